Source: an optimization exercise on an open RTL-to-GDS flow (aim: small area). Production flows keep margins and buffers that such runs may drop. At most, simulation tests tie the RTL to the original design; equivalence was not proved. Runs are listed by start time; runs that overlapped did not see each other's results, and the first one shown may already differ from the original design. The series may have gaps, and a smaller design here may also do less where the tests do not look. Only the layout flow was run in runs 3 to 7; the RTL was not checked for function there. Power and IR drop assume default switching activity.

===== design.v =====
`timescale 1ns / 1ns
module source(copy_memory, instruction, r1, r2, r3, clk);
input wire [11:0] instruction;
input wire clk;
parameter 	S0 = 3'b000,
			S1 = 3'b001,
			S2 = 3'b010,
			S3 = 3'b011,
			S4 = 3'b100,
			S5 = 3'b101,
			S6 = 3'b110,
			S7 = 3'b111;
integer c;
reg [7:0] memory [7:0];
output reg [7:0] r1;
output reg [7:0] r2;
output reg [7:0] r3;
output reg [63:0] copy_memory;
always@(posedge clk) begin
	if (instruction[11:9] > 0) begin
		r1 = memory[instruction[8:6]];
		r2 = memory[instruction[5:3]];
	end
	case(instruction[11:9])
		S0: begin
			memory[instruction[8:6]] = 0;
			memory[instruction[8:6]] = instruction[5:0];
		end
		S1: begin
			r3 = r1 ^ r2;
		end
		S2: begin
			r3 = r1 | r2;
		end
		S3: begin
			r3 = r1 & r2;
		end
		S4: begin
			r3 = ~r1;
		end
		S5: begin
			r3 = r1 << r2;
		end
		S6: begin
			r3 = r1 << instruction[5:3];
		end
		S7: begin
			r3 = r1 + r2;
		end
	endcase
	if (instruction[11:9] > 0) begin
		memory[instruction[2:0]] = r3;
	end
	for (c = 0; c < 8; c ++) begin
		copy_memory[c * 8 +:8] = memory[c];
	end
end
endmodule

===== run.sh =====
#!/bin/bash
# synth_recipe.tcl (not shown) runs the flow's synth.tcl, then flattens the netlist and writes it again
# the make line also repeats each setting of config.mk as NAME=value (left out here)
make -C /OpenROAD-flow-scripts/flow DESIGN_CONFIG=/design/flow/config.mk WORK_HOME=/design/flow/orfs CLKGATE_MAP_FILE= SYNTH_SCRIPT=/design/flow/synth_recipe.tcl finish

===== config.mk =====
export PLATFORM = sky130hd
export DESIGN_NAME = source
export DESIGN_NICKNAME = source
export VERILOG_FILES = /design/flow/design.v
export SDC_FILE = /design/flow/constraint.sdc
export NUM_CORES = 4
export LEC_CHECK = 0
export CAP_MARGIN = 20
export CORE_MARGIN = 2
export CORE_UTILIZATION = 40
export SLEW_MARGIN = 20

===== constraint.sdc =====
create_clock -name core_clock -period 5.5 [get_ports {clk}]
set_input_delay 1.1000 -clock core_clock [delete_from_list [all_inputs] [get_ports {clk}]]
set_output_delay 1.1000 -clock core_clock [all_outputs]
set_load 0.01 [all_outputs]

==> results of run 1 <==
## cell usage in the layout, fill, tap and decap left out, drive strengths merged, types with 15 or more instances in the layout
cell type      Yosys  final
a211oi            22     22
ha                16     16
mux2              33     33
nor2              75     75
o21ai             40     40
mux2i             64     64
nor2b             15     15
a21oi             66     66
inv               28     30
nand2             62     62
dfxtp             88     88
nand3             20     20
clkdlybuf4s50      0     99
buf               20     44
## worst max-delay path, stage by stage
cell and delay (ns):
clkdlybuf4s50_1 0.45, buf_4 0.20, mux4_2 0.54, o21ai_0 0.39
inv_1 0.15, ha_1 0.33, a21o_1 0.18, a21oi_1 0.22
o21ai_0 0.21, a2111oi_0 0.61, o21ai_0 0.16, nor3b_1 0.16
buf_4 0.18, nor4_1 0.30, a21oi_1 0.11
## per-layer routing
layer / wire, microns / vias up / share of wire / global-route usage
met5: 0 / - / 0 / 0
met4: 663 / 0 / 0.032 / 0.09869
met3: 999 / 44 / 0.048 / 0.04621
met2: 9573 / 228 / 0.46 / 0.4130
met1: 9684 / 2873 / 0.46 / 0.3639
li1: - / 2794 / - / -
## layout make-up
type	count	area (sq um)	area share
well taps	184	230.2	0.03050
multi-input cells	549	3832	0.5078
inverters	29	108.9	0.01442
flip-flops and latches	88	1762	0.2334
repair buffers	143	1344	0.1781
clock buffers	9	225.2	0.02984
clock inverters	6	45.04	0.005968
## registers in the layout (all words and copies together), names as in the netlist
signal       flops
memory          56
copy_memory      8
r1               8
r2               8
r3               8
## power breakdown
part	internal (uW)	switching, uW
Sequential	853	251
Clock	306	282
Combinational	799	769
## worst max path at each step
stage | to | cells past startpoint | slack [ns] | start
2_1_floorplan | copy_memory[63]$_DFF_P_ | 15 | 0.70 | instruction[11]
3_3_place_gp | memory[5][6]$_DFF_P_ | 19 | 0.18 | instruction[7]
3_5_place_dp | copy_memory[31]$_DFF_P_ | 15 | 0.13 | instruction[5]
4_1_cts | copy_memory[31]$_DFF_P_ | 15 | 0.48 | instruction[5]
5_1_grt | copy_memory[31]$_DFF_P_ | 16 | 0.06 | instruction[7]
6_report | copy_memory[31]$_DFF_P_ | 15 | 0.40 | instruction[5]
## logic make-up after synthesis
kind of cell / share of synthesized area
buffers and inverters: 0.05486
and+or+nand+nor: 0.1925
xor gates and xnor gates: 0.005932
adders and majority gates: 0.03728
AOI/OAI and AO/OA: 0.2207
DFF: 0.2982
muxes: 0.1904
## stage by stage
step	area [sq um]	utilization
global placement	7277	0.5026
detailed placement	7277	0.5026
global route	7547	0.5213
floorplan	5907	-
CTS	7547	0.5213
finish	7547	0.5213
==> results.cfg, run 1 <==
[outcome]
outcome = timing/DRC/antenna clean

[synthesis]
synthCells = 711
synth_top_area_frac = 0.2982
synthTopCellsByCount = dfxtp_1, nor2_1, a21oi_1
yosysTopAreaCell = dfxtp_1
async_flop_share = 0
ys_types = 73
yosysSeqAreaShare = 0.2982
synth_edf_count = 0
ys_warn_count = 2
synth_ff_type = dfxtp_1
yosysMostFrequentCell = dfxtp_1
synth_area_sq_mm = 0.005907
avgSynthCellArea_sq_um = 8.308
synth_area_leaders = dfxtp_1, mux2i_1, mux2_2, a21oi_1, nor2_1
syn-num-nets = 741
ys_ff_latch = 88

[floorplan]
die_h_microns = 125.5
die_x_microns = 125.5
core_sq_mm = 0.01448
placementRows = 44
dieArea_sq_mm = 0.01576
initial_core_util = 0.4080
io_pins = 101

[sta]
final_hold_viol_count = 0
slew_viol_final = 0
worst_slack_ns = 0.4007
fin_setup_tns_ns = 0
worst_pin_slew_ns = 1.031
period_share = 0.9271
fin_crit_ns = 5.099
setup_viol = 0
rsz0062_at_grt = no
slew_headroom = 0.3100
hold_ws_ns = 0.4837
clock.fmax_mhz = 196.1
clock_skew_ns = 0.009122

[placement]
dp_hpwl_microns = 15970
port_buffers = 100
dp_slack_ns = 0.1345
place_inst = 993
place_congestion = 0.9524

[global_route]
grtUsageTotal = 0.2639
globalRouteOverflowTotal = 0
grt_max_degree = 23
grt_pass1_wl_microns = 32910
antenna_found_initial = 0
grt_pass1_vias = 5879

[cts]
post_cts_resized = 0
cts_root_buf = clkbuf_16
cts_setup_buffers = 0
clk_pin_slew_worst_paths_ns = 0.07
cts_max_path_buffers = 2
h-tree-depth = 3
cts_buffers = 9
cts.sinks = 88
holdBufCountCts = 0
clkLatencyLatePin_ns = 0.36
cts_tree = built

[critical_path]
reg2reg_to = copy_memory[31]$_DFF_P_
crit_required_ns = 5.70
rrSetupSlack_ns = 1.27
ff2ff_path_depth = 14
path_class = input pin to flip-flop
rr_startpoint = memory[3][1]$_DFF_P_
cp.arrival_ns = 5.30
cp-start-kind = input pin
worstPathMaxFanout = 13
critPathCaptureType = flip-flop

[routing]
wirelength_microns = 20920
vias = 5939
drt-pass1-iter-count = 5
antenna_left = 0
drc_errors = 0
drtIter0Drc = 512
avgViaCountPerCell = 5.892
wl_per_cell_microns = 20.75

[worst_hold_path]
hp-class = flip-flop to flip-flop
hold_depth = 2
hold_end = r3[6]$_DFF_P_
min_from = r3[6]$_DFF_P_

[finish]
n_antenna_cell = 0
drive_above_1_share = 0.1444
fill_cells = 1396
final_cells = 1008
area_growth_pct = 27.77
nets = 850

[power_and_ir_drop]
power_leakage_uw = 0.003093
ir_drop_mv = 0.2462
power.density_mw_per_mm2 = 432.0
power_uw = 3260

[job]
maxCapViolCount = 0
==> inputs of run 2 (changes only) <==
==> design.v (replaced) <==
`timescale 1ns / 1ns
module source(copy_memory, instruction, r1, r2, r3, clk);
input wire [11:0] instruction;
input wire clk;
output reg [7:0] r1;
output reg [7:0] r2;
output reg [7:0] r3;
output wire [63:0] copy_memory;
reg [7:0] mem [0:7];
wire [2:0] op = instruction[11:9];
wire [2:0] fa = instruction[8:6];
wire [2:0] fb = instruction[5:3];
wire [2:0] fd = instruction[2:0];
wire alu = |op;
reg [7:0] a, b;
integer k;
always @(*) begin
	a = alu ? 8'd0 : r1;
	b = alu ? 8'd0 : r2;
	for (k = 0; k < 8; k = k + 1) begin
		a = a | (mem[k] & {8{alu && fa == k}});
		b = b | (mem[k] & {8{alu && fb == k}});
	end
end
wire [2:0] sh = op[0] ? b[2:0] : fb;
wire [7:0] shl = a << sh;
wire kill = op[0] & |b[7:3];
reg [7:0] res;
always @(*) begin
	case (op)
		3'd1: res = a ^ b;
		3'd2: res = a | b;
		3'd3: res = a & b;
		3'd4: res = ~a;
		3'd5, 3'd6: res = kill ? 8'd0 : shl;
		3'd7: res = a + b;
		default: res = {2'b00, instruction[5:0]};
	endcase
end
wire [2:0] wa = alu ? fd : fa;
always @(posedge clk) begin
	r1 <= a;
	r2 <= b;
	if (alu) r3 <= res;
	for (k = 0; k < 8; k = k + 1)
		if (wa == k) mem[k] <= res;
end
genvar g;
generate for (g = 0; g < 8; g = g + 1) begin : cm
	assign copy_memory[8*g +: 8] = mem[g];
end endgenerate
endmodule
==> run 2 against run 1 <==
Effect of this change: maximum frequency is 4.2% higher; area after synthesis is 15% lower; core utilization up 0.89 points; setup slack gained 0.21 ns; register-to-register slack gained 0.41 ns; clock skew down 0.0020 ns; hold slack improved by 0.048 ns; total power is 36% lower; combinational power down 67%; via count down 31%; sequential power shrank 23%; final cell count decreased by 28%; critical path type unchanged; highest routed layer unchanged.
==> results.cfg, run 2 <==
[outcome]
outcome = timing/DRC/antenna clean

[finish]
nets = 574
n_antenna_cell = 0
fill_cells = 1069
drive_above_1_share = 0.1275
final_cell_mix = clkdlybuf4s50_1, edfxtp_1, mux2i_1, nor2_1, a21oi_1
largest_register_ffs = 64
fin_util = 0.5302
final_common_cell = clkdlybuf4s50_1
area_growth_pct = 31.00

[critical_path]
worstPathMaxFanout = 11
worstSetupStartpoint = instruction[3]
cp.arrival_ns = 4.84
ff2ff_path_depth = 13
crit_required_ns = 5.45
cp-start-kind = input pin
reg2reg_to = mem[7][6]$_DFFE_PN_
slowest_delay_ns = 0.62
crit_slowest_cell = clkdlybuf4s50_1
rr_startpoint = mem[5][0]$_DFFE_PN_
timing.critical_path.cells = clkdlybuf4s50_1 > buf_4 > and2_1 > a221oi_1 > a2bb2oi_1 > nand3_1 > o21a_1 > ha_1 > a21o_1 > a21oi_1 > o21bai_1 > a21oi_1 > o21ai_0 > xor2_1 > nand2b_1 > o2111ai_1
path_class = input pin to flip-flop
rrSetupSlack_ns = 1.68
cpMostUsedCell = a21oi_1
cp-endpoint = mem[7][7]$_DFFE_PN_
critPathCaptureType = flip-flop

[floorplan]
dieArea_sq_mm = 0.01353
placementRows = 41
initial_core_util = 0.4047
die_h_microns = 116.3
core_sq_mm = 0.01247
die_x_microns = 116.3
io_pins = 101

[synthesis]
synth_xor_area_frac = 0.01042
ys_warn_count = 2
synth_top_family_by_area = compound AO/OA/AOI/OAI gates
async_flop_share = 0
yosysSeqAreaShare = 0.4921
syn-num-nets = 470
synth_edf_count = 72
synth-compound-area-share = 0.1644
synthCells = 440
muxShareOfSynthArea = 0.1364
synth_ff_type = edfxtp_1
synth_area_sq_mm = 0.005045
synthTopCellsByCount = edfxtp_1, mux2i_1, nor2_1
synth_area_leaders = edfxtp_1, mux2i_1, dfxtp_1, mux4_2, ha_1
yosysTopAreaCell = edfxtp_1
yosysMostFrequentCell = edfxtp_1
synthAdderAreaFrac = 0.04365
synth_top_area_frac = 0.4286
yosys.area_share.simple = 0.1047
ys_types = 69
ys_ff_latch = 88
avgSynthCellArea_sq_um = 11.47

[job]
maxCapViolCount = 0

[global_route]
grt_pass1_vias = 3953
grt_max_degree = 28
globalRouteOverflowTotal = 0
grtUsageTotal = 0.2377
antenna_found_initial = 0
grt_pass1_wl_microns = 23630

[routing]
wirelength_microns = 15810
wl_per_cell_microns = 21.92
drt-pass1-iter-count = 6
vias = 4082
avgViaCountPerCell = 5.662
antenna_left = 0
drtIter0Drc = 338
drc_errors = 0

[sta]
slew_headroom = 0.3194
fin_setup_tns_ns = 0
clock_skew_ns = 0.007152
worst_pin_slew_ns = 1.017
rsz0062_at_grt = no
period_share = 0.8897
slew_viol_final = 0
clock.fmax_mhz = 204.4
final_hold_viol_count = 0
fin_crit_ns = 4.893
setup_viol = 0

[cts]
cts_root_buf = clkbuf_16
clkLatencyLatePin_ns = 0.34
cts_tree = built
cts.sinks = 88
cts_max_path_buffers = 2
holdBufCountCts = 0
cts_buffers = 9
post_cts_resized = 0
cts_setup_buffers = 0
clk_pin_slew_worst_paths_ns = 0.06
h-tree-depth = 3

[placement]
place_congestion = 0.8875
dp_hpwl_microns = 11470
port_buffers = 100

[power_and_ir_drop]
power_leakage_uw = 0.002509
ir_drop_mv = 0.1545
power.density_mw_per_mm2 = 313.3

[worst_hold_path]
hp-class = flip-flop to flip-flop
==> run 2: worst min-delay path by stage <==
stage / from / to / slack (ns) / depth (start not counted)
2_1_floorplan: r2[7]$_DFF_P_ / r2[7]$_DFF_P_ / 0.53 / 2
3_3_place_gp: r2[7]$_DFF_P_ / r2[7]$_DFF_P_ / 0.52 / 2
3_5_place_dp: r2[7]$_DFF_P_ / r2[7]$_DFF_P_ / 0.52 / 2
4_1_cts: r2[7]$_DFF_P_ / r2[7]$_DFF_P_ / 0.53 / 2
5_1_grt: r2[7]$_DFF_P_ / r2[7]$_DFF_P_ / 0.59 / 2
6_report: r2[7]$_DFF_P_ / r2[7]$_DFF_P_ / 0.53 / 2
==> run 2: cells by family after synthesis <==
group	Yosys count
xor+xnor	6
mux	56
compound gates	119
flops	88
buf+inv	53
simple gates	101
fa+ha+maj	17
==> run 2: per-layer routing <==
layer  vias up  GRT usage  share of wire
met3        14    0.03892          0.063
met2       179     0.3574           0.46
met4         0    0.07063          0.015
li1       1883          -              -
met1      2006     0.3541           0.46
met5         -          0              0
==> run 2: final cells by class <==
class	count	area, sq um	area share
flip-flops and latches	88	2482	0.3756
clock buffers	11	252.7	0.03824
clock inverters	5	85.08	0.01287
repair buffers	121	1159	0.1753
well taps	172	215.2	0.03256
multi-input cells	299	2321	0.3512
inverters	25	93.84	0.01420
==> run 2: report_power, final <==
part	internal, uW	leakage (uW)	total [uW]	switching (uW)
clock network	427	0.000163	697	271
logic	242	0.00153	523	281
registers	808	0.000814	850	41.7
==> run 2: through the flow <==
stage	cell area, sq um	setup slack [ns]	power, uW	hold slack (ns)	instances
2_1_floorplan	5045	0.8919	1153	0.5342	440
3_3_place_gp	6269	0.3393	1378	0.5178	705
3_5_place_dp	6271	0.3447	1379	0.5227	705
4_1_cts	6609	0.6810	2072	0.5338	721
5_1_grt	6609	0.3220	2151	0.5873	721
6_report	6609	0.6069	2070	0.5319	721
==> run 2: worst max-delay path, delay by kind of cell <==
family                   cells  cell delay [ns]
AO/OA/AOI/OAI                9             1.91
adder cells (fa/ha/maj)      1             0.32
XOR/XNOR                     1             0.16
AND/OR/NAND/NOR              3             0.45
buffers and inverters        2             0.90
==> inputs of run 3 (changes only) <==
--- a/design.v
+++ b/design.v
@@ -26,16 +26,23 @@
 wire [7:0] shl = a << sh;
 wire kill = op[0] & |b[7:3];
-reg [7:0] res;
+reg [3:0] tt;
 always @(*) begin
 	case (op)
-		3'd1: res = a ^ b;
-		3'd2: res = a | b;
-		3'd3: res = a & b;
-		3'd4: res = ~a;
-		3'd5, 3'd6: res = kill ? 8'd0 : shl;
-		3'd7: res = a + b;
-		default: res = {2'b00, instruction[5:0]};
+		3'd2: tt = 4'b1110;
+		3'd3: tt = 4'b1000;
+		3'd4: tt = 4'b0011;
+		default: tt = 4'b0110;
 	endcase
 end
+wire add = &op;
+reg [7:0] lu, c;
+integer i;
+always @(*) begin
+	for (i = 0; i < 8; i = i + 1) lu[i] = tt[{a[i], b[i]}];
+	c[0] = 1'b0;
+	for (i = 1; i < 8; i = i + 1) c[i] = add & (a[i-1] & b[i-1] | (a[i-1] ^ b[i-1]) & c[i-1]);
+end
+wire isshift = op[2] & (op[1] ^ op[0]);
+wire [7:0] res = !alu ? {2'b00, instruction[5:0]} : isshift ? (kill ? 8'd0 : shl) : (lu ^ c);
 wire [2:0] wa = alu ? fd : fa;
 always @(posedge clk) begin
==> flow/run.sh (new file) <==
#!/bin/bash
# Standard ORFS layout with two changes: an area-only ABC mapping script and
# minimum-size port buffers. Every step's log stays under orfs/logs.
set -euo pipefail
W=$PWD
SD=$W/scripts_mod
rm -rf "$SD"
cp -r "$FLOW_HOME/scripts" "$SD"
cp "$W/flow/abc_area.script" "$SD/abc_area.script"
bash "$W/standard.sh" SCRIPTS_DIR="$SD" \
  BUFFER_PORTS_ARGS="-buffer_cell sky130_fd_sc_hd__buf_1" finish > "$W/make_finish.log" 2>&1
==> flow/abc_area.script (new file) <==
strash
&get -n
&st
&dch
&nf -a
&put
topo
==> standard.sh (new file) <==
#!/bin/bash
# synth_recipe.tcl (not shown) runs the flow's synth.tcl, then flattens the netlist and writes it again
# the make line also repeats each setting of config.mk as NAME=value (left out here)
make -C /OpenROAD-flow-scripts/flow DESIGN_CONFIG=/design/flow/config.mk WORK_HOME=/design/flow/orfs CLKGATE_MAP_FILE= SYNTH_SCRIPT=/design/flow/synth_recipe.tcl "${@:-finish}"
--- a/config.mk
+++ b/config.mk
@@ -6,4 +6,5 @@
 export NUM_CORES = 4
 export LEC_CHECK = 0
+export ABC_AREA = 1
 export CAP_MARGIN = 20
 export CORE_MARGIN = 2
removed: run.sh
==> run 3 against run 2 <==
Effect of this change: combinational power is 22% lower; hold slack better by 0.16 ns; final cell count shrank 12%; routed wire length decreased by 6.1%; non-clock buffer count grew 9; clock skew up 0.00099 ns; critical path type unchanged; critical endpoint unchanged.
==> results.cfg, run 3 <==
[outcome]
outcome = timing/DRC/antenna clean

[critical_path]
reg2reg_to = mem[2][5]$_DFFE_PN_
crit_required_ns = 5.56
cp.arrival_ns = 5.26
rr_startpoint = mem[6][4]$_DFFE_PN_
ff2ff_path_depth = 9
rrSetupSlack_ns = 1.80
critPathCaptureType = flip-flop
cp-start-kind = input pin
worstPathMaxFanout = 34
path_class = input pin to flip-flop

[worst_hold_path]
hold_end = r2[6]$_DFF_P_
hold_depth = 2
hp-class = flip-flop to flip-flop
min_from = mem[1][6]$_DFFE_PN_

[cts]
cts_setup_buffers = 0
cts_tree = built
clk_pin_slew_worst_paths_ns = 0.10
clkLatencyLatePin_ns = 0.36
cts_max_path_buffers = 2
post_cts_resized = 0
holdBufCountCts = 0
cts.sinks = 88
cts_buffers = 9
cts_root_buf = clkbuf_8
h-tree-depth = 3

[power_and_ir_drop]
ir_drop_mv = 0.1798
power.density_mw_per_mm2 = 332.1
power_leakage_uw = 0.001849
power_uw = 1730

[sta]
clock_skew_ns = 0.008138
final_hold_viol_count = 0
fin_setup_tns_ns = 0
clock.fmax_mhz = 192.5
period_share = 0.9447
worst_pin_slew_ns = 1.128
slew_viol_final = 0
fin_crit_ns = 5.196
rsz0062_at_grt = no
slew_headroom = 0.2452
setup_viol = 0
hold_ws_ns = 0.6947

[routing]
dr_wl_met2_microns = 6898
wl_per_cell_microns = 23.26
drc_errors = 0
drtIter0Drc = 571
wirelength_microns = 14840
wirelength_met1_microns = 6204
avgViaCountPerCell = 6.089
antenna_left = 0
vias = 3885
drt-pass1-iter-count = 8
topRoutingLayerUsed = met4
wl_met3_microns = 1393

[synthesis]
muxShareOfSynthArea = 0.04452
synth_edf_count = 72
ys_ff_latch = 88
yosys.area_share.simple = 0.1365
yosysSeqAreaShare = 0.5889
synth_ff_type = edfxtp_1
ys_types = 39
yosysTopAreaCell = edfxtp_1
synth_top_family_by_area = compound AO/OA/AOI/OAI gates
synth_area_sq_mm = 0.004215
synthTopCellsByCount = edfxtp_1, nand2_1, a222oi_1
yosysMostFrequentCell = edfxtp_1
avgSynthCellArea_sq_um = 11.84
synthCells = 356
ys_warn_count = 2
synthAdderAreaFrac = 0.02671
async_flop_share = 0
synth-compound-area-share = 0.1846
syn-num-nets = 378
synth_area_leaders = edfxtp_1, a222oi_1, dfxtp_1, nand2_1, a21oi_1
synth_top_area_frac = 0.5129
synth_xor_area_frac = 0.01247

[job]
maxCapViolCount = 0

[floorplan]
dieArea_sq_mm = 0.01138
die_h_microns = 106.7
die_x_microns = 106.7
io_pins = 101
core_sq_mm = 0.01028
placementRows = 37
initial_core_util = 0.4102

[global_route]
grtUsageTotal = 0.2562
grt_pass1_vias = 3655
antenna_found_initial = 0
grt_max_degree = 35
globalRouteOverflowTotal = 0
grt_pass1_wl_microns = 21560

[finish]
final_cells = 638
area_growth_pct = 23.57
area.sequential_sq_mm = 0.002482
nets = 519
multi_input_area_sq_mm = 0.001722
design_area_sq_mm = 0.005209
fill_cells = 981
drive_above_1_share = 0.09960
final_common_cell = buf_1
final_cell_mix = buf_1, edfxtp_1, nand2_1, a222oi_1, a21oi_1
largest_register_ffs = 64
n_antenna_cell = 0

[placement]
port_buffers = 100
place_inst = 622
place_area_sq_mm = 0.005015
place_congestion = 0.8985
dp_hpwl_microns = 10960
## run 3: changes by cell type after synthesis, sizes merged, moves of 9 or more
cell / change
a221oi: -11
a222oi: +39
o21ai: -10
buf: -20
and2: +10
nand2: +39
mux4: -9
nor2: -12
nor3b: -9
mux2i: -23
inv: -25
## run 3: cell type report
| class | count | area share |
|---|---|---|
| timing repair buffer | 130 | 0.1177 |
| multi-input combinational | 261 | 0.3305 |
| tap | 136 | 0.03267 |
| inverter | 7 | 0.005285 |
| sequential | 88 | 0.4766 |
| clock inverter | 7 | 0.01345 |
| clock buffer | 9 | 0.02378 |
## run 3: stage by stage
stage / util / worst slack, ns
CTS: 0.5068 / 0.4575
floorplan: - / 0.09459
global placement: 0.4879 / 0.1337
global route: 0.5068 / 0.1717
detailed placement: 0.4879 / 0.08148
finish: 0.5068 / 0.3041
## run 3: power breakdown
part           internal (uW)  leakage, uW  switching [uW]  total (uW)
clock                    179    0.0000977             269         448
sequential               824     0.000814            48.3         873
combinational            140     0.000938             268         409
total                   1140      0.00185             586        1730
## run 3: cell families after synthesis
family / after synthesis
adder cells (fa/ha/maj): 9
AND/OR/NAND/NOR: 124
XOR/XNOR: 6
flip-flops: 88
multiplexers: 18
AO/OA/AOI/OAI: 104
buffers and inverters: 7
## run 3: metal layers
| metal | global-route usage | vias up |
|---|---|---|
| met5 | 0 | - |
| met4 | 0.1002 | 0 |
| met2 | 0.3867 | 253 |
| li1 | - | 1736 |
| met3 | 0.04742 | 30 |
| met1 | 0.3670 | 1866 |
## run 3: critical path, stage by stage
cell,delay [ns]
buf_1,0.13
clkinv_1,0.10
ha_1,0.19
nor2b_2,0.19
buf_12,0.18
nor4_1,0.75
a222oi_1,0.14
and4_1,0.28
nand4_1,0.24
a41oi_1,0.21
o21bai_1,0.23
a21o_1,0.17
a21oi_1,0.10
o31ai_1,0.33
a21oi_1,0.14
xnor2_1,0.14
a21oi_1,0.63
## run 3: worst max path at each step
stage                          from                  end  slack [ns]  cells after the start
floorplan            instruction[9]  mem[0][6]$_DFFE_PN_        0.09                     17
global placement     instruction[9]  mem[7][7]$_DFFE_PN_        0.13                     18
detailed placement  instruction[10]  mem[7][7]$_DFFE_PN_        0.08                     18
CTS                 instruction[10]  mem[7][7]$_DFFE_PN_        0.46                     17
global route        instruction[10]  mem[7][7]$_DFFE_PN_        0.17                     17
finish              instruction[10]  mem[7][7]$_DFFE_PN_        0.30                     17
==> inputs of run 4 (changes only) <==
==> design.v (replaced) <==
`timescale 1ns / 1ns
module source(copy_memory, instruction, r1, r2, r3, clk);
input wire [11:0] instruction;
input wire clk;
output reg [7:0] r1;
output reg [7:0] r2;
output reg [7:0] r3;
output wire [63:0] copy_memory;
reg [7:0] mem0, mem1, mem2, mem3, mem4, mem5, mem6, mem7;
assign copy_memory = {mem7, mem6, mem5, mem4, mem3, mem2, mem1, mem0};
wire [2:0] op = instruction[11:9];
wire [2:0] fa = instruction[8:6];
wire [2:0] fb = instruction[5:3];
wire [2:0] fd = instruction[2:0];
wire nalu, alu, add, x01, isshift, t2x;
wire [3:0] tt;
g_nor3 u_nalu (.a(op[2]), .b(op[1]), .c(op[0]), .y(nalu));    
g_inv u_alu (.a(nalu), .y(alu));
g_and3 u_add (.a(op[2]), .b(op[1]), .c(op[0]), .y(add));      
g_xor2 u_x01 (.a(op[1]), .b(op[0]), .y(x01));
g_and2 u_sh (.a(op[2]), .b(x01), .y(isshift));               
g_nor3b u_t0 (.a(op[1]), .b(op[0]), .cn(op[2]), .y(tt[0]));   
g_mux2 u_t2 (.a0(x01), .a1(add), .s(op[2]), .y(tt[2]));       
g_or2 u_t1 (.a(tt[2]), .b(tt[0]), .y(tt[1]));                 
g_nor2b u_t3 (.a(op[2]), .bn(op[1]), .y(tt[3]));              
wire [2:0] fan, fbn;
wire [7:0] sa, sb;
genvar k, i;
generate for (i = 0; i < 3; i = i + 1) begin : inv_ab
	g_inv u_ia (.a(fa[i]), .y(fan[i]));
	g_inv u_ib (.a(fb[i]), .y(fbn[i]));
end endgenerate
generate for (k = 0; k < 8; k = k + 1) begin : dec_ab
	g_nor4 u_da (.a(nalu), .b(k[2] ? fan[2] : fa[2]), .c(k[1] ? fan[1] : fa[1]),
		.d(k[0] ? fan[0] : fa[0]), .y(sa[k]));
	g_nor4 u_db (.a(nalu), .b(k[2] ? fbn[2] : fb[2]), .c(k[1] ? fbn[1] : fb[1]),
		.d(k[0] ? fbn[0] : fb[0]), .y(sb[k]));
end endgenerate
wire [7:0] a, b;
generate for (i = 0; i < 8; i = i + 1) begin : rd
	wire a1, a2, a3, b1, b2, b3;
	g_a222oi u_a1 (.a1(sa[0]), .a2(mem0[i]), .b1(sa[1]), .b2(mem1[i]), .c1(sa[2]), .c2(mem2[i]), .y(a1));
	g_a222oi u_a2 (.a1(sa[3]), .a2(mem3[i]), .b1(sa[4]), .b2(mem4[i]), .c1(sa[5]), .c2(mem5[i]), .y(a2));
	g_a222oi u_a3 (.a1(sa[6]), .a2(mem6[i]), .b1(sa[7]), .b2(mem7[i]), .c1(nalu), .c2(r1[i]), .y(a3));
	g_nand3 u_a (.a(a1), .b(a2), .c(a3), .y(a[i]));
	g_a222oi u_b1 (.a1(sb[0]), .a2(mem0[i]), .b1(sb[1]), .b2(mem1[i]), .c1(sb[2]), .c2(mem2[i]), .y(b1));
	g_a222oi u_b2 (.a1(sb[3]), .a2(mem3[i]), .b1(sb[4]), .b2(mem4[i]), .c1(sb[5]), .c2(mem5[i]), .y(b2));
	g_a222oi u_b3 (.a1(sb[6]), .a2(mem6[i]), .b1(sb[7]), .b2(mem7[i]), .c1(nalu), .c2(r2[i]), .y(b3));
	g_nand3 u_b (.a(b1), .b(b2), .c(b3), .y(b[i]));
end endgenerate
wire [7:0] lu;
generate for (i = 0; i < 8; i = i + 1) begin : lut
	g_mux4 u_lu (.a0(tt[0]), .a1(tt[1]), .a2(tt[2]), .a3(tt[3]), .s0(b[i]), .s1(a[i]), .y(lu[i]));
end endgenerate
wire [7:0] cg;
wire [7:0] ag;
g_and3 u_c1 (.a(add), .b(a[0]), .c(b[0]), .y(cg[1]));
generate for (i = 1; i < 7; i = i + 1) begin : carry
	g_and2 u_ag (.a(add), .b(a[i]), .y(ag[i]));
	g_maj3 u_c (.a(ag[i]), .b(b[i]), .c(cg[i]), .y(cg[i+1]));
end endgenerate
wire [7:0] ln;
generate for (i = 1; i < 8; i = i + 1) begin : sum
	g_xnor2 u_x (.a(lu[i]), .b(cg[i]), .y(ln[i]));
end endgenerate
wire [2:0] sn, sp;
wire hi, big, enn;
generate for (i = 0; i < 3; i = i + 1) begin : samt
	g_mux2i u_s (.a0(fb[i]), .a1(b[i]), .s(op[0]), .y(sn[i]));
	g_inv u_si (.a(sn[i]), .y(sp[i]));
end endgenerate
g_nor4 u_hi (.a(b[7]), .b(b[6]), .c(b[5]), .d(b[4]), .y(hi));     
g_or2b u_big (.a(b[3]), .bn(hi), .y(big));                     
g_a21bo u_en (.a1(op[0]), .a2(big), .b1n(isshift), .y(enn));      
wire [7:0] d;
generate for (k = 0; k < 8; k = k + 1) begin : sdec
	g_nor4 u_d (.a(enn), .b(k[2] ? sn[2] : sp[2]), .c(k[1] ? sn[1] : sp[1]),
		.d(k[0] ? sn[0] : sp[0]), .y(d[k]));
end endgenerate
wire [7:0] res;
wire r0n;
g_a221oi u_r0 (.a1(d[0]), .a2(a[0]), .b1(nalu), .b2(instruction[0]), .c1(lu[0]), .y(r0n));
g_inv u_r0i (.a(r0n), .y(res[0]));
wire r1a;
g_a222oi u_r1a (.a1(d[0]), .a2(a[1]), .b1(d[1]), .b2(a[0]), .c1(nalu), .c2(instruction[1]), .y(r1a));
g_nand2 u_r1 (.a(r1a), .b(ln[1]), .y(res[1]));
wire r2a, r2b;
g_a222oi u_r2a (.a1(d[0]), .a2(a[2]), .b1(d[1]), .b2(a[1]), .c1(d[2]), .c2(a[0]), .y(r2a));
g_nand2 u_r2b (.a(nalu), .b(instruction[2]), .y(r2b));
g_nand3 u_r2 (.a(r2a), .b(r2b), .c(ln[2]), .y(res[2]));
wire r3a, r3b;
g_a222oi u_r3a (.a1(d[0]), .a2(a[3]), .b1(d[1]), .b2(a[2]), .c1(d[2]), .c2(a[1]), .y(r3a));
g_a22oi u_r3b (.a1(d[3]), .a2(a[0]), .b1(nalu), .b2(instruction[3]), .y(r3b));
g_nand3 u_r3 (.a(r3a), .b(r3b), .c(ln[3]), .y(res[3]));
wire r4a, r4b;
g_a222oi u_r4a (.a1(d[0]), .a2(a[4]), .b1(d[1]), .b2(a[3]), .c1(d[2]), .c2(a[2]), .y(r4a));
g_a222oi u_r4b (.a1(d[3]), .a2(a[1]), .b1(d[4]), .b2(a[0]), .c1(nalu), .c2(instruction[4]), .y(r4b));
g_nand3 u_r4 (.a(r4a), .b(r4b), .c(ln[4]), .y(res[4]));
wire r5a, r5b, r5c;
g_a222oi u_r5a (.a1(d[0]), .a2(a[5]), .b1(d[1]), .b2(a[4]), .c1(d[2]), .c2(a[3]), .y(r5a));
g_a222oi u_r5b (.a1(d[3]), .a2(a[2]), .b1(d[4]), .b2(a[1]), .c1(d[5]), .c2(a[0]), .y(r5b));
g_nand2 u_r5c (.a(nalu), .b(instruction[5]), .y(r5c));
g_nand4 u_r5 (.a(r5a), .b(r5b), .c(r5c), .d(ln[5]), .y(res[5]));
wire r6a, r6b, r6c;
g_a222oi u_r6a (.a1(d[0]), .a2(a[6]), .b1(d[1]), .b2(a[5]), .c1(d[2]), .c2(a[4]), .y(r6a));
g_a222oi u_r6b (.a1(d[3]), .a2(a[3]), .b1(d[4]), .b2(a[2]), .c1(d[5]), .c2(a[1]), .y(r6b));
g_nand2 u_r6c (.a(d[6]), .b(a[0]), .y(r6c));
g_nand4 u_r6 (.a(r6a), .b(r6b), .c(r6c), .d(ln[6]), .y(res[6]));
wire r7a, r7b, r7c;
g_a222oi u_r7a (.a1(d[0]), .a2(a[7]), .b1(d[1]), .b2(a[6]), .c1(d[2]), .c2(a[5]), .y(r7a));
g_a222oi u_r7b (.a1(d[3]), .a2(a[4]), .b1(d[4]), .b2(a[3]), .c1(d[5]), .c2(a[2]), .y(r7b));
g_a22oi u_r7c (.a1(d[6]), .a2(a[1]), .b1(d[7]), .b2(a[0]), .y(r7c));
g_nand4 u_r7 (.a(r7a), .b(r7b), .c(r7c), .d(ln[7]), .y(res[7]));
wire [2:0] wn, wp;
wire [7:0] we;
generate for (i = 0; i < 3; i = i + 1) begin : wadr
	g_mux2i u_w (.a0(fd[i]), .a1(fa[i]), .s(nalu), .y(wn[i]));
	g_inv u_wi (.a(wn[i]), .y(wp[i]));
end endgenerate
generate for (k = 0; k < 8; k = k + 1) begin : wdec
	g_nor3 u_we (.a(k[2] ? wn[2] : wp[2]), .b(k[1] ? wn[1] : wp[1]),
		.c(k[0] ? wn[0] : wp[0]), .y(we[k]));
end endgenerate
always @(posedge clk) begin
	r1 <= a;
	r2 <= b;
	if (alu) r3 <= res;
	if (we[0]) mem0 <= res;
	if (we[1]) mem1 <= res;
	if (we[2]) mem2 <= res;
	if (we[3]) mem3 <= res;
	if (we[4]) mem4 <= res;
	if (we[5]) mem5 <= res;
	if (we[6]) mem6 <= res;
	if (we[7]) mem7 <= res;
end
endmodule
module g_inv(input a, output y);
	assign y = ~a;
endmodule
module g_or2(input a, input b, output y);
	assign y = a | b;
endmodule
module g_nor2b(input a, input bn, output y);
	assign y = ~a & bn;
endmodule
module g_nor3b(input a, input b, input cn, output y);
	assign y = ~a & ~b & cn;
endmodule
module g_xor2(input a, input b, output y);
	assign y = a ^ b;
endmodule
module g_mux2(input a0, input a1, input s, output y);
	assign y = s ? a1 : a0;
endmodule
module g_mux2i(input a0, input a1, input s, output y);
	assign y = ~(s ? a1 : a0);
endmodule
module g_a21bo(input a1, input a2, input b1n, output y);
	assign y = a1 & a2 | ~b1n;
endmodule
module g_or2b(input a, input bn, output y);
	assign y = a | ~bn;
endmodule
module g_nand2(input a, input b, output y);
	assign y = ~(a & b);
endmodule
module g_nand3(input a, input b, input c, output y);
	assign y = ~(a & b & c);
endmodule
module g_nand4(input a, input b, input c, input d, output y);
	assign y = ~(a & b & c & d);
endmodule
module g_nor3(input a, input b, input c, output y);
	assign y = ~(a | b | c);
endmodule
module g_nor4(input a, input b, input c, input d, output y);
	assign y = ~(a | b | c | d);
endmodule
module g_and2(input a, input b, output y);
	assign y = a & b;
endmodule
module g_and3(input a, input b, input c, output y);
	assign y = a & b & c;
endmodule
module g_maj3(input a, input b, input c, output y);
	assign y = a & b | a & c | b & c;
endmodule
module g_xnor2(input a, input b, output y);
	assign y = ~(a ^ b);
endmodule
module g_a22oi(input a1, input a2, input b1, input b2, output y);
	assign y = ~(a1 & a2 | b1 & b2);
endmodule
module g_a221oi(input a1, input a2, input b1, input b2, input c1, output y);
	assign y = ~(a1 & a2 | b1 & b2 | c1);
endmodule
module g_a222oi(input a1, input a2, input b1, input b2, input c1, input c2, output y);
	assign y = ~(a1 & a2 | b1 & b2 | c1 & c2);
endmodule
module g_mux4(input a0, input a1, input a2, input a3, input s0, input s1, output y);
	assign y = s1 ? (s0 ? a3 : a2) : (s0 ? a1 : a0);
endmodule
==> flow/run.sh (replaced) <==
#!/bin/bash
# The standard ORFS layout (standard.sh) with three changes:
#  - ABC maps for area only (flow/abc_area.script, no buffering or upsizing);
#    synthesis is otherwise the standard one, so the registers are unchanged;
#  - port buffers are the smallest buffer, sky130_fd_sc_hd__buf_1;
#  - clock tree synthesis adds no dummy loads.
# Each ORFS step writes its full log under orfs/logs; make's output goes to make_finish.log.
set -euo pipefail
W=$PWD
SD=$W/scripts_mod
rm -rf "$SD"
cp -r "$FLOW_HOME/scripts" "$SD"
cp "$W/flow/abc_area.script" "$SD/abc_area.script"
bash "$W/standard.sh" SCRIPTS_DIR="$SD" \
  BUFFER_PORTS_ARGS="-buffer_cell sky130_fd_sc_hd__buf_1" \
  CTS_ARGS="-sink_clustering_enable -repair_clock_nets -dont_use_dummy_load" \
  finish > "$W/make_finish.log" 2>&1
--- a/config.mk
+++ b/config.mk
@@ -11,2 +11,4 @@
 export CORE_UTILIZATION = 40
 export SLEW_MARGIN = 20
+export SYNTH_HIERARCHICAL = 1
+export SYNTH_MINIMUM_KEEP_SIZE = 0
==> run 4 against run 3 <==
Effect of this change: hold slack worse by 0.048 ns; via count decreased by 6.8%; critical path type unchanged; clock power down 24%; sequential share of layout area shrank 0.30 points; synthesized cell count fell by 25%; register-to-register slack got worse by 0.19 ns; highest routed layer unchanged; global-route usage fell by 0.91 points; count of clock-buffer cells in the layout unchanged; final cell count down 10%.
==> results.cfg, run 4 <==
[placement]
place_area_sq_mm = 0.005102
place_congestion = 0.9344
dp_hpwl_microns = 9895
place_inst = 561
port_buffers = 100

[power_and_ir_drop]
power_leakage_uw = 0.001745
ir_drop_mv = 0.1989
power.density_mw_per_mm2 = 302.9
power_uw = 1588

[sta]
slew_viol_final = 0
clock.fmax_mhz = 191.9
rsz0062_at_grt = no
final_hold_viol_count = 0
setup_viol = 0
slew_headroom = 0.5478
hold_ws_ns = 0.6465
clock_skew_ns = 0.03673
fin_crit_ns = 5.212
period_share = 0.9476
worst_pin_slew_ns = 0.6761

[critical_path]
cp-start-kind = input pin
critPathCaptureType = flip-flop
crit_required_ns = 5.59
rrSetupSlack_ns = 1.61
cp.arrival_ns = 5.30
rr_startpoint = mem0[0]$_DFFE_PP_
worstSetupStartpoint = instruction[10]
ff2ff_path_depth = 13
path_class = input pin to flip-flop
cp-endpoint = mem7[7]$_DFFE_PP_
worstPathMaxFanout = 13
reg2reg_to = mem7[7]$_DFFE_PP_

[cts]
clk_pin_slew_worst_paths_ns = 0.08
cts_root_buf = clkbuf_8
cts_buffers = 9
holdBufCountCts = 0
cts.sinks = 88
cts_setup_buffers = 0
cts_tree = built
cts_max_path_buffers = 2
h-tree-depth = 3
post_cts_resized = 0
clkLatencyLatePin_ns = 0.36

[global_route]
grt_pass1_wl_microns = 19100
antenna_found_initial = 0
globalRouteOverflowTotal = 0
grtUsageTotal = 0.2471
grt_pass1_vias = 3308
grt_max_degree = 20

[synthesis]
yosysSeqAreaShare = 0.6278
synth_ff_type = edfxtp_1
synth_top_area_frac = 0.5468
syn-num-nets = 280
async_flop_share = 0
synth_edf_count = 72
synth_area_sq_mm = 0.003954
ys_ff_latch = 88
synthCells = 267
yosysTopAreaCell = edfxtp_1
avgSynthCellArea_sq_um = 14.81
synth_area_leaders = edfxtp_1, a222oi_1, dfxtp_1, mux4_2, nor4_1
synthTopCellsByCount = edfxtp_1, a222oi_1, nor4_1
ys_warn_count = 7
yosysMostFrequentCell = edfxtp_1
ys_types = 24

[routing]
wirelength_microns = 13000
drc_errors = 0
vias = 3622
wl_per_cell_microns = 22.72
antenna_left = 0
drtIter0Drc = 552
drt-pass1-iter-count = 9
avgViaCountPerCell = 6.332

[floorplan]
placementRows = 36
core_sq_mm = 0.009684
dieArea_sq_mm = 0.01070
io_pins = 101
die_h_microns = 103.4
initial_core_util = 0.4083
die_x_microns = 103.4

[worst_hold_path]
hp-class = flip-flop to flip-flop

[finish]
nets = 454
drive_above_1_share = 0.2323
fill_cells = 832
area_growth_pct = 32.56
final_common_cell = buf_1
n_antenna_cell = 0
design_area_sq_mm = 0.005241
multi_input_area_sq_mm = 0.001555
final_cells = 572
area.sequential_sq_mm = 0.002482
final_cell_mix = buf_1, edfxtp_1, buf_4, a222oi_1, nand3_1

[outcome]
outcome = timing/DRC/antenna clean

[job]
maxCapViolCount = 0
## run 4: changes by cell type after synthesis, sizes merged, moves of 7 or more
| cell | before | now |
|---|---|---|
| o21ai | 11 | 0 |
| nand3 | 3 | 19 |
| nand2 | 59 | 4 |
| nor4 | 2 | 25 |
| clkinv | 7 | 14 |
| nor2 | 21 | 0 |
| ha | 9 | 0 |
| a21oi | 32 | 0 |
| a222oi | 39 | 59 |
| mux4 | 0 | 8 |
## run 4: stage by stage
stage | setup TNS (ns) | setup WS [ns] | util
3_3_place_gp | -0.7599 | -0.08463 | 0.5269
4_1_cts | 0 | 0.1812 | 0.5397
6_report | 0 | 0.2880 | 0.5412
2_1_floorplan | -3.616 | -0.3407 | -
3_5_place_dp | -1.694 | -0.1817 | 0.5269
5_1_grt | 0 | 0.1218 | 0.5412
## run 4: cells by family (layout without fill, tap and decap cells)
logic type | after synthesis | count (layout) | share of synthesized area
DFF | 88 | 88 | 0.6278
AOI/OAI and AO/OA | 63 | 63 | 0.1579
buffers and inverters | 14 | 186 | 0.01329
muxes | 15 | 15 | 0.06361
xor gates and xnor gates | 8 | 8 | 0.01772
adders and majority gates | 6 | 6 | 0.01519
and+or+nand+nor | 73 | 73 | 0.1044
## run 4: power by group
group          total [uW]  switching [uW]  internal (uW)
logic                 375             233            143
clock network         341             195            147
registers             871            43.5            828
total                1590             471           1120
## run 4: final cells by class
type	instances	share of cell area
timing repair buffer	163	0.1642
inverter	14	0.01003
tap	133	0.03175
sequential	88	0.4736
clock buffer	9	0.02363
multi-input combinational	165	0.2967
## run 4: per-module statistics from Yosys (local to each module, per instance), excerpt
module / flip-flops and latches / cell area (sq um) / cells inside
g_or2: 0 / 6.256 / 1
g_and3: 0 / 6.256 / 1
g_a21bo: 0 / 10.01 / 1
g_inv: 0 / 3.754 / 1
g_mux2i: 0 / 10.01 / 1
g_nor3: 0 / 5.005 / 1
g_or2b: 0 / 6.256 / 1
g_nand2: 0 / 3.754 / 1
g_xor2: 0 / 8.758 / 1
g_a222oi: 0 / 10.01 / 1
g_xnor2: 0 / 8.758 / 1
g_mux4: 0 / 22.52 / 1
g_a22oi: 0 / 7.507 / 1
## run 4: metal layers
| metal | part of all wire | global-route usage |
|---|---|---|
| met1 | 0.41 | 0.3390 |
| met3 | 0.084 | 0.03495 |
| met5 | 0 | 0 |
| met2 | 0.48 | 0.3935 |
| met4 | 0.028 | 0.1083 |
## run 4: critical path: stages
cell	delay [ns]
buf_1	0.11
nor3_4	0.60
buf_4	0.27
nor4_2	0.07
a222oi_1	0.44
nand3_1	0.17
and3_4	0.18
maj3_2	0.30
maj3_2	0.32
maj3_2	0.31
maj3_2	0.33
maj3_2	0.32
maj3_2	0.31
xnor2_1	0.17
nand4_1	0.11
buf_4	0.19
## run 4: worst min-delay path by stage
stage	start	endpoint	cells past startpoint	slack, ns
6_report	r1[7]$_DFF_P_	r1[7]$_DFF_P_	2	0.65
5_1_grt	r1[7]$_DFF_P_	r1[7]$_DFF_P_	2	0.65
4_1_cts	r2[7]$_DFF_P_	r2[7]$_DFF_P_	2	0.65
3_5_place_dp	r2[7]$_DFF_P_	r2[7]$_DFF_P_	2	0.63
3_3_place_gp	r1[7]$_DFF_P_	r1[7]$_DFF_P_	2	0.61
2_1_floorplan	r1[7]$_DFF_P_	r1[7]$_DFF_P_	2	0.60
==> inputs of run 5 (changes only) <==
--- a/config.mk
+++ b/config.mk
@@ -10,4 +10,5 @@
 export CORE_MARGIN = 2
 export CORE_UTILIZATION = 40
+export GPL_TIMING_DRIVEN = 0
 export SLEW_MARGIN = 20
 export SYNTH_HIERARCHICAL = 1
==> run 5 against run 4 <==
Effect of this change: core utilization decreased by 3.3 points; critical endpoint is now r3[7]$_DFFE_PP_; routed wire length decreased by 3.3%; sequential power about the same; count of clock-buffer cells in the layout unchanged; still clean on timing, DRC and antenna; via count decreased by 4.9%.
==> results.cfg, run 5 <==
[sta]
slew_headroom = 0.2996
clock_skew_ns = 0.04052
final_hold_viol_count = 0
clock.fmax_mhz = 187.8
fin_crit_ns = 5.326
slew_viol_final = 0
worst_pin_slew_ns = 1.042
period_share = 0.9683
setup_viol = 0
rsz0062_at_grt = no
fin_setup_tns_ns = 0

[outcome]
outcome = timing/DRC/antenna clean

[global_route]
grt_max_degree = 21
antenna_found_initial = 0
grt_pass1_wl_microns = 18530
grt_pass1_vias = 3166
grtUsageTotal = 0.2372
globalRouteOverflowTotal = 0

[floorplan]
io_pins = 101
core_sq_mm = 0.009684
die_x_microns = 103.4
dieArea_sq_mm = 0.01070
die_h_microns = 103.4
placementRows = 36
initial_core_util = 0.4083

[cts]
cts.sinks = 88
cts_buffers = 9
holdBufCountCts = 0
h-tree-depth = 3
clkLatencyLatePin_ns = 0.37
clk_pin_slew_worst_paths_ns = 0.07
cts_max_path_buffers = 2
cts_tree = built
cts_root_buf = clkbuf_8

[synthesis]
yosysTopAreaCell = edfxtp_1
yosysMostFrequentCell = edfxtp_1
synth_top_area_frac = 0.5468
ys_types = 24
syn-num-nets = 280
async_flop_share = 0
synth_area_sq_mm = 0.003954
ys_ff_latch = 88
avgSynthCellArea_sq_um = 14.81
yosysSeqAreaShare = 0.6278
synth_edf_count = 72
synthTopCellsByCount = edfxtp_1, a222oi_1, nor4_1
synth_ff_type = edfxtp_1
synth_area_leaders = edfxtp_1, a222oi_1, dfxtp_1, mux4_2, nor4_1
ys_warn_count = 7
synthCells = 267

[job]
maxCapViolCount = 0

[routing]
drt-pass1-iter-count = 8
vias = 3444
drc_errors = 0
avgViaCountPerCell = 6.649
drtIter0Drc = 594
wl_per_cell_microns = 24.27
wirelength_microns = 12570
antenna_left = 0

[power_and_ir_drop]
ir_drop_mv = 0.2249
power_uw = 1562
p_comb_frac = 0.218
power.switching_uw = 477.9
power_leakage_uw = 0.001484
power.density_mw_per_mm2 = 317.1
p_sw_frac = 0.3061
power_frac_clock = 0.224
p_seq_frac = 0.558
internal_power_uw = 1084

[critical_path]
cpMostUsedCell = maj3_2
rr_startpoint = mem0[1]$_DFFE_PP_
crit_slowest_cell = a222oi_1
crit_required_ns = 5.60
slowest_delay_ns = 0.52
worstSetupStartpoint = instruction[9]
cp.arrival_ns = 5.42
rrSetupSlack_ns = 1.42
ff2ff_path_depth = 12
worstPathMaxFanout = 20
reg2reg_to = r3[7]$_DFFE_PP_
path_class = input pin to flip-flop
timing.critical_path.cells = clkbuf_2 > nor3_4 > buf_12 > buf_8 > nor4_4 > a222oi_1 > nand3_2 > and2_0 > maj3_2 > maj3_2 > maj3_2 > maj3_2 > maj3_2 > maj3_2 > xnor2_1 > nand4_1 > buf_4
critPathCaptureType = flip-flop
cp-start-kind = input pin

[worst_hold_path]
min_from = r1[7]$_DFF_P_
hold_end = r1[7]$_DFF_P_
hp-class = flip-flop to flip-flop
hold_depth = 2

[finish]
nets = 400
final_cells = 518
final_common_cell = buf_1
drive_above_1_share = 0.1636
fill_cells = 848
final_cell_mix = buf_1, edfxtp_1, a222oi_1, nand3_1, dfxtp_1
n_antenna_cell = 0
fin_util = 0.5085
area_growth_pct = 24.56

[placement]
dp_hpwl_microns = 9430
port_buffers = 100
place_congestion = 0.8949
place_inst = 504
run 5: timing repair:
| action | in CTS | in global routing |
|---|---|---|
| buffers inserted | 2 | 3 |
| endpoints found under the setup margin | 18 | 21 |
| pin swaps | 1 | 5 |
| resized for setup | 1 | 2 |
run 5: layout make-up:
| cell class | count | area [sq um] | share of cell area |
|---|---|---|---|
| Tap cell | 133 | 166.4 | 0.03379 |
| Timing Repair Buffer | 109 | 467.9 | 0.09502 |
| Multi-Input combinational cell | 165 | 1632 | 0.3313 |
| Clock buffer | 9 | 123.9 | 0.02515 |
| Inverter | 14 | 52.55 | 0.01067 |
| Sequential cell | 88 | 2482 | 0.5041 |
run 5: stage by stage:
step	hold WS, ns	setup slack, ns	instance area [sq um]
final	0.6695	0.1744	4925
after global routing	0.6816	0.006403	4925
after CTS	0.6624	0.01647	4875
after detailed placement	0.6468	-0.7216	4731
after global placement	0.6087	-1.811	4632
after floorplan	0.6032	-0.3407	4090
run 5: power by group through the flow:
stage	registers (uW)	logic, uW	clock network [uW]
floorplan	905	160	0
global route	876	366	378
CTS	870	329	351
global placement	883	310	0
detailed placement	884	321	0
finish	871	341	349
run 5: critical path: cells and delay by family:
| kind | cells | cell delay [ns] |
|---|---|---|
| compound gates | 1 | 0.52 |
| buf+inv | 4 | 0.78 |
| fa+ha+maj | 6 | 1.94 |
| xor+xnor | 1 | 0.17 |
| simple gates | 5 | 0.89 |
run 5: Yosys stat by module, one instance, submodules excluded, a selection:
module	copies in the design	cells inside	cell area, sq um
g_or2b	1	1	6.256
g_nor3	9	1	5.005
g_nor4	25	1	6.256
g_a22oi	2	1	7.507
g_or2	1	1	6.256
g_mux4	8	1	22.52
g_nand4	3	1	6.256
g_a21bo	1	1	10.01
g_a221oi	1	1	8.758
g_nor3b	1	1	7.507
g_nand2	4	1	3.754
g_and2	7	1	6.256
g_nand3	19	1	5.005
g_nor2b	1	1	6.256
run 5: worst max path at each step:
stage                             end  slack [ns]
CTS                   r3[7]$_DFFE_PP_        0.02
global route          r3[7]$_DFFE_PP_       0.006
detailed placement  mem1[7]$_DFFE_PP_       -0.72
global placement      r3[7]$_DFFE_PP_       -1.81
floorplan           mem0[7]$_DFFE_PP_       -0.34
finish                r3[7]$_DFFE_PP_        0.17
run 5: per-layer routing:
metal  vias to the layer above  wire, microns  global-route usage
li1                       1472              -                   -
met1                      1702           4893              0.3228
met2                       236           6049              0.3712
met3                        34           1310             0.05645
met4                         0            317             0.08907
met5                         -              0                   0
run 5: logic make-up after synthesis:
kind of cell             count (synthesis)  synth area share
AO/OA/AOI/OAI                           63            0.1579
XOR/XNOR                                 8           0.01772
adder cells (fa/ha/maj)                  6           0.01519
buffers and inverters                   14           0.01329
flip-flops                              88            0.6278
multiplexers                            15           0.06361
AND/OR/NAND/NOR                         73            0.1044
==> inputs of run 6 (changes only) <==
--- a/design.v
+++ b/design.v
@@ -16,4 +16,7 @@
 wire [3:0] tt;
 g_nor3 u_nalu (.a(op[2]), .b(op[1]), .c(op[0]), .y(nalu));    
+wire nalu_a, nalu_b;                                          
+g_nor3 u_nalu_a (.a(op[2]), .b(op[1]), .c(op[0]), .y(nalu_a));
+g_nor3 u_nalu_b (.a(op[2]), .b(op[1]), .c(op[0]), .y(nalu_b));
 g_inv u_alu (.a(nalu), .y(alu));
 g_and3 u_add (.a(op[2]), .b(op[1]), .c(op[0]), .y(add));      
@@ -32,7 +35,7 @@
 end endgenerate
 generate for (k = 0; k < 8; k = k + 1) begin : dec_ab
-	g_nor4 u_da (.a(nalu), .b(k[2] ? fan[2] : fa[2]), .c(k[1] ? fan[1] : fa[1]),
+	g_nor4 u_da (.a(nalu_a), .b(k[2] ? fan[2] : fa[2]), .c(k[1] ? fan[1] : fa[1]),
 		.d(k[0] ? fan[0] : fa[0]), .y(sa[k]));
-	g_nor4 u_db (.a(nalu), .b(k[2] ? fbn[2] : fb[2]), .c(k[1] ? fbn[1] : fb[1]),
+	g_nor4 u_db (.a(nalu_b), .b(k[2] ? fbn[2] : fb[2]), .c(k[1] ? fbn[1] : fb[1]),
 		.d(k[0] ? fbn[0] : fb[0]), .y(sb[k]));
 end endgenerate
@@ -42,26 +45,43 @@
 	g_a222oi u_a1 (.a1(sa[0]), .a2(mem0[i]), .b1(sa[1]), .b2(mem1[i]), .c1(sa[2]), .c2(mem2[i]), .y(a1));
 	g_a222oi u_a2 (.a1(sa[3]), .a2(mem3[i]), .b1(sa[4]), .b2(mem4[i]), .c1(sa[5]), .c2(mem5[i]), .y(a2));
-	g_a222oi u_a3 (.a1(sa[6]), .a2(mem6[i]), .b1(sa[7]), .b2(mem7[i]), .c1(nalu), .c2(r1[i]), .y(a3));
+	g_a222oi u_a3 (.a1(sa[6]), .a2(mem6[i]), .b1(sa[7]), .b2(mem7[i]), .c1(nalu_a), .c2(r1[i]), .y(a3));
 	g_nand3 u_a (.a(a1), .b(a2), .c(a3), .y(a[i]));
 	g_a222oi u_b1 (.a1(sb[0]), .a2(mem0[i]), .b1(sb[1]), .b2(mem1[i]), .c1(sb[2]), .c2(mem2[i]), .y(b1));
 	g_a222oi u_b2 (.a1(sb[3]), .a2(mem3[i]), .b1(sb[4]), .b2(mem4[i]), .c1(sb[5]), .c2(mem5[i]), .y(b2));
-	g_a222oi u_b3 (.a1(sb[6]), .a2(mem6[i]), .b1(sb[7]), .b2(mem7[i]), .c1(nalu), .c2(r2[i]), .y(b3));
+	g_a222oi u_b3 (.a1(sb[6]), .a2(mem6[i]), .b1(sb[7]), .b2(mem7[i]), .c1(nalu_b), .c2(r2[i]), .y(b3));
 	g_nand3 u_b (.a(b1), .b(b2), .c(b3), .y(b[i]));
 end endgenerate
 wire [7:0] lu;
 generate for (i = 0; i < 8; i = i + 1) begin : lut
-	g_mux4 u_lu (.a0(tt[0]), .a1(tt[1]), .a2(tt[2]), .a3(tt[3]), .s0(b[i]), .s1(a[i]), .y(lu[i]));
-end endgenerate
-wire [7:0] cg;
-wire [7:0] ag;
-g_and3 u_c1 (.a(add), .b(a[0]), .c(b[0]), .y(cg[1]));
-generate for (i = 1; i < 7; i = i + 1) begin : carry
-	g_and2 u_ag (.a(add), .b(a[i]), .y(ag[i]));
-	g_maj3 u_c (.a(ag[i]), .b(b[i]), .c(cg[i]), .y(cg[i+1]));
+	if (i != 1 && i != 3 && i != 5) begin : p
+		g_mux4 u_lu (.a0(tt[0]), .a1(tt[1]), .a2(tt[2]), .a3(tt[3]), .s0(b[i]), .s1(a[i]), .y(lu[i]));
+	end
+end endgenerate
+wire [3:0] ttn;
+generate for (i = 0; i < 4; i = i + 1) begin : tinv
+	g_inv u_ti (.a(tt[i]), .y(ttn[i]));
+end endgenerate
+wire [7:0] lun;       
+wire [7:0] c;         
+wire [7:0] cn;        
+wire [7:0] g, gn;
+g_nand3 u_g0 (.a(add), .b(a[0]), .c(b[0]), .y(cn[1]));
+generate for (i = 1; i < 7; i = i + 2) begin : codd
+	g_mux4 u_lun (.a0(ttn[0]), .a1(ttn[1]), .a2(ttn[2]), .a3(ttn[3]), .s0(b[i]), .s1(a[i]), .y(lun[i]));
+	g_nand3 u_gn (.a(add), .b(a[i]), .c(b[i]), .y(gn[i]));
+	g_o21ai u_c (.a1(lun[i]), .a2(cn[i]), .b1(gn[i]), .y(c[i+1]));
+end endgenerate
+generate for (i = 2; i < 7; i = i + 2) begin : ceven
+	g_and3 u_g (.a(add), .b(a[i]), .c(b[i]), .y(g[i]));
+	g_a21oi u_c (.a1(lu[i]), .a2(c[i]), .b1(g[i]), .y(cn[i+1]));
 end endgenerate
 wire [7:0] ln;
-generate for (i = 1; i < 8; i = i + 1) begin : sum
-	g_xnor2 u_x (.a(lu[i]), .b(cg[i]), .y(ln[i]));
-end endgenerate
+g_xnor2 u_x1 (.a(lun[1]), .b(cn[1]), .y(ln[1]));
+g_xnor2 u_x2 (.a(lu[2]), .b(c[2]), .y(ln[2]));
+g_xnor2 u_x3 (.a(lun[3]), .b(cn[3]), .y(ln[3]));
+g_xnor2 u_x4 (.a(lu[4]), .b(c[4]), .y(ln[4]));
+g_xnor2 u_x5 (.a(lun[5]), .b(cn[5]), .y(ln[5]));
+g_xnor2 u_x6 (.a(lu[6]), .b(c[6]), .y(ln[6]));
+g_xor2 u_x7 (.a(lu[7]), .b(cn[7]), .y(ln[7]));
 wire [2:0] sn, sp;
 wire hi, big, enn;
@@ -184,6 +204,9 @@
 	assign y = a & b & c;
 endmodule
-module g_maj3(input a, input b, input c, output y);
-	assign y = a & b | a & c | b & c;
+module g_a21oi(input a1, input a2, input b1, output y);
+	assign y = ~(a1 & a2 | b1);
+endmodule
+module g_o21ai(input a1, input a2, input b1, output y);
+	assign y = ~((a1 | a2) & b1);
 endmodule
 module g_xnor2(input a, input b, output y);
==> run 6 against run 5 <==
Effect of this change: still clean on timing, DRC and antenna; synthesized cell count up 2.2%; die area down 0.24%; combinational power up 4%; setup slack better by 0.12 ns; critical path depth down 2; hold slack worse by 0.049 ns; routed wire length up 6.1%; global-route usage up 1.3 points; clock skew down 0.014 ns; register-to-register slack better by 0.16 ns; core utilization up 1.7 points.
==> results.cfg, run 6 <==
[sta]
period_share = 0.9456
worst_slack_ns = 0.2991
fin_setup_tns_ns = 0
final_hold_viol_count = 0
worst_pin_slew_ns = 0.9457
setup_viol = 0
clock.fmax_mhz = 192.3
clock_skew_ns = 0.02636
hold_ws_ns = 0.6200
fin_crit_ns = 5.201
slew_viol_final = 0
rsz0062_at_grt = no
slew_headroom = 0.3637

[finish]
n_antenna_cell = 0
area_growth_pct = 29.00
nets = 420
fill_cells = 843
final_common_cell = buf_1
drive_above_1_share = 0.1852
design_area_sq_mm = 0.005087
final_cell_mix = buf_1, edfxtp_1, a222oi_1, nand3_1, buf_4

[critical_path]
critPathBufInv = 3
rr_startpoint = mem3[1]$_DFFE_PP_
reg2reg_to = mem6[7]$_DFFE_PP_
cp-start-kind = input pin
crit_slowest_cell = nor4_4
cp.arrival_ns = 5.30
ff2ff_path_depth = 12
slowest_delay_ns = 0.60
timing.critical_path.cells = clkbuf_2 > clkinv_1 > nor4_4 > a222oi_1 > nand3_1 > mux4_2 > o21ai_0 > a21oi_1 > o21ai_0 > a21oi_1 > o21ai_0 > a21oi_1 > xor2_1 > nand4_1 > buf_4
rrSetupSlack_ns = 1.58
critPathCaptureType = flip-flop
crit_family = compound AO/OA/AOI/OAI gates
cp.depth = 15
crit_required_ns = 5.60
worstPathMaxFanout = 9
path_class = input pin to flip-flop

[floorplan]
die_h_microns = 103.3
core_sq_mm = 0.009684
die_x_microns = 103.3
placementRows = 36
initial_core_util = 0.4072
dieArea_sq_mm = 0.01067
io_pins = 101

[synthesis]
synth_area_leaders = edfxtp_1, a222oi_1, dfxtp_1, mux4_2, nor4_1
yosysSeqAreaShare = 0.6294
ys_ff_latch = 88
ys_types = 25
synthAdderAreaFrac = 0
synth_area_sq_mm = 0.003944
synthCells = 273
avgSynthCellArea_sq_um = 14.45
async_flop_share = 0
yosys.area_share.simple = 0.1060
synth-compound-area-share = 0.1659
ys_warn_count = 7
yosysMostFrequentCell = edfxtp_1
synthTopCellsByCount = edfxtp_1, a222oi_1, nor4_1
synth_top_area_frac = 0.5482
synth_edf_count = 72
muxShareOfSynthArea = 0.06377
yosysTopAreaCell = edfxtp_1
synth_ff_type = edfxtp_1
syn-num-nets = 286
synth_xor_area_frac = 0.01777
synth_top_family_by_area = compound AO/OA/AOI/OAI gates

[cts]
h-tree-depth = 3
cts_tree = built
clk_pin_slew_worst_paths_ns = 0.07
cts_root_buf = clkbuf_8
cts_max_path_buffers = 2
holdBufCountCts = 0
cts.sinks = 88
cts_buffers = 9
clkLatencyLatePin_ns = 0.36

[worst_hold_path]
hold_end = r1[7]$_DFF_P_
hp-class = flip-flop to flip-flop
hold_depth = 2
min_from = r1[7]$_DFF_P_

[global_route]
grt_util_met3 = 0.03831
grt_max_degree = 18
grt_pass1_vias = 3303
grtUsageTotal = 0.2505
busiest_layer = met2
globalRouteOverflowTotal = 0
met2_usage = 0.4031
grt_pass1_wl_microns = 19380
antenna_found_initial = 0
globalRouteMet1Util = 0.3336

[power_and_ir_drop]
power.density_mw_per_mm2 = 308.0
power_uw = 1567
ir_drop_mv = 0.1783
power_leakage_uw = 0.001571

[outcome]
outcome = timing/DRC/antenna clean

[routing]
wl_per_cell_microns = 24.79
drt-pass1-iter-count = 10
vias = 3591
wirelength_microns = 13340
drc_errors = 0
drtIter0Drc = 759
avgViaCountPerCell = 6.675
antenna_left = 0

[placement]
dp_hpwl_microns = 9719
place_area_sq_mm = 0.004688
port_buffers = 100
place_congestion = 0.9402
dp_slack_ns = -0.7764

[job]
maxCapViolCount = 0
run 6: timing repair:
item | CTS | global route
gates resized for setup | 18 | 6
endpoints found under the setup margin | 27 | 54
pin swaps | 2 | 10
setup buffers | 3 | 12
endpoints found under the hold margin | 0 | 0
run 6: cell type report:
cell class | instances | area [sq um] | area share
Sequential cell | 88 | 2482 | 0.4879
Multi-Input combinational cell | 167 | 1700 | 0.3342
Timing Repair Buffer | 123 | 546.8 | 0.1075
Tap cell | 133 | 166.4 | 0.03271
Clock buffer | 9 | 123.9 | 0.02435
Inverter | 18 | 67.56 | 0.01328
run 6: routing by layer:
metal,part of all wire,routed length (microns)
met1,0.37,4950
met2,0.50,6622
met3,0.10,1362
met4,0.030,400
met5,0,0
run 6: cells by family after synthesis:
| logic type | after synthesis |
|---|---|
| flip-flops | 88 |
| AND/OR/NAND/NOR | 75 |
| AO/OA/AOI/OAI | 69 |
| buffers and inverters | 18 |
| multiplexers | 15 |
| XOR/XNOR | 8 |
run 6: power by group:
part	switching, uW	total [uW]	internal (uW)
registers	43.2	870	827
logic	241	353	111
clock network	198	345	147
total	482	1570	1080
run 6: worst register-to-register path: cells and delay by family, from the launching register on:
family,cells,cell delay [ns]
AND/OR/NAND/NOR,2,0.44
flip-flops,1,0.43
AO/OA/AOI/OAI,7,1.87
multiplexers,1,0.55
XOR/XNOR,1,0.17
buffers and inverters,1,0.20
run 6: Yosys stat by module, one instance, submodules excluded, excerpt:
module / cells / flops+latches
source: 88 / 88
g_mux4: 1 / 0
g_a222oi: 1 / 0
g_a21bo: 1 / 0
g_or2b: 1 / 0
g_and3: 1 / 0
g_and2: 1 / 0
g_nand2: 1 / 0
g_inv: 1 / 0
run 6: worst max-delay path by stage:
stage,end,startpoint,slack [ns]
6_report,mem6[7]$_DFFE_PP_,instruction[3],0.30
3_3_place_gp,r3[7]$_DFFE_PP_,instruction[9],-1.56
5_1_grt,mem0[7]$_DFFE_PP_,instruction[3],0.001
4_1_cts,mem7[6]$_DFFE_PP_,instruction[10],0.14
2_1_floorplan,mem0[7]$_DFFE_PP_,instruction[10],0.34
3_5_place_dp,r3[7]$_DFFE_PP_,instruction[9],-0.78
run 6: metrics by stage:
step / std cells / utilization
2_1_floorplan: 273 / -
6_report: 538 / 0.5253
3_5_place_dp: 514 / 0.4841
5_1_grt: 538 / 0.5253
3_3_place_gp: 506 / 0.4632
4_1_cts: 526 / 0.5127
==> inputs of run 7 (changes only) <==
--- a/config.mk
+++ b/config.mk
@@ -9,5 +9,7 @@
 export CAP_MARGIN = 20
 export CORE_MARGIN = 2
-export CORE_UTILIZATION = 40
+export CORE_UTILIZATION = 60
+export CTS_CLUSTER_DIAMETER = 60
+export CTS_CLUSTER_SIZE = 30
 export GPL_TIMING_DRIVEN = 0
 export SLEW_MARGIN = 20
==> run 7 against run 6 <==
Effect of this change: count of clock-buffer cells in the layout stayed put; via count is 4.9% higher; critical path depth rose by 1; die area is 32% lower; critical endpoint is now mem4[7]$_DFFE_PP_; largest power group unchanged.
==> results.cfg, run 7 <==
[outcome]
outcome = timing/DRC/antenna clean

[routing]
drt-pass1-iter-count = 10
vias = 3768
wirelength_microns = 13030
wl_per_cell_microns = 27.04
antenna_left = 0
avgViaCountPerCell = 7.817
drc_errors = 0
drtIter0Drc = 790

[synthesis]
yosysMostFrequentCell = edfxtp_1
yosysTopAreaCell = edfxtp_1
synth_xor_area_frac = 0.01777
ys_warn_count = 7
synth_ff_type = edfxtp_1
synth_top_family_by_area = compound AO/OA/AOI/OAI gates
async_flop_share = 0
synth_edf_count = 72
syn-num-nets = 286
avgSynthCellArea_sq_um = 14.45
ys_ff_latch = 88
synth_area_leaders = edfxtp_1, a222oi_1, dfxtp_1, mux4_2, nor4_1
synthAdderAreaFrac = 0
yosysSeqAreaShare = 0.6294
ys_types = 25
synth_area_sq_mm = 0.003944
yosys.area_share.simple = 0.1060
synth-compound-area-share = 0.1659
muxShareOfSynthArea = 0.06377
synthCells = 273
synth_top_area_frac = 0.5482
synthTopCellsByCount = edfxtp_1, a222oi_1, nor4_1

[critical_path]
crit_slowest_cell = nor4_4
crit_required_ns = 5.60
crit_family = compound AO/OA/AOI/OAI gates
worstSetupStartpoint = instruction[11]
slowest_delay_ns = 0.57
path_class = input pin to flip-flop
timing.critical_path.cells = buf_1 > nor3_4 > buf_4 > nor4_4 > a222oi_1 > nand3_1 > mux4_2 > o21ai_0 > a21oi_1 > o21ai_0 > a21oi_1 > o21ai_0 > a21oi_1 > xor2_1 > nand4_1 > buf_4
worstPathMaxFanout = 10
cp.arrival_ns = 5.42
critPathBufInv = 3
rr_startpoint = mem0[1]$_DFFE_PP_
cp-start-kind = input pin
critPathCaptureType = flip-flop

[finish]
multi_input_area_sq_mm = 0.001688
nets = 420
n_antenna_cell = 0
design_area_sq_mm = 0.005005
final_cells = 482
fin_util = 0.7882
final_cell_mix = buf_1, edfxtp_1, a222oi_1, nand3_1, buf_4
fill_cells = 390
final_common_cell = buf_1
area_growth_pct = 26.90
drive_above_1_share = 0.1778
area.sequential_sq_mm = 0.002482

[floorplan]
initial_core_util = 0.6211
die_x_microns = 85.08
placementRows = 29
core_sq_mm = 0.006350
dieArea_sq_mm = 0.007238
die_h_microns = 85.08
io_pins = 101

[cts]
cts_buffers = 9
clkLatencyLatePin_ns = 0.37
cts.sinks = 88
cts_tree = built
holdBufCountCts = 0
h-tree-depth = 3
cts_root_buf = clkbuf_8
cts_max_path_buffers = 2
clk_pin_slew_worst_paths_ns = 0.07

[placement]
dp_slack_ns = -0.7591
place_area_sq_mm = 0.004616
place_inst = 458
dp_hpwl_microns = 9136
place_congestion = 0.9335
port_buffers = 100

[sta]
worst_pin_slew_ns = 1.053
setup_viol = 0
fin_setup_tns_ns = 0
fin_crit_ns = 5.323
clock_skew_ns = 0.02509
slew_headroom = 0.2914
slew_viol_final = 0
final_hold_viol_count = 0
clock.fmax_mhz = 187.9
period_share = 0.9678
worst_slack_ns = 0.1770

[job]
maxCapViolCount = 0

[worst_hold_path]
hp-class = flip-flop to flip-flop
min_from = r1[7]$_DFF_P_

[global_route]
grt_pass1_wl_microns = 18690
grtUsageTotal = 0.3505
globalRouteOverflowTotal = 0
antenna_found_initial = 0
grt_max_degree = 17
grt_pass1_vias = 3379

[power_and_ir_drop]
ir_drop_mv = 0.2466
power.density_mw_per_mm2 = 313.2
power_leakage_uw = 0.001559
[run 7: cell counts after synthesis]
No cell type changed its count.
[run 7: worst register-to-register path, stage by stage (launching register included)]
cell and delay (ns):
edfxtp_1 0.44, a222oi_1 0.50, nand3_1 0.29, mux4_2 0.53, o21ai_0 0.29, a21oi_1 0.18
o21ai_0 0.38, a21oi_1 0.16, o21ai_0 0.30, a21oi_1 0.12, xor2_1 0.17, nand4_1 0.12
buf_4 0.20
[run 7: timing repair]
item,in CTS,in global routing
pin swaps,4,8
gates cloned,0,0
setup buffers,1,14
setup endpoints to repair,22,18
resized for setup,18,1
[run 7: path summary, 6_finish.rpt]
check | to | slack (ns) | cells after the start
worst min-delay path | r1[7]$_DFF_P_ | 0.65 | 2
worst max register to register | mem4[7]$_DFFE_PP_ | 1.54 | 12
worst min register to register | r1[7]$_DFF_P_ | 0.65 | 2
worst max-delay path | mem4[7]$_DFFE_PP_ | 0.18 | 16
[run 7: cells by family after synthesis]
family	after synthesis
AOI/OAI and AO/OA	69
xor gates and xnor gates	8
buffers and inverters	18
DFF	88
muxes	15
and+or+nand+nor	75
[run 7: per-module statistics from Yosys (local to each module, per instance), a selection]
module,copies in the design,area (sq um),flip-flops and latches
g_a221oi,1,8.758,0
g_a22oi,2,7.507,0
g_and2,1,6.256,0
g_and3,4,6.256,0
g_inv,18,3.754,0
g_mux4,8,22.52,0
g_nand2,4,3.754,0
g_nand3,23,5.005,0
g_nand4,3,6.256,0
g_nor3b,1,7.507,0
g_or2,1,6.256,0
g_xnor2,6,8.758,0
g_xor2,2,8.758,0
[run 7: power by group]
group | total (uW) | internal, uW | switching, uW
clock network | 346 | 147 | 199
registers | 868 | 826 | 41.8
logic | 353 | 111 | 243
[run 7: per-stage QoR]
step	power [uW]	hold slack (ns)
global placement	1174	0.6111
CTS	1541	0.6407
finish	1568	0.6501
detailed placement	1196	0.6145
floorplan	1057	0.6032
global route	1611	0.6655
[run 7: cell type report]
class / count / share of cell area
tap: 77 / 0.01925
clock buffer: 9 / 0.02475
inverter: 18 / 0.01350
multi-input combinational: 167 / 0.3373
timing repair buffer: 123 / 0.1092
sequential: 88 / 0.4960
[run 7: per-layer routing]
metal  wire length (microns)  GRT usage  vias up  share of wire
met4                     514     0.1688        0          0.039
met2                    6095     0.5355      397           0.47
met1                    4563     0.4866     1780           0.35
met3                    1860    0.07101       58           0.14
met5                       0          0        -              0
li1                        -          -     1533              -
==> inputs of run 8 (changes only) <==
--- a/design.v
+++ b/design.v
@@ -13,14 +13,15 @@
 wire [2:0] fb = instruction[5:3];
 wire [2:0] fd = instruction[2:0];
-wire nalu, alu, add, x01, isshift, t2x;
+wire nalu, nalu_a, nalu_b, alu, alu_a, alu_b, add, x01, isshift;
 wire [3:0] tt;
-g_nor3 u_nalu (.a(op[2]), .b(op[1]), .c(op[0]), .y(nalu));    
-wire nalu_a, nalu_b;                                          
-g_nor3 u_nalu_a (.a(op[2]), .b(op[1]), .c(op[0]), .y(nalu_a));
+g_nor3 u_nalu (.a(op[2]), .b(op[1]), .c(op[0]), .y(nalu));      
+g_nor3 u_nalu_a (.a(op[2]), .b(op[1]), .c(op[0]), .y(nalu_a));  
 g_nor3 u_nalu_b (.a(op[2]), .b(op[1]), .c(op[0]), .y(nalu_b));
-g_inv u_alu (.a(nalu), .y(alu));
-g_and3 u_add (.a(op[2]), .b(op[1]), .c(op[0]), .y(add));      
+g_or3 u_alu (.a(op[2]), .b(op[1]), .c(op[0]), .y(alu));
+g_or3 u_alu_a (.a(op[2]), .b(op[1]), .c(op[0]), .y(alu_a));
+g_or3 u_alu_b (.a(op[2]), .b(op[1]), .c(op[0]), .y(alu_b));
+g_and3 u_add (.a(op[2]), .b(op[1]), .c(op[0]), .y(add));        
 g_xor2 u_x01 (.a(op[1]), .b(op[0]), .y(x01));
-g_and2 u_sh (.a(op[2]), .b(x01), .y(isshift));               
+g_and2 u_sh (.a(op[2]), .b(x01), .y(isshift));                 
 g_nor3b u_t0 (.a(op[1]), .b(op[0]), .cn(op[2]), .y(tt[0]));   
 g_mux2 u_t2 (.a0(x01), .a1(add), .s(op[2]), .y(tt[2]));       
@@ -35,8 +36,8 @@
 end endgenerate
 generate for (k = 0; k < 8; k = k + 1) begin : dec_ab
-	g_nor4 u_da (.a(nalu_a), .b(k[2] ? fan[2] : fa[2]), .c(k[1] ? fan[1] : fa[1]),
-		.d(k[0] ? fan[0] : fa[0]), .y(sa[k]));
-	g_nor4 u_db (.a(nalu_b), .b(k[2] ? fbn[2] : fb[2]), .c(k[1] ? fbn[1] : fb[1]),
-		.d(k[0] ? fbn[0] : fb[0]), .y(sb[k]));
+	g_and4 u_da (.a(alu_a), .b(k[2] ? fa[2] : fan[2]), .c(k[1] ? fa[1] : fan[1]),
+		.d(k[0] ? fa[0] : fan[0]), .y(sa[k]));
+	g_and4 u_db (.a(alu_b), .b(k[2] ? fb[2] : fbn[2]), .c(k[1] ? fb[1] : fbn[1]),
+		.d(k[0] ? fb[0] : fbn[0]), .y(sb[k]));
 end endgenerate
 wire [7:0] a, b;
@@ -54,36 +55,28 @@
 wire [7:0] lu;
 generate for (i = 0; i < 8; i = i + 1) begin : lut
-	if (i != 1 && i != 3 && i != 5) begin : p
-		g_mux4 u_lu (.a0(tt[0]), .a1(tt[1]), .a2(tt[2]), .a3(tt[3]), .s0(b[i]), .s1(a[i]), .y(lu[i]));
-	end
-end endgenerate
-wire [3:0] ttn;
-generate for (i = 0; i < 4; i = i + 1) begin : tinv
-	g_inv u_ti (.a(tt[i]), .y(ttn[i]));
-end endgenerate
-wire [7:0] lun;       
-wire [7:0] c;         
-wire [7:0] cn;        
-wire [7:0] g, gn;
+	g_mux4 u_lu (.a0(tt[0]), .a1(tt[1]), .a2(tt[2]), .a3(tt[3]), .s0(b[i]), .s1(a[i]), .y(lu[i]));
+end endgenerate
+wire [7:0] c, cn, g, gn, t, tn;
 g_nand3 u_g0 (.a(add), .b(a[0]), .c(b[0]), .y(cn[1]));
 generate for (i = 1; i < 7; i = i + 2) begin : codd
-	g_mux4 u_lun (.a0(ttn[0]), .a1(ttn[1]), .a2(ttn[2]), .a3(ttn[3]), .s0(b[i]), .s1(a[i]), .y(lun[i]));
+	g_nor2 u_tn (.a(a[i]), .b(b[i]), .y(tn[i]));
 	g_nand3 u_gn (.a(add), .b(a[i]), .c(b[i]), .y(gn[i]));
-	g_o21ai u_c (.a1(lun[i]), .a2(cn[i]), .b1(gn[i]), .y(c[i+1]));
+	g_o21ai u_c (.a1(tn[i]), .a2(cn[i]), .b1(gn[i]), .y(c[i+1]));
 end endgenerate
 generate for (i = 2; i < 7; i = i + 2) begin : ceven
+	g_or2 u_t (.a(a[i]), .b(b[i]), .y(t[i]));
 	g_and3 u_g (.a(add), .b(a[i]), .c(b[i]), .y(g[i]));
-	g_a21oi u_c (.a1(lu[i]), .a2(c[i]), .b1(g[i]), .y(cn[i+1]));
+	g_a21oi u_c (.a1(t[i]), .a2(c[i]), .b1(g[i]), .y(cn[i+1]));
 end endgenerate
 wire [7:0] ln;
-g_xnor2 u_x1 (.a(lun[1]), .b(cn[1]), .y(ln[1]));
+g_xor2 u_x1 (.a(lu[1]), .b(cn[1]), .y(ln[1]));
 g_xnor2 u_x2 (.a(lu[2]), .b(c[2]), .y(ln[2]));
-g_xnor2 u_x3 (.a(lun[3]), .b(cn[3]), .y(ln[3]));
+g_xor2 u_x3 (.a(lu[3]), .b(cn[3]), .y(ln[3]));
 g_xnor2 u_x4 (.a(lu[4]), .b(c[4]), .y(ln[4]));
-g_xnor2 u_x5 (.a(lun[5]), .b(cn[5]), .y(ln[5]));
+g_xor2 u_x5 (.a(lu[5]), .b(cn[5]), .y(ln[5]));
 g_xnor2 u_x6 (.a(lu[6]), .b(c[6]), .y(ln[6]));
 g_xor2 u_x7 (.a(lu[7]), .b(cn[7]), .y(ln[7]));
 wire [2:0] sn, sp;
-wire hi, big, enn;
+wire hi, big, en;
 generate for (i = 0; i < 3; i = i + 1) begin : samt
 	g_mux2i u_s (.a0(fb[i]), .a1(b[i]), .s(op[0]), .y(sn[i]));
@@ -92,9 +85,9 @@
 g_nor4 u_hi (.a(b[7]), .b(b[6]), .c(b[5]), .d(b[4]), .y(hi));     
 g_or2b u_big (.a(b[3]), .bn(hi), .y(big));                     
-g_a21bo u_en (.a1(op[0]), .a2(big), .b1n(isshift), .y(enn));      
+g_a21boi u_en (.a1(op[0]), .a2(big), .b1n(isshift), .y(en));     
 wire [7:0] d;
 generate for (k = 0; k < 8; k = k + 1) begin : sdec
-	g_nor4 u_d (.a(enn), .b(k[2] ? sn[2] : sp[2]), .c(k[1] ? sn[1] : sp[1]),
-		.d(k[0] ? sn[0] : sp[0]), .y(d[k]));
+	g_and4 u_d (.a(en), .b(k[2] ? sp[2] : sn[2]), .c(k[1] ? sp[1] : sn[1]),
+		.d(k[0] ? sp[0] : sn[0]), .y(d[k]));
 end endgenerate
 wire [7:0] res;
@@ -139,6 +132,6 @@
 end endgenerate
 generate for (k = 0; k < 8; k = k + 1) begin : wdec
-	g_nor3 u_we (.a(k[2] ? wn[2] : wp[2]), .b(k[1] ? wn[1] : wp[1]),
-		.c(k[0] ? wn[0] : wp[0]), .y(we[k]));
+	g_and3 u_we (.a(k[2] ? wp[2] : wn[2]), .b(k[1] ? wp[1] : wn[1]),
+		.c(k[0] ? wp[0] : wn[0]), .y(we[k]));
 end endgenerate
 always @(posedge clk) begin
@@ -177,7 +170,4 @@
 	assign y = ~(s ? a1 : a0);
 endmodule
-module g_a21bo(input a1, input a2, input b1n, output y);
-	assign y = a1 & a2 | ~b1n;
-endmodule
 module g_or2b(input a, input bn, output y);
 	assign y = a | ~bn;
@@ -210,4 +200,16 @@
 	assign y = ~((a1 | a2) & b1);
 endmodule
+module g_a21boi(input a1, input a2, input b1n, output y);
+	assign y = ~(a1 & a2 | ~b1n);
+endmodule
+module g_nor2(input a, input b, output y);
+	assign y = ~(a | b);
+endmodule
+module g_or3(input a, input b, input c, output y);
+	assign y = a | b | c;
+endmodule
+module g_and4(input a, input b, input c, input d, output y);
+	assign y = a & b & c & d;
+endmodule
 module g_xnor2(input a, input b, output y);
 	assign y = ~(a ^ b);
==> flow/run.sh (replaced) <==
#!/bin/bash
# The standard ORFS layout (standard.sh) with these changes:
#  - ABC maps for area only (flow/abc_area.script: no buffering or upsizing);
#    synthesis is otherwise the standard one, so the registers are unchanged;
#  - the weak *_0 cells are added to the platform's don't-use list (flow/dont_use.txt
#    is the platform's list plus those), so each gate gets its _1 cell of equal area;
#  - port buffers are the smallest buffer, sky130_fd_sc_hd__buf_1;
#  - clock tree synthesis adds no dummy loads.
# Each ORFS step writes its full log under orfs/logs; make's output goes to make_finish.log.
set -euo pipefail
W=$PWD
SD=$W/scripts_mod
rm -rf "$SD"
cp -r "$FLOW_HOME/scripts" "$SD"
cp "$W/flow/abc_area.script" "$SD/abc_area.script"
bash "$W/standard.sh" SCRIPTS_DIR="$SD" \
  DONT_USE_CELLS="$(cat "$W/flow/dont_use.txt")" \
  BUFFER_PORTS_ARGS="-buffer_cell sky130_fd_sc_hd__buf_1" \
  CTS_ARGS="-sink_clustering_enable -repair_clock_nets -dont_use_dummy_load" \
  finish > "$W/make_finish.log" 2>&1
==> flow/dont_use.txt (new file) <==
sky130_fd_sc_hd__probe_p_8 sky130_fd_sc_hd__probec_p_8 sky130_fd_sc_hd__lpflow_bleeder_1 sky130_fd_sc_hd__lpflow_clkbufkapwr_1 sky130_fd_sc_hd__lpflow_clkbufkapwr_16 sky130_fd_sc_hd__lpflow_clkbufkapwr_2 sky130_fd_sc_hd__lpflow_clkbufkapwr_4 sky130_fd_sc_hd__lpflow_clkbufkapwr_8 sky130_fd_sc_hd__lpflow_clkinvkapwr_1 sky130_fd_sc_hd__lpflow_clkinvkapwr_16 sky130_fd_sc_hd__lpflow_clkinvkapwr_2 sky130_fd_sc_hd__lpflow_clkinvkapwr_4 sky130_fd_sc_hd__lpflow_clkinvkapwr_8 sky130_fd_sc_hd__lpflow_decapkapwr_12 sky130_fd_sc_hd__lpflow_decapkapwr_3 sky130_fd_sc_hd__lpflow_decapkapwr_4 sky130_fd_sc_hd__lpflow_decapkapwr_6 sky130_fd_sc_hd__lpflow_decapkapwr_8 sky130_fd_sc_hd__lpflow_inputiso0n_1 sky130_fd_sc_hd__lpflow_inputiso0p_1 sky130_fd_sc_hd__lpflow_inputiso1n_1 sky130_fd_sc_hd__lpflow_inputiso1p_1 sky130_fd_sc_hd__lpflow_inputisolatch_1 sky130_fd_sc_hd__lpflow_isobufsrc_1 sky130_fd_sc_hd__lpflow_isobufsrc_16 sky130_fd_sc_hd__lpflow_isobufsrc_2 sky130_fd_sc_hd__lpflow_isobufsrc_4 sky130_fd_sc_hd__lpflow_isobufsrc_8 sky130_fd_sc_hd__lpflow_isobufsrckapwr_16 sky130_fd_sc_hd__lpflow_lsbuf_lh_hl_isowell_tap_1 sky130_fd_sc_hd__lpflow_lsbuf_lh_hl_isowell_tap_2 sky130_fd_sc_hd__lpflow_lsbuf_lh_hl_isowell_tap_4 sky130_fd_sc_hd__lpflow_lsbuf_lh_isowell_4 sky130_fd_sc_hd__lpflow_lsbuf_lh_isowell_tap_1 sky130_fd_sc_hd__lpflow_lsbuf_lh_isowell_tap_2 sky130_fd_sc_hd__lpflow_lsbuf_lh_isowell_tap_4 sky130_fd_sc_hd__a2111oi_0 sky130_fd_sc_hd__a21boi_0 sky130_fd_sc_hd__and2_0 sky130_fd_sc_hd__einvn_0 sky130_fd_sc_hd__o21ai_0 sky130_fd_sc_hd__o311ai_0 sky130_fd_sc_hd__or2_0
--- a/config.mk
+++ b/config.mk
@@ -7,11 +7,9 @@
 export LEC_CHECK = 0
 export ABC_AREA = 1
-export CAP_MARGIN = 20
+export CAP_MARGIN = 0
 export CORE_MARGIN = 2
 export CORE_UTILIZATION = 60
-export CTS_CLUSTER_DIAMETER = 60
-export CTS_CLUSTER_SIZE = 30
 export GPL_TIMING_DRIVEN = 0
-export SLEW_MARGIN = 20
+export SLEW_MARGIN = 0
 export SYNTH_HIERARCHICAL = 1
 export SYNTH_MINIMUM_KEEP_SIZE = 0
==> run 8 against run 7 <==
Effect of this change: still clean; critical path depth is 2 lower; sequential share of layout area is 3.8 points higher; highest routed layer unchanged; sequential cell count stayed put; cell area is 7.1% lower; register-to-register slack better by 0.18 ns; total power is 0.86% lower; via count is 1.4% lower; area after synthesis is 2.5% higher; first-iteration DRC count is 15% higher; critical endpoint is now mem2[7]$_DFFE_PP_; hold slack better by 0.0047 ns; largest cell class unchanged.
==> results.cfg, run 8 <==
[critical_path]
timing.critical_path.cells = buf_1 > or3_1 > and4_1 > a222oi_1 > nand3_2 > nand3_1 > o21ai_1 > a21oi_1 > o21ai_1 > a21oi_1 > o21ai_1 > a21oi_1 > xor2_1 > nand4_1
path_class = input pin to flip-flop
crit_family = simple AND/OR/NAND/NOR gates
slowest_delay_ns = 0.60
critPathBufInv = 1
crit_slowest_cell = a222oi_1
critPathCaptureType = flip-flop
worstPathMaxFanout = 13
cp.depth = 14
cp.arrival_ns = 5.13
ff2ff_path_depth = 11
cp-start-kind = input pin
crit_required_ns = 5.38

[cts]
cts_max_path_buffers = 2
holdBufCountCts = 0
cts_root_buf = clkbuf_8
cts.sinks = 88
cts_buffers = 9
cts_tree = built
h-tree-depth = 3
clk_pin_slew_worst_paths_ns = 0.06
clkLatencyLatePin_ns = 0.36
cts_setup_buffers = 0

[floorplan]
initial_core_util = 0.6293
io_pins = 101
placementRows = 29
die_x_microns = 86.07
core_sq_mm = 0.006422
die_h_microns = 86.07
dieArea_sq_mm = 0.007408

[global_route]
grtUsageTotal = 0.3565
globalRouteOverflowTotal = 0
grt_max_degree = 16
grt_pass1_vias = 3322
grt_pass1_wl_microns = 19290
antenna_found_initial = 0

[synthesis]
yosysTopAreaCell = edfxtp_1
async_flop_share = 0
synth_area_sq_mm = 0.004041
synth_ff_type = edfxtp_1
synthAdderAreaFrac = 0
ys_warn_count = 7
ys_types = 28
yosys.area_share.simple = 0.1328
avgSynthCellArea_sq_um = 14.59
synth_edf_count = 72
muxShareOfSynthArea = 0.06223
synth_area_leaders = edfxtp_1, a222oi_1, dfxtp_1, and4_1, mux4_2
synthCells = 277
synthTopCellsByCount = edfxtp_1, a222oi_1, and4_1
synth_top_area_frac = 0.5350
synth_top_family_by_area = compound AO/OA/AOI/OAI gates
ys_ff_latch = 88
syn-num-nets = 290
yosysMostFrequentCell = edfxtp_1
synth_xor_area_frac = 0.01734
yosysSeqAreaShare = 0.6142
synth-compound-area-share = 0.1613

[worst_hold_path]
hp-class = flip-flop to flip-flop
hold_depth = 2

[finish]
drive_above_1_share = 0.04922
design_area_sq_mm = 0.004647
final_common_cell = buf_1
area_growth_pct = 14.98
n_antenna_cell = 0
final_cell_mix = buf_1, edfxtp_1, a222oi_1, and4_1, nand3_1
fill_cells = 456
nets = 401
final_cells = 463

[routing]
drc_errors = 0
drt-pass1-iter-count = 8
wl_met3_microns = 1850
avgViaCountPerCell = 8.022
drtIter0Drc = 910
antenna_left = 0
vias = 3714
wl_per_cell_microns = 28.05
wirelength_met1_microns = 4825
wirelength_microns = 12990
dr_wl_met2_microns = 5863
topRoutingLayerUsed = met4

[power_and_ir_drop]
power.density_mw_per_mm2 = 334.5
ir_drop_mv = 0.2836
power_leakage_uw = 0.001516

[placement]
place_congestion = 0.9448
place_area_sq_mm = 0.004513
place_inst = 454
port_buffers = 100
dp_hpwl_microns = 9160

[outcome]
outcome = timing/DRC/antenna clean

[sta]
fin_crit_ns = 5.243
clock_skew_ns = 0.02438
slew_headroom = 0.1345
slew_viol_final = 0
fin_setup_tns_ns = 0
rsz0062_at_grt = no
period_share = 0.9533
final_hold_viol_count = 0
clock.fmax_mhz = 190.7
setup_viol = 0
worst_pin_slew_ns = 1.288

[job]
maxCapViolCount = 0
run 8: layout make-up:
type | count | area (sq um) | area share
inverter | 13 | 48.80 | 0.01050
tap | 77 | 96.34 | 0.02073
timing repair buffer | 100 | 375.4 | 0.08078
sequential | 88 | 2482 | 0.5342
multi-input combinational | 176 | 1520 | 0.3271
clock buffer | 9 | 123.9 | 0.02666
run 8: cell families (layout without fill, tap and decap cells):
| kind of cell | after synthesis | count (layout) |
|---|---|---|
| buffers and inverters | 13 | 122 |
| AND/OR/NAND/NOR | 84 | 84 |
| AO/OA/AOI/OAI | 69 | 69 |
| multiplexers | 15 | 15 |
| XOR/XNOR | 8 | 8 |
| flip-flops | 88 | 88 |
run 8: worst register-to-register path, delay by kind of cell (launching register included):
family	cells	cell delay, ns
simple gates	3	1.06
xor+xnor	1	0.16
compound gates	7	1.65
flops	1	0.42
run 8: timing repair:
action                                  in CTS  in global routing
endpoints found under the setup margin       0                  9
endpoints found under the hold margin        0                  0
resized for setup                            0                  2
run 8: modules after synthesis (local to each module, per instance), a selection:
module / times used / cells / area, sq um / flip-flops and latches
g_nor3b: 1 / 1 / 7.507 / 0
g_mux2: 1 / 1 / 11.26 / 0
g_nor3: 3 / 1 / 5.005 / 0
g_a22oi: 2 / 1 / 7.507 / 0
g_nand3: 23 / 1 / 5.005 / 0
g_nand2: 4 / 1 / 3.754 / 0
g_xor2: 5 / 1 / 8.758 / 0
g_nor2b: 1 / 1 / 6.256 / 0
run 8: metal layers:
metal / vias up / global-route usage
li1: 1501 / -
met1: 1764 / 0.5301
met2: 394 / 0.5278
met3: 55 / 0.06064
met4: 0 / 0.1400
met5: - / 0
run 8: report_power, final:
| part | leakage (uW) | internal [uW] | switching, uW | total, uW |
|---|---|---|---|---|
| logic | 0.000633 | 97.4 | 232 | 330 |
| clock network | 0.0000647 | 147 | 200 | 347 |
| registers | 0.000818 | 832 | 44.9 | 877 |
run 8: final timing paths:
check,endpoint,slack [ns],start
worst max-delay path,mem2[7]$_DFFE_PP_,0.26,instruction[9]
worst max register to register,mem2[7]$_DFFE_PP_,1.72,mem3[0]$_DFFE_PP_
worst min-delay path,r2[1]$_DFF_P_,0.65,r2[1]$_DFF_P_
worst min register to register,r2[1]$_DFF_P_,0.65,r2[1]$_DFF_P_
run 8: through the flow:
step	hold slack, ns	worst slack, ns	power, uW	util
after floorplan	0.6032	1.355	1068	-
after global placement	0.6175	0.04451	1201	0.7027
after detailed placement	0.6222	-0.002541	1206	0.7027
after CTS	0.6523	0.3613	1540	0.7220
after global routing	0.6903	0.07680	1602	0.7236
final	0.6547	0.2569	1554	0.7236
==> inputs of run 9 (changes only) <==
--- a/design.v
+++ b/design.v
@@ -13,5 +13,5 @@
 wire [2:0] fb = instruction[5:3];
 wire [2:0] fd = instruction[2:0];
-wire nalu, nalu_a, nalu_b, alu, alu_a, alu_b, add, x01, isshift;
+wire nalu, nalu_a, nalu_b, alu, add, x01, isshift;
 wire [3:0] tt;
 g_nor3 u_nalu (.a(op[2]), .b(op[1]), .c(op[0]), .y(nalu));      
@@ -19,6 +19,4 @@
 g_nor3 u_nalu_b (.a(op[2]), .b(op[1]), .c(op[0]), .y(nalu_b));
 g_or3 u_alu (.a(op[2]), .b(op[1]), .c(op[0]), .y(alu));
-g_or3 u_alu_a (.a(op[2]), .b(op[1]), .c(op[0]), .y(alu_a));
-g_or3 u_alu_b (.a(op[2]), .b(op[1]), .c(op[0]), .y(alu_b));
 g_and3 u_add (.a(op[2]), .b(op[1]), .c(op[0]), .y(add));        
 g_xor2 u_x01 (.a(op[1]), .b(op[0]), .y(x01));
@@ -28,16 +26,23 @@
 g_or2 u_t1 (.a(tt[2]), .b(tt[0]), .y(tt[1]));                 
 g_nor2b u_t3 (.a(op[2]), .bn(op[1]), .y(tt[3]));              
-wire [2:0] fan, fbn;
 wire [7:0] sa, sb;
+wire [1:0] ha, hb;    
+wire [3:0] la, lb;    
+g_or2 u_ha0 (.a(nalu_a), .b(fa[2]), .y(ha[0]));
+g_nand2b u_ha1 (.an(nalu_a), .b(fa[2]), .y(ha[1]));
+g_or2 u_la0 (.a(fa[1]), .b(fa[0]), .y(la[0]));
+g_nand2b u_la1 (.an(fa[1]), .b(fa[0]), .y(la[1]));
+g_nand2b u_la2 (.an(fa[0]), .b(fa[1]), .y(la[2]));
+g_nand2 u_la3 (.a(fa[1]), .b(fa[0]), .y(la[3]));
+g_or2 u_hb0 (.a(nalu_b), .b(fb[2]), .y(hb[0]));
+g_nand2b u_hb1 (.an(nalu_b), .b(fb[2]), .y(hb[1]));
+g_or2 u_lb0 (.a(fb[1]), .b(fb[0]), .y(lb[0]));
+g_nand2b u_lb1 (.an(fb[1]), .b(fb[0]), .y(lb[1]));
+g_nand2b u_lb2 (.an(fb[0]), .b(fb[1]), .y(lb[2]));
+g_nand2 u_lb3 (.a(fb[1]), .b(fb[0]), .y(lb[3]));
 genvar k, i;
-generate for (i = 0; i < 3; i = i + 1) begin : inv_ab
-	g_inv u_ia (.a(fa[i]), .y(fan[i]));
-	g_inv u_ib (.a(fb[i]), .y(fbn[i]));
-end endgenerate
 generate for (k = 0; k < 8; k = k + 1) begin : dec_ab
-	g_and4 u_da (.a(alu_a), .b(k[2] ? fa[2] : fan[2]), .c(k[1] ? fa[1] : fan[1]),
-		.d(k[0] ? fa[0] : fan[0]), .y(sa[k]));
-	g_and4 u_db (.a(alu_b), .b(k[2] ? fb[2] : fbn[2]), .c(k[1] ? fb[1] : fbn[1]),
-		.d(k[0] ? fb[0] : fbn[0]), .y(sb[k]));
+	g_nor2 u_da (.a(ha[k/4]), .b(la[k%4]), .y(sa[k]));
+	g_nor2 u_db (.a(hb[k/4]), .b(lb[k%4]), .y(sb[k]));
 end endgenerate
 wire [7:0] a, b;
@@ -87,7 +92,14 @@
 g_a21boi u_en (.a1(op[0]), .a2(big), .b1n(isshift), .y(en));     
 wire [7:0] d;
+wire [1:0] hd;    
+wire [3:0] ld;    
+g_nand2 u_hd0 (.a(en), .b(sn[2]), .y(hd[0]));
+g_nand2 u_hd1 (.a(en), .b(sp[2]), .y(hd[1]));
+g_nand2 u_ld0 (.a(sn[1]), .b(sn[0]), .y(ld[0]));
+g_nand2 u_ld1 (.a(sn[1]), .b(sp[0]), .y(ld[1]));
+g_nand2 u_ld2 (.a(sp[1]), .b(sn[0]), .y(ld[2]));
+g_nand2 u_ld3 (.a(sp[1]), .b(sp[0]), .y(ld[3]));
 generate for (k = 0; k < 8; k = k + 1) begin : sdec
-	g_and4 u_d (.a(en), .b(k[2] ? sp[2] : sn[2]), .c(k[1] ? sp[1] : sn[1]),
-		.d(k[0] ? sp[0] : sn[0]), .y(d[k]));
+	g_nor2 u_d (.a(hd[k/4]), .b(ld[k%4]), .y(d[k]));
 end endgenerate
 wire [7:0] res;
@@ -131,7 +143,11 @@
 	g_inv u_wi (.a(wn[i]), .y(wp[i]));
 end endgenerate
+wire [3:0] lw;    
+g_nand2 u_lw0 (.a(wn[1]), .b(wn[0]), .y(lw[0]));
+g_nand2 u_lw1 (.a(wn[1]), .b(wp[0]), .y(lw[1]));
+g_nand2 u_lw2 (.a(wp[1]), .b(wn[0]), .y(lw[2]));
+g_nand2 u_lw3 (.a(wp[1]), .b(wp[0]), .y(lw[3]));
 generate for (k = 0; k < 8; k = k + 1) begin : wdec
-	g_and3 u_we (.a(k[2] ? wp[2] : wn[2]), .b(k[1] ? wp[1] : wn[1]),
-		.c(k[0] ? wp[0] : wn[0]), .y(we[k]));
+	g_nor2 u_we (.a(k[2] ? wn[2] : wp[2]), .b(lw[k%4]), .y(we[k]));
 end endgenerate
 always @(posedge clk) begin
@@ -209,4 +225,7 @@
 	assign y = a | b | c;
 endmodule
+module g_nand2b(input an, input b, output y);
+	assign y = an | ~b;
+endmodule
 module g_and4(input a, input b, input c, input d, output y);
 	assign y = a & b & c & d;
==> run 9 against run 8 <==
Effect of this change: still clean on timing, DRC and antenna; register-to-register slack got worse by 0.20 ns; critical path depth is 1 lower; total power rose by 1.2%; clock power up 2%; core utilization down 0.24 points; setup slack worse by 0.077 ns; via count shrank 1.0%; combinational power grew 4%; sequential power about the same; sequential share of layout area grew 0.48 points; highest routed layer unchanged.
==> results.cfg, run 9 <==
[finish]
n_antenna_cell = 0
final_common_cell = buf_1
drive_above_1_share = 0.05736
final_cell_mix = buf_1, edfxtp_1, a222oi_1, nor2_1, nand3_1
area_growth_pct = 15.90
nets = 416

[critical_path]
cp-start-kind = input pin
cp.arrival_ns = 5.38
path_class = input pin to flip-flop
critPathBufInv = 1
crit_required_ns = 5.56
worstPathMaxFanout = 10
critPathCaptureType = flip-flop
slowest_delay_ns = 0.83
crit_slowest_cell = a222oi_1
crit_family = simple AND/OR/NAND/NOR gates
timing.critical_path.cells = buf_1 > nor3_4 > or2_1 > nor2_1 > a222oi_1 > nand3_1 > nor4_1 > nand2b_1 > a21boi_1 > nand2_1 > nor2_1 > a222oi_1 > nand4_1

[placement]
dp_slack_ns = -0.6687
port_buffers = 100
place_congestion = 0.8900
dp_hpwl_microns = 9424

[floorplan]
io_pins = 101
core_sq_mm = 0.006386
die_x_microns = 85.38
placementRows = 29
initial_core_util = 0.6223
die_h_microns = 85.38
dieArea_sq_mm = 0.007290

[cts]
clk_pin_slew_worst_paths_ns = 0.06
cts_tree = built
h-tree-depth = 3
cts_max_path_buffers = 2
holdBufCountCts = 0
cts_buffers = 9
cts.sinks = 88
clkLatencyLatePin_ns = 0.37
cts_root_buf = clkbuf_8

[synthesis]
synth_xor_area_frac = 0.01763
synthAdderAreaFrac = 0
synthTopCellsByCount = edfxtp_1, a222oi_1, nor2_1
synth_top_family_by_area = compound AO/OA/AOI/OAI gates
syn-num-nets = 304
synth_area_sq_mm = 0.003974
synthCells = 291
avgSynthCellArea_sq_um = 13.66
synth_area_leaders = edfxtp_1, a222oi_1, dfxtp_1, mux4_2, nor2_1
yosysTopAreaCell = edfxtp_1
synth_edf_count = 72
yosysMostFrequentCell = edfxtp_1
ys_warn_count = 7
synth_ff_type = edfxtp_1
yosysSeqAreaShare = 0.6247
synth-compound-area-share = 0.1640
synth_top_area_frac = 0.5441
ys_types = 27
yosys.area_share.simple = 0.1237
ys_ff_latch = 88
async_flop_share = 0
muxShareOfSynthArea = 0.06329

[sta]
final_hold_viol_count = 0
clock.fmax_mhz = 188.0
clock_skew_ns = 0.02823
fin_setup_tns_ns = 0
fin_crit_ns = 5.321
period_share = 0.9674
slew_headroom = 0.1592
worst_slack_ns = 0.1795
setup_viol = 0
worst_pin_slew_ns = 1.252
slew_viol_final = 0
rsz0062_at_grt = no

[routing]
avgViaCountPerCell = 7.690
wl_per_cell_microns = 28.03
antenna_left = 0
drc_errors = 0
drtIter0Drc = 859
vias = 3676
wirelength_microns = 13400
drt-pass1-iter-count = 9

[power_and_ir_drop]
power.density_mw_per_mm2 = 341.7
p_comb_frac = 0.219
power_frac_clock = 0.225
p_seq_frac = 0.556
power_leakage_uw = 0.001482
power.switching_uw = 496.3
ir_drop_mv = 0.2923
p_sw_frac = 0.3154
internal_power_uw = 1077

[global_route]
grt_pass1_wl_microns = 19330
grt_max_degree = 15
grtUsageTotal = 0.3644
antenna_found_initial = 0
globalRouteOverflowTotal = 0
grt_pass1_vias = 3362

[job]
maxCapViolCount = 0

[outcome]
outcome = timing/DRC/antenna clean

[worst_hold_path]
hp-class = flip-flop to flip-flop
run 9: kinds of logic after synthesis:
| family | after synthesis |
|---|---|
| AO/OA/AOI/OAI | 69 |
| buffers and inverters | 7 |
| AND/OR/NAND/NOR | 104 |
| multiplexers | 15 |
| flip-flops | 88 |
| XOR/XNOR | 8 |
run 9: cell type report:
cell class	instances	area, sq um
Clock buffer	9	123.9
Fill cell	463	1780
Sequential cell	88	2482
Tap cell	77	96.34
Multi-Input combinational cell	196	1493
Inverter	7	26.28
Timing Repair Buffer	101	384.1
run 9: Yosys stat by module (local to each module, per instance), a selection:
module | cells | cell area (sq um) | copies in the design
g_nor3 | 1 | 5.005 | 3
g_or3 | 1 | 6.256 | 1
g_a21boi | 1 | 7.507 | 1
g_a22oi | 1 | 7.507 | 2
source | 88 | 2482 | 1
g_nand2b | 1 | 6.256 | 6
run 9: worst paths after layout:
check             slack [ns]                 to  cells after the start         startpoint
hold reg to reg         0.64      r1[7]$_DFF_P_                      2      r1[7]$_DFF_P_
setup / recovery        0.18  mem3[6]$_DFFE_PP_                     13    instruction[10]
setup reg to reg        1.52  mem1[7]$_DFFE_PP_                     11  mem3[1]$_DFFE_PP_
hold / removal          0.64      r1[7]$_DFF_P_                      2      r1[7]$_DFF_P_
run 9: power groups by stage:
stage	logic (uW)	registers (uW)	clock network, uW
floorplan	160	910	0
global placement	320	883	0
detailed placement	329	887	0
CTS	331	873	348
global route	360	880	368
finish	344	875	354
run 9: per-layer routing:
| layer | part of all wire | vias to the layer above | track usage |
|---|---|---|---|
| met2 | 0.46 | 398 | 0.5518 |
| met5 | 0 | - | 0 |
| met4 | 0.041 | 0 | 0.1703 |
| met1 | 0.34 | 1731 | 0.5119 |
| li1 | - | 1495 | - |
| met3 | 0.16 | 52 | 0.07296 |
run 9: worst register-to-register path: cells and delay by family (launching register included):
kind	cells	cell delay [ns]
xor+xnor	1	0.17
flops	1	0.43
compound gates	7	1.70
simple gates	3	1.20
run 9: metrics by stage:
step	cell area (sq um)	total power [uW]	instances	hold slack (ns)	utilization
6_report	4606	1574	478	0.6380	0.7212
5_1_grt	4606	1609	478	0.6597	0.7212
4_1_cts	4579	1552	477	0.6308	0.7171
3_5_place_dp	4446	1216	468	0.6148	0.6961
3_3_place_gp	4446	1203	468	0.6070	0.6961
2_1_floorplan	3974	1071	291	0.6032	-
run 9: timing repair:
action / 4_1_cts / 5_1_grt
setup buffers: 0 / 1
gates cloned: 0 / 0
gates resized for setup: 2 / 5
endpoints found under the setup margin: 25 / 23
pin swaps: 0 / 1
==> inputs of run 10 (changes only) <==
--- a/design.v
+++ b/design.v
@@ -13,5 +13,5 @@
 wire [2:0] fb = instruction[5:3];
 wire [2:0] fd = instruction[2:0];
-wire nalu, nalu_a, nalu_b, alu, add, x01, isshift;
+wire nalu, nalu_a, nalu_b, alu, alu_d, add, x01, isshift;
 wire [3:0] tt;
 g_nor3 u_nalu (.a(op[2]), .b(op[1]), .c(op[0]), .y(nalu));      
@@ -19,4 +19,5 @@
 g_nor3 u_nalu_b (.a(op[2]), .b(op[1]), .c(op[0]), .y(nalu_b));
 g_or3 u_alu (.a(op[2]), .b(op[1]), .c(op[0]), .y(alu));
+g_or3 u_alu_d (.a(op[2]), .b(op[1]), .c(op[0]), .y(alu_d));    
 g_and3 u_add (.a(op[2]), .b(op[1]), .c(op[0]), .y(add));        
 g_xor2 u_x01 (.a(op[1]), .b(op[0]), .y(x01));
@@ -29,12 +30,12 @@
 wire [1:0] ha, hb;    
 wire [3:0] la, lb;    
-g_or2 u_ha0 (.a(nalu_a), .b(fa[2]), .y(ha[0]));
-g_nand2b u_ha1 (.an(nalu_a), .b(fa[2]), .y(ha[1]));
+g_nand2b u_ha0 (.an(fa[2]), .b(alu_d), .y(ha[0]));
+g_nand2 u_ha1 (.a(alu_d), .b(fa[2]), .y(ha[1]));
 g_or2 u_la0 (.a(fa[1]), .b(fa[0]), .y(la[0]));
 g_nand2b u_la1 (.an(fa[1]), .b(fa[0]), .y(la[1]));
 g_nand2b u_la2 (.an(fa[0]), .b(fa[1]), .y(la[2]));
 g_nand2 u_la3 (.a(fa[1]), .b(fa[0]), .y(la[3]));
-g_or2 u_hb0 (.a(nalu_b), .b(fb[2]), .y(hb[0]));
-g_nand2b u_hb1 (.an(nalu_b), .b(fb[2]), .y(hb[1]));
+g_nand2b u_hb0 (.an(fb[2]), .b(alu_d), .y(hb[0]));
+g_nand2 u_hb1 (.a(alu_d), .b(fb[2]), .y(hb[1]));
 g_or2 u_lb0 (.a(fb[1]), .b(fb[0]), .y(lb[0]));
 g_nand2b u_lb1 (.an(fb[1]), .b(fb[0]), .y(lb[1]));
==> run 10 against run 9 <==
Effect of this change: hold slack worse by 0.00083 ns; setup slack better by 0.046 ns; clock skew decreased by 0.0020 ns; total power down 0.69%; clock power decreased by 1%; sequential share of layout area grew 0.32 points; sequential cell count unchanged; global-route usage fell by 0.45 points; critical path depth rose by 2; highest routed layer unchanged; largest cell class unchanged; die area barely moved; sequential power about the same; critical path type unchanged; combinational power fell by 2%; still clean on timing, DRC and antenna.
==> results.cfg, run 10 <==
[outcome]
outcome = timing/DRC/antenna clean

[sta]
slew_headroom = 0.1719
rsz0062_at_grt = no
slew_viol_final = 0
setup_viol = 0
period_share = 0.9590
final_hold_viol_count = 0
worst_pin_slew_ns = 1.233
fin_crit_ns = 5.274
clock.fmax_mhz = 189.6
clock_skew_ns = 0.02621
fin_setup_tns_ns = 0

[cts]
cts_root_buf = clkbuf_8
holdBufCountCts = 0
clk_pin_slew_worst_paths_ns = 0.07
cts_max_path_buffers = 2
h-tree-depth = 3
cts_buffers = 9
cts.sinks = 88
cts_tree = built
clkLatencyLatePin_ns = 0.36

[floorplan]
die_x_microns = 85.40
initial_core_util = 0.6225
core_sq_mm = 0.006386
die_h_microns = 85.40
dieArea_sq_mm = 0.007292
io_pins = 101
placementRows = 29

[synthesis]
synthTopCellsByCount = edfxtp_1, a222oi_1, nor2_1
synth_area_sq_mm = 0.003975
async_flop_share = 0
ys_warn_count = 7
syn-num-nets = 305
yosysTopAreaCell = edfxtp_1
ys_ff_latch = 88
yosysSeqAreaShare = 0.6245
synth_edf_count = 72
synth_top_area_frac = 0.5439
synthCells = 292
synth_ff_type = edfxtp_1
synth_area_leaders = edfxtp_1, a222oi_1, dfxtp_1, mux4_2, nor2_1
ys_types = 27
avgSynthCellArea_sq_um = 13.61
yosysMostFrequentCell = edfxtp_1

[routing]
drc_errors = 0
wirelength_microns = 12970
drt-pass1-iter-count = 7
avgViaCountPerCell = 7.485
antenna_left = 0
vias = 3578
wl_per_cell_microns = 27.13
drtIter0Drc = 751

[finish]
design_area_sq_mm = 0.004578
final_cell_mix = buf_1, edfxtp_1, a222oi_1, nor2_1, nand3_1
final_common_cell = buf_1
drive_above_1_share = 0.04738
n_antenna_cell = 0
area_growth_pct = 15.17
nets = 416
fill_cells = 470
final_cells = 478

[job]
maxCapViolCount = 0

[power_and_ir_drop]
ir_drop_mv = 0.2491
power_uw = 1563
power.density_mw_per_mm2 = 341.4
power_leakage_uw = 0.001475

[critical_path]
worstPathMaxFanout = 12
cp-start-kind = input pin
rrSetupSlack_ns = 1.61
critPathCaptureType = flip-flop
crit_required_ns = 5.40
path_class = input pin to flip-flop
cp.arrival_ns = 5.17

[global_route]
grt_max_degree = 17
globalRouteOverflowTotal = 0
grt_pass1_wl_microns = 19010
antenna_found_initial = 0
grtUsageTotal = 0.3600
grt_pass1_vias = 3290

[placement]
place_congestion = 0.9372
port_buffers = 100
place_inst = 469
place_area_sq_mm = 0.004447
dp_hpwl_microns = 9340

[worst_hold_path]
hp-class = flip-flop to flip-flop
## run 10: cells by family (layout without fill, tap and decap cells)
group,after synthesis,in the layout,synth area share
flops,88,88,0.6245
xor+xnor,8,8,0.01763
simple gates,105,105,0.1240
mux,15,15,0.06327
compound gates,69,69,0.1640
buf+inv,7,116,0.006611
## run 10: metal layers
metal,track usage,wire (microns),vias to the layer above
met4,0.1457,414,0
met1,0.4973,4656,1725
li1,-,-,1489
met2,0.5313,5929,329
met5,0,0,-
met3,0.1187,1966,35
## run 10: layout make-up
class | count | area [sq um] | area share
Clock buffer | 9 | 123.9 | 0.02706
Inverter | 7 | 26.28 | 0.005739
Multi-Input combinational cell | 197 | 1474 | 0.3219
Sequential cell | 88 | 2482 | 0.5422
Tap cell | 77 | 96.34 | 0.02104
Timing Repair Buffer | 100 | 375.4 | 0.08199
## run 10: through the flow
step                worst slack (ns)    util  hold WS [ns]
finish                        0.2257  0.7169        0.6372
floorplan                      1.389       -        0.6032
detailed placement          -0.04318  0.6963        0.6192
CTS                           0.3061  0.7157        0.6362
global placement             0.04312  0.6963        0.6115
global route                 0.06453  0.7169        0.6564
## run 10: final timing paths
path / start / endpoint / depth (start not counted)
hold / removal: r2[7]$_DFF_P_ / r2[7]$_DFF_P_ / 2
setup reg to reg: mem3[1]$_DFFE_PP_ / mem4[7]$_DFFE_PP_ / 11
hold reg to reg: r2[7]$_DFF_P_ / r2[7]$_DFF_P_ / 2
setup / recovery: instruction[9] / mem4[7]$_DFFE_PP_ / 15
## run 10: repair_timing
action / CTS / global route
setup buffers: 0 / 0
endpoints found under the setup margin: 0 / 9
resized for setup: 0 / 2
## run 10: Yosys stat by module (local to each module, per instance), excerpt
module,cells,times used,area [sq um]
g_nand2b,1,6,6.256
g_nor2b,1,1,6.256
g_or3,1,2,6.256
g_nor2,1,35,3.754
g_mux4,1,8,22.52
g_a21oi,1,3,5.005
g_nor4,1,1,6.256
g_nand2,1,18,3.754
source,88,1,2482
g_and3,1,4,6.256
g_or2b,1,1,6.256
g_nand3,1,23,5.005
## run 10: critical path, cell delays in order
cell and delay [ns]:
buf_1 0.24, or3_1 0.45, nand2b_1 0.16, nor2_1 0.17, a222oi_1 0.70, nand3_2 0.39
nor2_1 0.20, o21ai_1 0.15, a21oi_1 0.27, o21ai_1 0.15, a21oi_1 0.23, o21ai_1 0.14
a21oi_1 0.17, xor2_1 0.19, nand4_1 0.46
## run 10: power by group
| part | leakage, uW | switching (uW) | internal, uW |
|---|---|---|---|
| sequential | 0.000818 | 42.1 | 833 |
| combinational | 0.000592 | 241 | 97.0 |
| clock | 0.0000647 | 203 | 147 |

==> afterwards: timing with drivers on the ports <==
In the flow no input, the clock included, has a driving cell. The finished layouts below were timed again as built, in two steps.
Step 1 (the two cells are an assumption about what drives the block):
set clk [get_ports {clk}]
set_driving_cell -lib_cell sky130_fd_sc_hd__clkbuf_16 $clk
set_driving_cell -lib_cell sky130_fd_sc_hd__buf_2 [delete_from_list [all_inputs] $clk]
Step 2 adds t to the input delays and takes it off the output delays; t is the mean of the earliest and latest rising clock arrival at the registers after step 1. Input paths then give back, and output paths get back, about the clock's delay inside the block.
a / b / c = ideal ports / drivers / drivers and shift; a / b = the first two.
run | t (ns) | slack for setup (ns) | pins driven straight from the clock port
run 1 | 0.396 | 0.401 / 0.415 / 0.019 | 1
run 2 | 0.379 | 0.607 / 0.626 / 0.247 | 1
run 3 | 0.394 | 0.304 / 0.313 / -0.081 | 1
run 4 | 0.371 | 0.288 / 0.296 / -0.075 | 1
run 5 | 0.381 | 0.174 / 0.185 / -0.196 | 1
run 6 | 0.385 | 0.299 / 0.302 / -0.083 | 1
run 7 | 0.389 | 0.177 / 0.184 / -0.204 | 1
run 8 | 0.374 | 0.257 / 0.262 / -0.112 | 1
run 9 | 0.385 | 0.179 / 0.190 / -0.195 | 1
run 10 | 0.379 | 0.226 / 0.237 / -0.142 | 1
With both steps, setup timing fails in 8 of these runs, where it was met with ideal ports. The setup slack of run 3, which loses most, moves by +0.009 ns with the drivers and by -0.385 ns with both steps.
